Background: an optimization exercise with open tools, aiming at small area. Do not read the settings as production practice.
At most, simulation tests tie the RTL to the original design; equivalence was not proved.
Runs are listed by start time; runs that overlapped did not see each other's results, and the first one shown may already differ from the original design.
The series may have gaps, and a smaller design here may also do less where the tests do not look.
The RTL of runs 1 and 2 was laid out without a check of its function.
No activity file was given, so power comes from the tool's default toggle rates.

<file path="flow/run.sh">
#!/bin/bash
# synth_recipe.tcl (not shown) runs the flow's synth.tcl, then flattens the netlist and writes it again
# the make line also repeats each setting of config.mk as NAME=value (left out here)
make -C /OpenROAD-flow-scripts/flow DESIGN_CONFIG=/design/flow/config.mk WORK_HOME=/design/flow/orfs CLKGATE_MAP_FILE= SYNTH_SCRIPT=/design/flow/synth_recipe.tcl finish
</file>
<file path="flow/config.mk">
export PLATFORM = sky130hd
export DESIGN_NAME = gstmcu
export DESIGN_NICKNAME = gstmcu
export VERILOG_FILES = /design/flow/design.v
export SDC_FILE = /design/flow/constraint.sdc
export NUM_CORES = 4
export LEC_CHECK = 0
export CAP_MARGIN = 20
export CORE_MARGIN = 2
export CORE_UTILIZATION = 40
export HOLD_SLACK_MARGIN = 0.1
export SLEW_MARGIN = 20
</file>
<file path="flow/constraint.sdc">
create_clock -name core_clock -period 20.0 [get_ports {clk32}]
set_input_delay 4.0000 -clock core_clock [delete_from_list [all_inputs] [get_ports {clk32}]]
set_output_delay 4.0000 -clock core_clock [all_outputs]
set_load 0.01 [all_outputs]
</file>
<file path="flow/design.v">
module mlatch (
    input clock,
    input s,     
    input r,     
    input g,     
    input  [WIDTH-1:0] d,  
    output reg [WIDTH-1:0] q   
);
parameter WIDTH = 1;
reg [WIDTH-1:0] val_reg;
always @(*) begin
    if (r)
        q = 0;
    else if (s)
        q = 1;
    else if (g)
        q = d;
    else
        q = val_reg;
end
always @(posedge clock) begin
    val_reg <= q;
end
endmodule
module register (
    input clock,
    input s,     
    input r,     
    input c,     
    input [WIDTH-1:0] d,     
    output reg [WIDTH-1:0] q     
);
parameter WIDTH = 1;
reg [WIDTH-1:0] val_reg;
reg c_d;
always @(*) begin
    if (r)
        q = 0;
    else if (s)
        q = 1;
    else
        q = val_reg;
end
always @(negedge clock) begin
    c_d <= c;
    if  (~c_d & c & ~r & ~s)
        val_reg <= d;
    else
        val_reg <= q;
end
endmodule
/*verilator lint_off UNOPTFLAT*/
module clockgen (
	input clk32,
	input resb,
	input porb,
	input turbo,
	output clk,
	output mhz8,
	output reg mhz8_en1,
	output reg mhz8_en2,
	output mhz4,
	output reg mhz4_en,
	output time0,
	output time1,
	output time2,
	output time3,
	output time4,
	output time5,
	output time6,
	output time7,
	output m2clock,
	output m2clock_en_p,
	output m2clock_en_n,
	output khz500,
	output khz500_en,
	output clk4,
	output latch
);
assign clk          = mhz16_s;
assign mhz8         = mhz8_s;
assign mhz4         = mhz4_s;
assign time0        = time0_s;
assign time1        = time1_s;
assign time2        = time2_s;
assign time3        = time3_s;
assign time4        = time4_s;
assign time5        = time5_s;
assign time6        = time6_s;
assign time7        = time7_s;
assign m2clock      = ~time6_s;
assign m2clock_en_p = ~time5_s &  time6_s;
assign m2clock_en_n =  time5_s & ~time6_s;
assign clk4         = l2_s;
assign latch        = ~latchb_s;
reg mhz16_s;
reg mhz8_sD, mhz8_s;
reg l2_s, l3_s;
reg mhz4_s;
reg time0_s;
reg time1_s;
reg time2_s;
reg time3_s;
reg time4_s;
reg time5_s;  
reg time6_s;
reg time7_s;  
reg latchb_s;
wire rst_all_n = porb & resb;
wire rst_l_n   = ~(porb & ~resb);
always @(posedge clk32, negedge rst_all_n) begin
	if (!rst_all_n) begin
		{ mhz16_s, mhz8_sD, mhz8_s, mhz8_en1, mhz8_en2, mhz4_s } <= 0;
	end else begin
		{ mhz8_en1, mhz8_en2 } <= 0;
		mhz16_s <= ~mhz16_s;
		if ( mhz16_s) mhz8_sD <= ~mhz8_sD;
		if (~mhz16_s) mhz8_s <= mhz8_sD;
		if ( mhz16_s & ~mhz8_s) mhz8_en1 <= 1;
		if ( mhz16_s &  mhz8_s) mhz8_en2 <= 1;
		if (~mhz16_s & ~mhz8_s) mhz4_s <= ~l2_s;
	end
end
always @(posedge clk32) begin
	if (rst_all_n) mhz4_en <= mhz16_s & ~mhz8_s & l2_s;
end
always @(posedge clk32, negedge rst_l_n) begin
	if (!rst_l_n) begin
		l2_s <= 0;
		l3_s <= 1;
	end else if (porb) begin
		if ( mhz16_s & ~mhz8_s) l2_s <= ~l2_s;
		if (mhz16_s & ~l2_s & ~mhz8_s) l3_s <= ~l3_s;
	end
end
always @(posedge clk32, negedge porb) begin
	if (!porb) begin
		{ time0_s, time1_s, time2_s, time3_s, time4_s, time5_s, time6_s, time7_s } <= 0;
		latchb_s <= 1;
	end else if (resb) begin
		if (~mhz16_s) time0_s <= turbo ? ~l2_s : ~l3_s;
		if ( mhz16_s) time1_s <= time0_s;
		if (~mhz16_s) time2_s <= time1_s;
		if ( mhz16_s) time3_s <= time2_s;
		if (~mhz16_s) time4_s <= time3_s;
		if ( mhz16_s) time5_s <= time4_s;
		if (~mhz16_s) time6_s <= time5_s;
		if ( mhz16_s) time7_s <= time6_s;
		if (~mhz16_s) latchb_s <= turbo ? ~(time2_s & ~time0_s) : ~(time5_s & ~time1_s);
	end
end
reg [1:0] khz500_cnt;
always @(posedge clk32, negedge porb) begin
	if (!porb)
		khz500_cnt <= 0;
	else if (m2clock_en_p) begin
		khz500_cnt <= khz500_cnt + 1'd1;
	end
end
assign khz500 = khz500_cnt[1];
assign khz500_en = khz500_cnt == 0 && m2clock_en_p;
endmodule
/*verilator lint_off UNOPTFLAT*/
module mcucontrol (
    input clk32,
    input porb,
    input resb,
    input turbo,
    input clk,
    input ias,
    input idev,
    input iram,
    input iuds,
    input ilds,
    input irwz,
    input ixdmab,
    input vmapb,
    input smapb,
    input ideb,
    input hde1,
    input addrselb,
    input time0,
    input time1,
    input lcycsel,
    input cycsel_en,
    input ivsync,
    input sreq,
    input sndon,
    input sfrep,
    input [21:1] snd,
    input [21:1] sft,
    output cmpcycb,
    output ramcycb,
    output refb,
    output frame,
    output reg vidb,
    output viden,
    output vos,
    output sndclk,
    output snden,  
    output sframe,
    output stoff,
    output rdat_n,
    output we_n,
    output wdat_n,
    output cmpcs_n,
    output dcyc_n,
    output sload_n,
    output sint
);
wire c1 = ~(lcycsel & time1);  
wire c1_en_p = lcycsel & time1 & clk;
wire c1_en_n = cycsel_en;
reg c1_rise, c1_fall;
always @(posedge clk32) begin
    c1_rise <= c1_en_p;
    c1_fall <= c1_en_n;
end
assign frame = ~pk005;
assign viden = ~vidb;  
assign refb = pk016 | pk024;
assign vos = ~(vidb & ~snden);
reg pk005,pk016;
always @(posedge clk32, negedge porb) begin
	if (!porb) { pk005, vidb, pk016 } <= { 1'b0, 1'b1, 1'b0 };
	else if (c1_en_p) begin
		pk005 <= ivsync;
		vidb  <= ideb;
		pk016 <= hde1;
	end
end
assign sndclk = ~(addrselb & snden);
assign snden = ~pk016 & pk024;
wire pk061 = (snd == sft) & ~c1;
wire sintsb = sframe;
assign stoff = pk061 & ~sfrep;
reg pk024, pk031;
always @(posedge clk32) begin
    if (!porb) pk031 <= 1'b0;  
    else if (c1_en_p) pk031 <= sndon;
end
mlatch sframe_l(clk32, 1'b0, !pk031, !clk ^ turbo, ~(pk061 & sfrep), sframe);
mlatch sint_l(clk32, !sintsb, 1'b0, c1_fall, 1'b0, sint);
always @(posedge clk32, negedge pk031) begin
    if (!pk031) pk024 <= 0;
    else if (c1_en_p) pk024 <= sreq;
end
mlatch sload_n_l(clk32, !porb, 1'b0, clk, ~(time1 & addrselb & snden), sload_n);  
wire cmap = (~irwz | iuds | ilds) & (~vmapb | ~smapb) & idev & ias;
wire ramsel = (~irwz | ilds | iuds) & ias & iram;
reg ramcyc,cmpcyc;
always @(posedge clk32, negedge cmap) begin
    if (!cmap) cmpcyc <= 0;
    else if(cycsel_en) cmpcyc <= cmap;
end
always @(posedge clk32, negedge ramsel) begin
    if (!ramsel) ramcyc <= 0;
    else if (cycsel_en) ramcyc <= ramsel;
end
wire dcyc;
mlatch dcyc_l(clk32, !porb, 1'b0, clk ^ turbo, !resb | (time1 & addrselb & viden), dcyc);  
assign dcyc_n = ~dcyc;
assign cmpcycb = ~cmpcyc;
assign ramcycb = ~ramcyc;
assign we_n = ~(ramcyc & cmpcycb & ~irwz & ~time0 & ~addrselb);
assign rdat_n = ~((cmpcyc & ramcycb & irwz) | (ramcyc & cmpcycb & irwz));
assign wdat_n = ~(~we_n | (cmpcyc & ramcycb & ~irwz & ~time1 & ~addrselb));
assign cmpcs_n =~((cmpcyc & ramcycb & ~irwz & ~time1 & ~addrselb) | (cmpcyc & ramcycb & irwz & lcycsel & ~time1) | ~resb);
endmodule
module gstmcu (
    input clk32,
    input resb,
    input porb,
    input  FC0,
    input  FC1,
    input  FC2,
    input  AS_N,
    input  RW,
    input  UDS_N,
    input  LDS_N,
    input  VMA_N,
    input  MFPINT_N,
    input  [23:1] A,     
    output reg [23:1] ADDR,  
    input  [15:0] DIN,
    output [15:0] DOUT,
    output OE_L,
    output OE_H,
    output CLK_O,  
    output MHZ8,
    output MHZ8_EN1,
    output MHZ8_EN2,
    output MHZ4,
    output MHZ4_EN,
    output KHZ500,
    output KHZ500_EN,
    input  RDY_N_I,
    output RDY_N_O,
    input  BG_N,
    input  BR_N_I,
    output BR_N_O,
    input  BGACK_N_I,
    output BGACK_N_O,
    output BERR_N,
    output IPL0_N,
    output IPL1_N,
    output IPL2_N,
    input  DTACK_N_I,
    output DTACK_N_O,
    output IACK_N,
    output ROM0_N,
    output ROM1_N,
    output ROM2_N,
    output ROM3_N,
    output ROM4_N,
    output ROM5_N,
    output ROM6_N,
    output ROMP_N,
    output RAM_N,
    output RAS0_N,
    output RAS1_N,
    output CAS0L_N,
    output CAS0H_N,
    output CAS1L_N,
    output CAS1H_N,
    output RAM_LDS,  
    output RAM_UDS,  
    output REF,  
    output VPA_N,
    output MFPCS_N,
    output SNDIR,
    output SNDCS,
    output N6850,
    output FCS_N,
    output RTCCS_N,
    output RTCRD_N,
    output RTCWR_N,
    output LATCH,
    output HSYNC_N,
    output VSYNC_N,
    output reg DE,
    output reg BLANK_N,
    output reg BLANK_H_N,  
    output reg BLANK_V_N,  
    output RDAT_N,
    output WE_N,
    output WDAT_N,
    output CMPCS_N,
    output DCYC_N,
    input  SREQ,
    output SLOAD_N,
    output SINT,
    output BUTTON_N,
    output reg JOYWE_N,
    output JOYRL_N,
    output JOYWL,
    output JOYRH_N,
    input  st,              
    input  extra_ram,       
    input  tos192k,         
    input  turbo,           
    input  viking_at_c0,    
    input  viking_at_e8,    
    output [1:0] bus_cycle  
);
always @(*) begin
    casez ({ addrselb, ixdmab, snden, refb })
        4'b00??: ADDR = dma_reg;  
        4'b01??: ADDR = A;  
        4'b1??0: ADDR = 0;  
        4'b1?11: ADDR = { 2'b0, snd };  
        4'b1?01: ADDR = vid_reg;  
    endcase
end
assign REF = addrselb & ~refb;
wire         ias  = ixdma ? aso : ~AS_N;
wire         irwz = ixdma ? drw : RW;
wire         irwb = ~irwz;
wire         iuds = ixdma ? dso : ~UDS_N;
wire         ilds = ixdma ? dso : ~LDS_N;
wire         ivma = ~VMA_N;
wire         ifc0  = ixdma ? 1'b1 : FC0;
wire         ifc1  = ixdma ? 1'b0 : FC1;
wire         ifc2  = ixdma ? 1'b1 : FC2;
wire         iiack = ias & ifc0 & ifc1 & ifc2;
wire         ifc2z = ifc2;
wire         fcx = ifc0 ^ ifc1;
wire [15:0]  id = DIN;
reg          udenb;
wire         doutb;
assign       OE_H = ~udenb;
assign       OE_L = ~doutb;
wire vclrb = ~(iiack & A[3:1] == 3'b100);
wire hclrb = ~(iiack & A[3:1] == 3'b010);
wire device = ixdmab & ifc2z & fcx;
wire idev = device & A[23:16] == 8'hFF;
assign IACK_N = ~(iiack & A[3:1] == 3'b110);
assign VPA_N = ~((idev & ias & A[15:9] == { 4'hF, 3'b110 }) | ~vclrb | ~hclrb);  
assign MFPCS_N = ~(idev & ias & A[15:6] == { 8'hFA, 2'b00 });   
wire   isndcsb = ~(idev & ias & A[15:8] == 8'h88);              
assign SNDIR   = ~isndcsb & ~irwz;
assign SNDCS   = ~isndcsb & ~A[1];
assign N6850   = idev & ivma & A[15:3] == { 12'hFC0, 1'b0 };   
wire   pifcsb  = ~(idev & ias & ilds & iuds & A[15:2] == { 12'h860, 2'b01 });  
wire   ifcsb   = pifcsb & resb;
assign FCS_N   = ifcsb;
assign RTCCS_N = ~(idev & ias & A[15:5] == { 8'hFC, 3'b001 });  
assign RTCRD_N = ~(irwz & ivma & ilds);
assign RTCWR_N = ~(irwb & ivma & ilds);
wire overlap = |A[15:3];
wire rvec = irwz & ~overlap & ifc2z & fcx & ixdmab;
wire rom = irwz & fcx & ixdmab;
wire irom0 = rom & ias & ~tos192k & A[23:18] == { 4'hE, 2'b10 };  
wire irom1 = rom & ias & ~tos192k & A[23:18] == { 4'hE, 2'b01 };  
wire irom2 = (ias & rvec & A[23:16] == 8'h00) |                  
             (rom & ias & ((~tos192k & A[23:18] == { 4'hE, 2'b00 }) | (tos192k & A[23:18] == { 4'hF, 2'b11 } & A[19:16] != 4'hF)));  
wire irom3 = (rom & ias & ~gamecart & A[23:16] == 8'hFB) | (rom & ias & gamecart & A[23:18] == { 4'hD, 2'b11 });
wire irom4 = (rom & ias & ~gamecart & A[23:16] == 8'hFA) | (rom & ias & gamecart & A[23:18] == { 4'hD, 2'b10 });
wire irom5 = rom & ias & A[23:18] == { 4'hD, 2'b01 };
wire irom6 = rom & ias & A[23:18] == { 4'hD, 2'b00 };
wire romp  = rom & ias & A[23:13] == { 8'hFE, 3'b000 };
wire romxb = ~(irom0 | irom1 | irom2 | irom3 | irom4 | irom6 | irom6 | romp);
assign ROM0_N = ~irom0;
assign ROM1_N = ~irom1;
assign ROM2_N = ~irom2;
assign ROM3_N = ~irom3;
assign ROM4_N = ~irom4;
assign ROM5_N = ~irom5;
assign ROM6_N = ~irom6;
assign ROMP_N = ~romp;
wire viking_c0 = viking_at_c0 && A[23:18] == 6'b110000;  
wire viking_e8 = viking_at_e8 && A[23:19] == 5'b11101;   
wire iram_extra = fcx & extra_ram & ((A[23] ^ A[22]) | (A[23] & A[22] & ~A[21]));
wire system = ifc2z | A[15:11] != 0;
wire irama = |A[21:16];
wire iramb = fcx & ~A[23] & ~A[22];
wire iramaa = irama & iramb;  
wire iramc = overlap & fcx & system;
wire iramab = A[23:16] == 0 & iramc;
wire iram = iramaa | iramab | ~ixdmab | viking_c0 | viking_e8 | iram_extra | ~resb;
assign RAM_N = ~iram;
wire dmadir  = idev & ias & iuds & A[15:1] == { 12'h860, 3'b011 };
wire dmadirb = ~dmadir;
wire mdesel  = idev & ias & A[15:1] == { 12'h826, 3'b000 };  
wire syncsel = idev & ias & A[15:1] == { 12'h820, 3'b101 };  
wire scrlsel = idev & ias & ilds & A[15:1] == { 12'h826, 3'b010 } & ~st;  
wire cartsel = idev & ias & A[15:1] == { 12'h900, 3'b000 } & ~st;
wire butsel  = idev & ias & A[15:1] == { 12'h920, 3'b000 } & ~st;
wire joysel  = idev & ias & A[15:1] == { 12'h920, 3'b001 } & ~st;
wire padsel  = idev & ias & A[15:3] == { 12'h921, 1'b0 } & ~st;
wire pensel  = idev & ias & A[15:2] == { 12'h922, 2'b00 } & ~st;
wire regs    = idev & ias & A[15:12] == 4'h8 & ~A[8] & ~A[11];
wire dma     =  A[9] &  A[10];   
wire video   =  A[9] & ~A[10];   
wire conf    = ~A[9] & ~A[10];   
wire vmapb   = ~(idev & A[15:6] == { 8'h82, 2'b01 });  
wire regrd   = irwz & A[7:4] == 4'h0 & ilds;
wire regwr   = irwb & A[7:4] == 4'h0 & ilds;
wire rconfigb = ~(regs & conf & regrd & A[3:1] == 3'd0);   
wire wconfigb = ~(regs & conf & regwr & A[3:1] == 3'd0);
wire rvidbhb  = ~(regs & video & regrd & A[3:1] == 3'd0);  
wire wvidbhb  = ~(regs & video & regwr & A[3:1] == 3'd0);
wire rvidbmb  = ~(regs & video & regrd & A[3:1] == 3'd1);  
wire wvidbmb  = ~(regs & video & regwr & A[3:1] == 3'd1);
wire rlochb   = ~(regs & video & regrd & A[3:1] == 3'd2);  
wire wlochb   = ~(regs & video & regwr & A[3:1] == 3'd2) | st;
wire rlocmb   = ~(regs & video & regrd & A[3:1] == 3'd3);  
wire wlocmb   = ~(regs & video & regwr & A[3:1] == 3'd3) | st;
wire rloclb   = ~(regs & video & regrd & A[3:1] == 3'd4);  
wire wloclb   = ~(regs & video & regwr & A[3:1] == 3'd4) | st;
wire rvidblb  = ~(regs & video & regrd & A[3:1] == 3'd6) | st;  
wire wvidblb  = ~(regs & video & regwr & A[3:1] == 3'd6) | st;
wire rhoffb   = ~(regs & video & regrd & A[3:1] == 3'd7) | st;  
wire whoffb   = ~(regs & video & regwr & A[3:1] == 3'd7) | st;
wire rdmahb   = ~(regs & dma & regrd & A[3:1] == 3'd4);    
wire wdmah    = ~(regs & dma & regwr & A[3:1] == 3'd4);
wire rdmamb   = ~(regs & dma & regrd & A[3:1] == 3'd5);    
wire wdmam    = ~(regs & dma & regwr & A[3:1] == 3'd5);
wire rdmalb   = ~(regs & dma & regrd & A[3:1] == 3'd6);    
wire wdmal    = ~(regs & dma & regwr & A[3:1] == 3'd6);
wire regxackb = ~((regs & (A[9] | ~A[10]) & (~dma | A[3]) & A[7:4] == 4'h0) | ~srgackb);
wire srgackb = ~(idev & ias & A[15:5] == { 8'h89, 3'b000 }) | st;  
wire sndrgb  = ~(~srgackb & ilds & irwz);
wire smapb   = ~(idev & A[15:5] == { 8'h89, 3'b001 }) | st;        
wire rscntlb = ~(idev & ias & ilds & irwz & A[15:1] == { 12'h890, 3'd0 }) | st;
wire wscntlb = ~(idev & ias & ilds & irwb & A[15:1] == { 12'h890, 3'd0 }) | st;
wire rsfbhb  = ~(idev & ias & ilds & irwz & A[15:1] == { 12'h890, 3'd1 }) | st;
wire wsfbhb  = ~(idev & ias & ilds & irwb & A[15:1] == { 12'h890, 3'd1 }) | st;
wire rsfbmb  = ~(idev & ias & ilds & irwz & A[15:1] == { 12'h890, 3'd2 }) | st;
wire wsfbmb  = ~(idev & ias & ilds & irwb & A[15:1] == { 12'h890, 3'd2 }) | st;
wire rsfblb  = ~(idev & ias & ilds & irwz & A[15:1] == { 12'h890, 3'd3 }) | st;
wire wsfblb  = ~(idev & ias & ilds & irwb & A[15:1] == { 12'h890, 3'd3 }) | st;
wire rsfchb  = ~(idev & ias & ilds & irwz & A[15:1] == { 12'h890, 3'd4 }) | st;
wire rsfcmb  = ~(idev & ias & ilds & irwz & A[15:1] == { 12'h890, 3'd5 }) | st;
wire rsfclb  = ~(idev & ias & ilds & irwz & A[15:1] == { 12'h890, 3'd6 }) | st;
wire rsfthb  = ~(idev & ias & ilds & irwz & A[15:1] == { 12'h890, 3'd7 }) | st;
wire wsfthb  = ~(idev & ias & ilds & irwb & A[15:1] == { 12'h890, 3'd7 }) | st;
wire rsftmb  = ~(idev & ias & ilds & irwz & A[15:1] == { 12'h891, 3'd0 }) | st;
wire wsftmb  = ~(idev & ias & ilds & irwb & A[15:1] == { 12'h891, 3'd0 }) | st;
wire rsftlb  = ~(idev & ias & ilds & irwz & A[15:1] == { 12'h891, 3'd1 }) | st;
wire wsftlb  = ~(idev & ias & ilds & irwb & A[15:1] == { 12'h891, 3'd1 }) | st;
wire padrb = 1;  
wire penrb = 1;  
assign doutb = ~(~sndrgb | ~padrb | ~penrb | (regs & (A[9] | ~A[10]) & (~dma | A[3]) & A[7:4] == 4'h0 & ilds & irwz));
assign DOUT[15:8] = { 6'b111111, idout_h };
assign DOUT[ 7:0] = vid_o & snd_o & dma_o;
assign HSYNC_N = resb & iihsync;
assign VSYNC_N = resb & iivsync;
assign IPL0_N = 1'b1;
assign IPL1_N = MFPINT_N & (hintb | ~vintb);
assign IPL2_N = MFPINT_N & vintb;
wire hintb;
register hintb_r(clk32, ~(resb & porb & hclrb), 1'b0, iihsync, 1'b0, hintb);
wire vintb;
register vintb_r(clk32, ~(resb & porb & vclrb), 1'b0, iivsync, 1'b0, vintb);
reg [6:0] berr_cnt;
assign BERR_N = ~berr_cnt[6];
always @(posedge clk32, negedge porb) begin
    if (!porb) berr_cnt <= 0;
    else if (~ias) berr_cnt <= 0;
    else if (MHZ8_EN1) berr_cnt <= berr_cnt + 1'd1;
end
wire gamecart;
register gamecart_r(clk32, 1'b0, ~(resb & porb), irwb & cartsel & iuds, id[8], gamecart);
wire noscroll;
mlatch noscroll_l(clk32, ~(resb & porb), 1'b0, scrlsel, ~|id[3:0], noscroll);
wire mde1;
register mde1_r(clk32, 1'b0, ~(resb & porb), ~(irwb & mdesel & iuds) ^ st, id[9], mde1);
wire mde0;
register mde0_r(clk32, 1'b0, ~(resb & porb), ~(irwb & mdesel & iuds) ^ st, id[8], mde0);
wire pal;
register pal_r(clk32, 1'b0, ~(resb & porb), ~(irwb & syncsel & iuds), id[9], pal);
wire ntsc = ~pal;
reg drw;
wire porb_resb = porb & resb;
reg dmadirb_d;
always @(posedge clk32) dmadirb_d <= dmadirb;  
always @(posedge clk32, negedge porb_resb) begin : drw_block
	if (!porb_resb) drw <= 1;
	else if (~dmadirb_d & dmadirb) drw <= id[8];
end
wire penr = iuds & ilds & irwz & pensel;
wire padr = ilds & irwz & padsel;
wire butr = ilds & irwz & butsel;
assign BUTTON_N = ~butr;
assign JOYRL_N = ~(joysel & ilds & irwz);
assign JOYWL = joysel & irwb & ilds;
assign JOYRH_N = ~(joysel & iuds & irwz);
always @(posedge clk32) begin
    if (!resb || !JOYRL_N) JOYWE_N <= 1;
    else if (JOYWL) JOYWE_N <= 0;
end
reg [9:8] idout_h;
always @(*) begin
	idout_h = 2'b11;
	if (cartsel & irwz & iuds) idout_h = { 1'b0, gamecart };
	if (syncsel & irwz & iuds) idout_h = { pal, 1'b0 };
	udenb = ~(irwz & iuds & (cartsel | syncsel));
end
reg wloclb_rs, wlocmb_rs, wlochb_rs;
always @(posedge clk32) begin
    if (~porb | ~frame) { wloclb_rs, wlocmb_rs, wlochb_rs } <= 3'b000;
    if (~wloclb) wloclb_rs <= 1'b1;
    if (~wlocmb) wlocmb_rs <= 1'b1;
    if (~wlochb) wlochb_rs <= 1'b1;
end
wire [23:1] vld;
assign vld[23:22] = extra_ram ? ((~wlochb | wlochb_rs)? id[7:6] : lvd[23:22]) : 2'b00;
assign vld[21:16] = (~wlochb | wlochb_rs) ? id[5:0] : lvd[21:16];
assign vld[15: 8] = (~wlocmb | wlocmb_rs) ? id[7:0] : lvd[15: 8];
assign vld[ 7: 1] = (~wloclb | wloclb_rs) ? id[7:1] : lvd[ 7: 1];
wire [7:0] hoff;
mlatch #(.WIDTH(8)) hoff_l(clk32, 1'b0, ~(resb & porb), ~whoffb, id[7:0], hoff);
wire [23:1] lvd;
mlatch #(.WIDTH(7)) lvd_ll(clk32, 1'b0, ~(resb & porb & wvidbmb & wvidbhb), ~wvidblb, id[7:1], lvd[ 7: 1]);
mlatch #(.WIDTH(8)) lvd_ml(clk32, 1'b0, ~(resb & porb), ~wvidbmb, id[7:0], lvd[15: 8]);
mlatch #(.WIDTH(8)) lvd_hl(clk32, 1'b0, ~(resb & porb), ~wvidbhb, id[7:0], lvd[23:16]);
wire [3:0] conf_reg;
mlatch #(.WIDTH(4)) conf_l(clk32, 1'b0, ~porb, ~wconfigb, id[3:0], conf_reg[3:0]);
wire rs2b = ~conf_reg[2];
wire rs3b = ~conf_reg[3];
reg [7:0] vid_o;
always @(*) begin
	vid_o = 8'hff;
	if (~rhoffb)   vid_o = hoff;
	if (~rvidblb)  vid_o = { lvd[7:1], 1'b0 };
	if (~rvidbmb)  vid_o = lvd[15:8];
	if (~rvidbhb)  vid_o = { extra_ram ? lvd[23:22] : 2'b00, lvd[21:16] };
	if (~rconfigb) vid_o = { 4'b0000, conf_reg };
	if (~rloclb)   vid_o = { vid[7:1], 1'b0 };
	if (~rlocmb)   vid_o = vid[15:8];
	if (~rlochb)   vid_o = vid[23:16];
end
wire [21:1] sfb, sft_l;
reg  [21:1] sft;
wire  [3:1] snd_ctrl;
wire sndon;
wire sfrep = snd_ctrl[1];
mlatch #(.WIDTH(7)) sfb_ll(clk32, 1'b0, (~resb & porb), ~wsfblb, id[7:1], sfb[ 7: 1]);
mlatch #(.WIDTH(8)) sfb_ml(clk32, 1'b0, (~resb & porb), ~wsfbmb, id[7:0], sfb[15: 8]);
mlatch #(.WIDTH(6)) sfb_hl(clk32, 1'b0, (~resb & porb), ~wsfbhb, id[5:0], sfb[21:16]);
mlatch #(.WIDTH(3)) sctl_l(clk32, 1'b0, (~resb & porb), ~wscntlb, id[3:1], snd_ctrl);
mlatch #(.WIDTH(1)) sndon_l(clk32, 1'b0, (~resb & porb) | stoff, ~wscntlb, id[0], sndon);
mlatch #(.WIDTH(7)) sft_lll(clk32, 1'b0, (~resb & porb), ~wsftlb, id[7:1], sft_l[ 7: 1]);
mlatch #(.WIDTH(8)) sft_mll(clk32, 1'b0, (~resb & porb), ~wsftmb, id[7:0], sft_l[15: 8]);
mlatch #(.WIDTH(6)) sft_hll(clk32, 1'b0, (~resb & porb), ~wsfthb, id[5:0], sft_l[21:16]);
always @(posedge clk32) if (~porb) sft <= 0; else if (~sframe) sft <= sft_l;
reg [7:0] snd_o;
always @(*) begin
	snd_o = 8'hff;
	if (~rsfblb)  snd_o = { sfb[7:1], 1'b0 };
	if (~rsfbmb)  snd_o = sfb[15:8];
	if (~rsfbhb)  snd_o = { 2'b00, sfb[21:16] };
	if (~rscntlb) snd_o = { 4'b0000, snd_ctrl, sndon };
	if (~rsftlb)  snd_o = { sft[7:1], 1'b0 };
	if (~rsftmb)  snd_o = sft[15:8];
	if (~rsfthb)  snd_o = { 2'b00, sft[21:16] };
	if (~rsfclb)  snd_o = { snd[7:1], 1'b0 };
	if (~rsfcmb)  snd_o = snd[15:8];
	if (~rsfchb)  snd_o = { 2'b00, snd[21:16] };
end
reg sndack;   
always @(posedge clk32, posedge isndcsb) begin
	reg sndack1;
	if (isndcsb) { sndack, sndack1 } <= 0;
	else if (MHZ8_EN1) begin
		sndack1 <= ~isndcsb;
		sndack  <= sndack1;
	end
end
assign RDY_N_O = ~aso;
wire   ready = RDY_N_O & RDY_N_I;
wire fcsackb;
register fcsackb_r(clk32, ~(porb & ias), 1'b0, ready, ifcsb, fcsackb);
reg dtack_d;
always @(posedge clk32, negedge porb) begin
	if (!porb) dtack_d <= 0;
	else if (MHZ8_EN2) dtack_d <= dtack & ~DTACK_N_I;
end
reg p8001_s, p8008_s, p8010_s;
wire porb_ixdma = porb & ixdma;
always @(posedge clk32, negedge porb_ixdma) begin
	if (!porb_ixdma) {p8001_s, p8008_s, p8010_s} <= 3'b001;
	else if (MHZ8_EN1) begin
		p8001_s <= p8008_s;
		p8008_s <= p8001_s ^ ~(p8008_s & p8001_s & ~dtack_d);
	end else if (MHZ8_EN2) begin
		p8010_s <= ~(p8001_s & p8008_s);
	end
end
wire   aso   = p8008_s | ~p8010_s;
wire   dso   = (p8008_s & p8001_s) | (p8008_s & drw) | ~p8010_s;
wire   dtack   = sndack | ~ramcycb | ~cmpcycb | ~romxb | ~regxackb | cartsel | syncsel | butr | joysel | padr | penr | ~fcsackb;
assign DTACK_N_O = ~dtack;
wire   ixdmab    = ~ixdma;
wire   br_n      = BR_N_I & BR_N_O;
wire   bgack_n   = BGACK_N_I & BGACK_N_O;
assign BGACK_N_O = ixdmab;
assign BR_N_O    = ~br_o;
reg    ixdma;    
reg    p9033;
reg    br_o;     
wire   p9033_i   = (ready & ~ias) | (p9033 & ias);
wire   ixdma_i   = ixdma | (~ias & ~BG_N);
wire   br_o_i    = (br_n | br_o) & (BG_N | br_o) & p9033 & bgack_n;
always @(posedge clk32, negedge porb_resb) begin
	if (!porb_resb) begin
		p9033 <= 0;
		br_o <= 0;
		ixdma <= 0;
	end else if (MHZ8_EN1) begin
		p9033 <= p9033_i;
		br_o <= br_o_i;
		if (!p9033_i) ixdma <= 0;
	end else if (MHZ8_EN2) begin
		ixdma <= ixdma_i;
	end
end
wire sela = rs2b & rs3b;
wire [3:0] ramaaa = sela ? { ~ADDR[21] & ~ADDR[20], ~ADDR[19], ~ADDR[18], ~ADDR[17] } : { 1'b1, ~ADDR[21], ~ADDR[20], ~ADDR[19] };
wire ram1 = (extra_ram & (~ADDR[23] | ~ADDR[22] | (ADDR[23] & ADDR[22] & ~ADDR[21]))) | viking_c0 | viking_e8 | (rs3b ? &ramaaa : ADDR[21]);
wire ram2 = rs3b ? ramaaa[3] & ramaaa[2] & ramaaa[1] & ~ramaaa[0] : ~ADDR[21];
wire ram1a, ram2a;
wire udsl, ldsl;
mlatch ram1a_l(clk32, 1'b0, !porb, turbo ? MHZ8 : clk4, ram1, ram1a);
mlatch ram2a_l(clk32, 1'b0, !porb, turbo ? MHZ8 : clk4, ram2, ram2a);
mlatch ldsl_l (clk32, 1'b0, !porb, turbo ? MHZ8 : clk4, ilds, ldsl);
mlatch udsl_l (clk32, 1'b0, !porb, turbo ? MHZ8 : clk4, iuds, udsl);
wire rascyc = turbo ? ~time3_t : time0_s;
assign RAS0_N = ~( (rascyc & addrselb & (~refb | (ram1a & vos))) | (~rascyc & ~addrselb & ram1a & ~ramcycb) );
assign RAS1_N = ~( (rascyc & addrselb & (~refb | (ram2a & vos))) | (~rascyc & ~addrselb & ram2a & ~ramcycb) );
assign CAS0L_N = ~( (time2 & ~lcycsel & ram1a & vos) | (~time2 & lcycsel & ram1a & ~ramcycb & ldsl) );
assign CAS0H_N = ~( (time2 & ~lcycsel & ram1a & vos) | (~time2 & lcycsel & ram1a & ~ramcycb & udsl) );
assign CAS1L_N = ~( (time2 & ~lcycsel & ram2a & vos) | (~time2 & lcycsel & ram2a & ~ramcycb & ldsl) );
assign CAS1H_N = ~( (time2 & ~lcycsel & ram2a & vos) | (~time2 & lcycsel & ram2a & ~ramcycb & udsl) );
assign RAM_LDS = (time0 & addrselb & (ram1a | ram2a) & vos) | (~time0 & ~addrselb & (ram1a | ram2a) & ~ramcycb & ldsl);
assign RAM_UDS = (time0 & addrselb & (ram1a | ram2a) & vos) | (~time0 & ~addrselb & (ram1a | ram2a) & ~ramcycb & udsl);
wire clk,clk4,m2clock,m2clock_en_p,m2clock_en_n;
wire time0_s,time1_s,time2_s,time3_s,time4_s,time5_s,time6_s,time7_s;
wire latch_s;
assign bus_cycle = { ~time4_s, ~time0_s };
assign CLK_O = clk;
clockgen clockgen_s (
    .clk32(clk32),
    .clk(clk),
    .resb(resb),
    .porb(porb),
    .turbo(1'b0),
    .mhz8(MHZ8),
    .mhz8_en1(MHZ8_EN1),
    .mhz8_en2(MHZ8_EN2),
    .mhz4(MHZ4),
    .mhz4_en(MHZ4_EN),
    .clk4(clk4),
    .time0(time0_s),
    .time1(time1_s),
    .time2(time2_s),
    .time3(time3_s),
    .time4(time4_s),
    .time5(time5_s),
    .time6(time6_s),
    .time7(time7_s),
    .m2clock(m2clock),
    .m2clock_en_p(m2clock_en_p),
    .m2clock_en_n(m2clock_en_n),
    .khz500(KHZ500),
    .khz500_en(KHZ500_EN),
    .latch(latch_s)
);
wire clk4_t,time0_t,time1_t,time2_t,time3_t,time4_t,time5_t,time6_t,time7_t,latch_t;
clockgen clockgen_t (
    .clk32(clk32),
    .clk(),
    .resb(resb),
    .porb(porb),
    .turbo(1'b1),
    .mhz8(),
    .mhz8_en1(),
    .mhz8_en2(),
    .mhz4(),
    .mhz4_en(),
    .clk4(),
    .time0(time0_t),
    .time1(time1_t),
    .time2(time2_t),
    .time3(time3_t),
    .time4(time4_t),
    .time5(time5_t),
    .time6(time6_t),
    .time7(time7_t),
    .m2clock(),
    .m2clock_en_p(),
    .m2clock_en_n(),
    .khz500(),
    .khz500_en(),
    .latch(latch_t)
);
assign LATCH = turbo ? latch_t : latch_s;
wire time0 = turbo ? time0_t : time0_s;
wire time1 = turbo ? time1_t : time1_s;
wire time2 = turbo ? time2_t : time2_s;
wire time4 = turbo ? time4_t : time4_s;
wire addrselb = turbo ? ~time4_t : ~time5_s;
wire lcycsel = turbo ? time4_t : time7_s;
wire cycsel_en = turbo ? (time3_t & ~time4_t) : (time6_s & ~time7_s);
wire stoff, sframe;
wire refb,frame,vidb,viden,sndclk_loc,sload_n_loc,snden,vos;
wire cmpcycb, ramcycb;
wire dcyc_n_loc;
mcucontrol mcucontrol (
    .clk32(clk32),
    .porb(porb),
    .resb(resb),
    .turbo(turbo),
    .clk(clk),
    .ias(ias),
    .idev(idev),
    .iram(iram),
    .iuds(iuds),
    .ilds(ilds),
    .irwz(irwz),
    .ixdmab(ixdmab),
    .vmapb(vmapb),
    .smapb(smapb),
    .ivsync(ivsync),
    .ideb(ideb),
    .hde1(hde1),
    .addrselb(addrselb),
    .sreq(SREQ),
    .sndon(sndon),
    .lcycsel(lcycsel),
    .cycsel_en(cycsel_en),
    .time0(time0),
    .time1(time1),
    .frame(frame),
    .refb(refb),
    .vidb(vidb),
    .viden(viden),
    .vos(vos),
    .snd(snd),
    .sft(sft),
    .stoff(stoff),
    .sfrep(sfrep),
    .sframe(sframe),
    .sndclk(sndclk_loc),
    .snden(snden),
    .cmpcycb(cmpcycb),
    .ramcycb(ramcycb),
    .rdat_n(RDAT_N),
    .we_n(WE_N),
    .wdat_n(WDAT_N),
    .cmpcs_n(CMPCS_N),
    .dcyc_n(dcyc_n_loc),
    .sload_n(sload_n_loc),
    .sint(SINT)
);
wire vidclkb = turbo ? ~(time0_s | vidb) : ~(time5_s | vidb);  
assign DCYC_N = dcyc_n_loc | (time5_s & turbo);
wire sndclk = sndclk_loc | (time1_s & turbo);
wire sndclk_en = (turbo ? (~time0_s & ~time7_s) : (addrselb & time4)) & snden;
assign SLOAD_N = sload_n_loc | (time1_s & turbo);
wire interlace = 0;  
wire ihsync = ~(iihsync & resb);
wire ivsync = ~(iivsync & resb);
wire vertclk;
reg  [6:0] hsc;
wire [6:0] hsc_load_val_ste = { mde1 | interlace, 2'b00, mde1, 1'b0, ntsc & ~mde1, ~(ntsc & ~mde1) };
wire [6:0] hsc_load_val_st = mde1 ? 7'h48 : ntsc ? 7'h1 : 7'h0;
reg        hsc_load;  
wire       hsc_reload = hsc == 7'd127;
reg        iihsync;
wire [6:0] ihsync_set = mde1 ? 7'd121 : 7'd101;
wire [6:0] ihsync_res = mde1 ? 7'd127 : 7'd111;
always @(posedge clk32, negedge resb) begin
	if (!resb) begin
		hsc <= 0;
		hsc_load <= 0;
		iihsync <= 1;
	end else if (m2clock_en_p) begin
		hsc <= hsc + 1'd1;
		if (hsc_reload | hsc_load) begin
			hsc_load <= ~hsc_load;
			if (st & ~hsc_load) hsc <= hsc_load_val_st;
			if (~st) hsc <= hsc_load_val_ste;
		end
		if (hsc == ihsync_set) iihsync <= 0;
		if (hsc == ihsync_res) iihsync <= 1;
	end
end
wire ideb = ~DE;
wire cpal = ~mde1 & ~ntsc;
wire cntsc = ~mde1 & ntsc;
reg  [7:0] hdec;
reg        hblank;
wire       hblank_set = (cntsc & hdec == 8'd8 ) |  (cpal & hdec == 8'd9);
wire       hblank_reset = mde1 | hdec == 8'd114;
reg        hde, hde1;
wire       hde_set_ste = (cntsc & hdec == 8'd11) | (cpal & hdec == 8'd12) | (mde1 & hdec == 8'd2);
wire       hde_set_st  = (cntsc & hdec == 8'd15) | (cpal & hdec == 8'd16) | (mde1 & hdec == 8'd3);
wire       hde_reset   = (cntsc & hdec == 8'd95) | (cpal & hdec == 8'd96) | (mde1 & hdec == 8'd43);
reg        hde_set_r1, hde_set_r2, hde_set_r3, hde_set_r4;
always @(posedge clk32, negedge porb) begin
	if (!porb) begin
		hdec <= 0;
		hblank <= 0;
		{ hde_set_r1, hde_set_r2, hde_set_r3, hde_set_r4 } <= 0;
		hde <= 0;
	end else begin
		if ((m2clock_en_p && hsc == ihsync_set) || ihsync) begin
			hdec <= 0;
			hblank <= 0;
			{ hde_set_r1, hde_set_r2, hde_set_r3, hde_set_r4 } <= 0;
			hde <= 0;
		end else
		if (m2clock_en_n) begin
			hdec <= hdec + 1'd1;
			if (hblank_set) hblank <= 1;
			if (hblank_reset) hblank <= 0;
			hde_set_r1 <= hde_set_ste;
			hde_set_r2 <= hde_set_r1;
			hde_set_r3 <= hde_set_r2;
			hde_set_r4 <= hde_set_r3;
			if (hde_reset) hde <= 0;
			else if (~st &&  noscroll && ((~mde1 & hde_set_r4 ) || (mde1 && hde_set_r1))) hde <= 1;
			else if (~st && !noscroll && ((~mde0 & hde_set_ste) || (mde0 && hde_set_r2))) hde <= 1;
			else if ( st && hde_set_st) hde <= 1;
		end
	end
end
always @(posedge clk32, negedge porb) begin
	if (!porb) begin
		BLANK_N <= 1;
		hde1 <= 0;
		DE <= 1;
	end else if (m2clock_en_p) begin
		BLANK_N <= hblank & vblank;
		hde1 <= hde;
		DE <= hde & vde;
	end
end
wire iivsync_a;
wire       vertclk_en = (st ? hsc_reload : hsc_load) & m2clock_en_p;
reg  [8:0] vsc;
wire [8:0] vsc_load_val_ste = { 1'b0, ~mde1, ~mde1, ~mde1 & ntsc, ~mde1 & ntsc, 1'b1, mde1, ~mde1 & ntsc, 1'b0 };
wire [8:0] vsc_load_val_st  = mde1 ? 9'd11 : cpal ? 9'd199 : 9'd249;
reg        vsc_load;
reg        iivsync;
wire [8:0] ivsync_set = mde1 ? 9'd510 : 9'd508;
always @(posedge clk32, negedge resb) begin
	if (!resb) begin
		vsc <= 0;
		vsc_load <= 1;
		iivsync <= 1;
	end else if (vertclk_en) begin
		vsc <= vsc + 1'd1;
		if (~st && (vsc == 9'd511 || vsc_load)) begin
			vsc_load <= ~vsc_load;
			vsc <= vsc_load_val_ste;
			iivsync <= 1;
		end
		if (st && vsc == 9'd511) begin
			vsc <= vsc_load_val_st;
			iivsync <= 1;
		end
		if (vsc == ivsync_set) iivsync <= 0;
	end
end
reg vde, vblank;
reg  [8:0] vdec;
wire       vblank_set =   (cpal & vdec == 9'd24) | (cntsc & vdec == 9'd15);         
wire       vblank_reset = mde1 | (cpal & vdec == 9'd307) | (cntsc & vdec == 9'd257);  
wire       vde_set =      (mde1 & vdec == 9'd35 ) | (cpal & vdec == 9'd62 ) | (cntsc & vdec == 9'd33 );  
wire       vde_reset =    (mde1 & vdec == 9'd435) | (cpal & vdec == 9'd262) | (cntsc & vdec == 9'd233);  
always @(posedge clk32, negedge porb) begin
	if (!porb) begin
		vdec <= 0;
		vde <= 0;
		vblank <= 0;
	end else begin
		if ((vertclk_en & vsc == ivsync_set) | ivsync) begin
			vdec <= 0;
			vde <= 0;
			vblank <= 0;
		end else
		if (m2clock_en_p && hsc == ihsync_res) begin
			vdec <= vdec + 1'd1;
			if (vde_set)   vde <= 1;
			if (vde_reset) vde <= 0;
			if (vblank_set) vblank <= 1;
			if (vblank_reset) vblank <= 0;
		end
	end
end
reg        mde1_l, cpal_l, cntsc_l;
reg        vblank_l, hblank_l;
always @(posedge clk32) begin
	if (ivsync) begin
		mde1_l <= mde1;
		cpal_l <= cpal;
		cntsc_l <= cntsc;
	end
	if (!porb) begin
		vblank_l <= 0;
		hblank_l <= 0;
		BLANK_V_N <= 0;
		BLANK_H_N <= 0;
	end else begin
	if (m2clock_en_p && hsc == ihsync_res) begin
		if ((mde1_l & vdec == 9'd35 ) | (cntsc_l & vdec == 9'd15 ) | (cpal_l & vdec == 9'd24 )) vblank_l <= 1;
		if ((mde1_l & vdec == 9'd435) | (cntsc_l & vdec == 9'd257) | (cpal_l & vdec == 9'd307)) vblank_l <= 0;
	end
	if (m2clock_en_n) begin
		if ((mde1_l & hdec == 8'd3 ) | (cntsc_l & hdec == 8'd8) | (cpal_l & hdec == 8'd9)) hblank_l <= 1;
		if ((mde1_l & hdec == 8'd43) | hdec == 8'd114) hblank_l <= 0;
	end
	if (m2clock_en_p) begin
		BLANK_V_N <= vblank_l;
		BLANK_H_N <= hblank_l;
	end
	end
end
reg  [23:1] vid, vid_reg;
reg vid_r_d, vidclk_d, vidb_d;
reg pf071, pf071_reg;
wire vid_r = pf071 & vidb;
wire vid_xll = wloclb & frame;
wire vid_xlm = wlocmb & frame;
wire vid_xlh = wlochb & frame;
wire vid_rr = ~(!porb | !frame | !wlochb | !wlocmb | !wloclb);
always @(*) begin
	vid = vid_reg;
	if (~vid_r_d & vid_r) vid = vid + {15'd0, hoff };
	else if (~vidclk_d & ~vidclkb) vid = vid_reg + 1'd1;
	if (!vid_xll) vid[ 7: 1] = vld[ 7: 1];
	if (!vid_xlm) vid[15: 8] = vld[15: 8];
	if (!vid_xlh) vid[23:16] = vld[23:16];
	if (!extra_ram) vid[23:22] = 2'b00;
	pf071 = pf071_reg;
	if (!vid_rr) pf071 = 0;
	else if (~vidb_d & vidb) pf071 = 1;
end
always @(posedge clk32) begin
	vid_r_d <= vid_r;
	vidclk_d <= ~vidclkb;
	vid_reg <= porb ? vid : 23'd0;  
	vidb_d <= vidb;
	pf071_reg <= pf071;
end
reg [21:1] snd;
always @(posedge clk32) begin
    if (!(porb & resb)) snd <= 0;
    else if (!sframe) snd <= sfb;  
    else if (sndclk_en) snd <= snd + 1'd1;
end
wire        dmaclk = ~(dso & ixdma);
reg  [23:1] dmaa, dma_reg;
reg         dmaclk_d;
always @(*) begin
	dmaa = dma_reg;
	if (~dmaclk_d & dmaclk) dmaa = dmaa + 1'd1;
	if (!wdmal) dmaa[ 7: 1] = id[7:1];
	if (!wdmam) dmaa[15: 8] = id[7:0];
	if (!wdmah) dmaa[23:16] = id[7:0];
	if (!extra_ram) dmaa[23:22] = 2'b00;
	if (~(resb & porb)) dmaa = 0;
end
always @(posedge clk32) begin
	dmaclk_d <= dmaclk;
	dma_reg <= dmaa;
end
reg [7:0] dma_o;
always @(*) begin
	dma_o = 8'hff;
	if (~rdmalb) dma_o = { dmaa[7:1], 1'b0 };
	if (~rdmamb) dma_o = dmaa[15:8];
	if (~rdmahb) dma_o = dmaa[23:16];
end
endmodule
</file>
==> results of run 1 <==
==> cells in the final DEF (no fill, tap or decap), types with 41 or more instances in the layout <==
cell             netlist  routed
a211oi_1              70      70
a21oi_1              122     121
and3_1                41      41
clkdlybuf4s50_1        0     153
dfrtp_1               89      88
dfxtp_1              207     207
inv_1                 49      61
mux2i_1              130     130
nand2_1              268     267
nand3_1               96      96
nand4_1               51      51
nor2_1               311     310
nor3_1                42      42
o21ai_0               97      97
xnor2_1               55      55
xor2_1                65      65
==> metal layers <==
layer,GRT usage [%],part of all wire [%]
met4,11.1,3.6
met3,4.94,8.0
met2,46.1,44
met1,43.4,45
met5,0,0
==> power by group <==
part / total [uW] / switching [uW] / internal, uW
clock network: 753 / 292 / 461
registers: 755 / 74.9 / 681
logic: 517 / 313 / 203
total: 2030 / 680 / 1350
==> kinds of logic (layout without fill, tap and decap cells) <==
group / after synthesis / in the layout / share of synthesized area, %
mux: 163 / 163 / 8.91
compound gates: 499 / 499 / 17.6
xor+xnor: 120 / 120 / 5.58
flops: 311 / 311 / 36.0
simple gates: 1001 / 1001 / 25.8
fa+ha+maj: 27 / 27 / 1.82
other cells: 1 / 7 / 0.0199
buf+inv: 199 / 324 / 4.29
==> critical path, delay by kind of cell <==
family	cells	cell delay (ns)
and+or+nand+nor	5	2.05
muxes	1	0.21
adders and majority gates	1	0.21
buffers and inverters	1	0.60
AOI/OAI and AO/OA	1	0.32
==> repair_timing <==
action | 4_1_cts | 5_1_grt
endpoints found under the hold margin | 1 | 0
endpoints found under the setup margin | 0 | 0
hold buffers | 1 | 0
gates resized for setup | 0 | 0
==> worst min path at each step <==
stage	cells past startpoint	endpoint	from	slack (ns)
floorplan	0	mcucontrol.pk024	mcucontrol.pk031	-0.003
global route	0	vidb_d	mcucontrol.vidb	0.46
global placement	0	mcucontrol.pk024	mcucontrol.pk031	0.007
CTS	0	vidb_d	mcucontrol.vidb	0.45
finish	0	vidb_d	mcucontrol.vidb	0.45
detailed placement	0	mcucontrol.pk024	mcucontrol.pk031	0.01
==> through the flow <==
stage,power (uW),setup WS (ns),area [sq um],util (%)
5_1_grt,2110,2.80,22200,47.8
3_5_place_dp,1280,2.56,20800,44.8
4_1_cts,2030,3.18,22200,47.7
2_1_floorplan,1050,3.84,18900,-
3_3_place_gp,1270,2.61,20800,44.8
6_report,2030,3.06,22200,47.8
==> layout make-up <==
type / instances / area share [%]
multi-input cells: 1817 / 50.8
flip-flops and latches: 311 / 30.5
repair buffers: 193 / 8.27
clock buffers: 49 / 4.69
well taps: 607 / 3.42
clock inverters: 31 / 1.43
inverters: 51 / 0.861
==> flow_summary.ini, run 1 <==
[critical_path]
slowest_stage = nor4_2
crit_required_ns = 10.46
start_kind = primary input
path_class = in -> reg
worstPathMaxFanout = 12
path_common_cell = nand2_1
arrival_ns = 7.40
crit_path_cell_trace = clkdlybuf4s50_1 -> ha_1 -> nand2_1 -> nor4_2 -> nand2_1 -> nor4_1 -> a21boi_0 -> mux2i_1 -> nand3_1
crit_end = fcsackb_r.val_reg
ff2ff_path_depth = 8
r2r_slack_ns = 6.82
r2r-end = gamecart_r.val_reg
reg2reg_from = ixdma
crit_path_start = A[22]
cpPeakStageDelay_ns = 0.72
crit_path_end_kind = flip-flop

[synthesis]
synth_flop_cell = dfxtp_1
syn_area_per_cell_sq_um = 8.12
synth_top_area_share_pct = 22.0
synth_seq_cells = 311
async_flop_share_pct = 32.2
synth_edf_count = 4
yosys-top-cells-area = dfxtp_1 (22%), dfrtp_1 (12%), mux2i_1 (6.9%), nor2_1 (6.2%), nand2_1 (5.3%)
synth_common_cells = nor2_1 (311), nand2_1 (268), dfxtp_1 (207)
syn-cell-area_sq_um = 18800
ys_types = 99
synthCells = 2321
ys_seq_area_share_pct = 36.0
yosysTopAreaCell = dfxtp_1
yosysMostFrequentCell = nor2_1
yosysWarnings = 11

[detailed_routing]
firstDrtPassIters = 5
routed_wl_mm = 75.9
ant_nets = 0
drt_iter0_markers = 2308
routed_via_density = 6.14
vias = 18800
wl_per_cell_microns = 24.8
drc = 0

[place]
io_buffers = 155
dp_cells = 2978
dp_hpwl_mm = 55.9
gp_congestion = 0.985

[clock_tree]
postCtsSetupRepairBufs = 0
ctsHtreeMaxLevel = 2
cts_made_buffers = 37
cts.clk_slew.worst_paths_ns = 0.06
cts.path.max_buffers = 3
cts_root_buffer = clkbuf_16
clk_latency_ns = 0.61
cts_tree = built
clock_sinks = 311

[global_routing]
overflow = 0
grt_antenna_before_repair = 0
grt_max_degree = 65
grt_pass1_wl_mm = 114
grt_usage_pct = 30.4
grt_pass1_vias = 17700

[outcome]
status = complete, no violations

[floorplanning]
die_w_microns = 221
initial_core_util_pct = 40.5
coreArea_sq_um = 46600
pin_count = 169
fp.dieArea_sq_um = 48900
rows = 79
die_height_microns = 221

[worst_hold_path]
holdCritPathClass = reg -> reg

[sta]
worst_slew_pin_slew_ns = 1.10
grt_setup_unrepaired = no
slew-limit-headroom_pct = 26.5
whs_ns = 0.448
fin_setup_tns_ns = 0
hold_violations = 0
skew_ns = 0.0613
finalSetupViolCount = 0
report.final.slew_viol_count = 0

[pwr]
cellPowerDensity_nw_per_um2 = 91.1
ir_worst_vdd_mv = 0.0640
p_leak_uw = 0.00865

[flow_run]
drv_cap = 0

[final_layout]
drive_above_1_share_pct = 7.54
nets = 2513
antenna_cells = 0
syn2layout_area_growth_pct = 18.0
regArea_sq_um = 6780
num-fill-cells = 4561
multi_input_area_sq_um = 11300
fin_cells = 3059
==> run 2, diff against run 1 <==
--- a/flow/design.v
+++ b/flow/design.v
@@ -54,7 +54,6 @@
 	input clk32,
 	input resb,
 	input porb,
-	input turbo,
 	output clk,
 	output mhz8,
 	output reg mhz8_en1,
@@ -75,7 +74,13 @@
 	output khz500,
 	output khz500_en,
 	output clk4,
-	output latch
+	output latch,
+	output time0_t,
+	output time1_t,
+	output time2_t,
+	output time3_t,
+	output time4_t,
+	output latch_t
 );
 assign clk          = mhz16_s;
 assign mhz8         = mhz8_s;
@@ -93,6 +98,12 @@
 assign m2clock_en_n =  time5_s & ~time6_s;
 assign clk4         = l2_s;
 assign latch        = ~latchb_s;
+assign time0_t      = time0_u;
+assign time1_t      = time1_u;
+assign time2_t      = time2_u;
+assign time3_t      = time3_u;
+assign time4_t      = time4_u;
+assign latch_t      = ~latchb_u;
 reg mhz16_s;
 reg mhz8_sD, mhz8_s;
 reg l2_s, l3_s;
@@ -138,7 +149,7 @@
 		{ time0_s, time1_s, time2_s, time3_s, time4_s, time5_s, time6_s, time7_s } <= 0;
 		latchb_s <= 1;
 	end else if (resb) begin
-		if (~mhz16_s) time0_s <= turbo ? ~l2_s : ~l3_s;
+		if (~mhz16_s) time0_s <= ~l3_s;
 		if ( mhz16_s) time1_s <= time0_s;
 		if (~mhz16_s) time2_s <= time1_s;
 		if ( mhz16_s) time3_s <= time2_s;
@@ -146,7 +157,21 @@
 		if ( mhz16_s) time5_s <= time4_s;
 		if (~mhz16_s) time6_s <= time5_s;
 		if ( mhz16_s) time7_s <= time6_s;
-		if (~mhz16_s) latchb_s <= turbo ? ~(time2_s & ~time0_s) : ~(time5_s & ~time1_s);
+		if (~mhz16_s) latchb_s <= ~(time5_s & ~time1_s);
+	end
+end
+reg time0_u, time1_u, time2_u, time3_u, time4_u, latchb_u;
+always @(posedge clk32, negedge porb) begin
+	if (!porb) begin
+		{ time0_u, time1_u, time2_u, time3_u, time4_u } <= 0;
+		latchb_u <= 1;
+	end else if (resb) begin
+		if (~mhz16_s) time0_u <= ~l2_s;
+		if ( mhz16_s) time1_u <= time0_u;
+		if (~mhz16_s) time2_u <= time1_u;
+		if ( mhz16_s) time3_u <= time2_u;
+		if (~mhz16_s) time4_u <= time3_u;
+		if (~mhz16_s) latchb_u <= ~(time2_u & ~time0_u);
 	end
 end
 reg [1:0] khz500_cnt;
@@ -698,6 +723,7 @@
 wire clk,clk4,m2clock,m2clock_en_p,m2clock_en_n;
 wire time0_s,time1_s,time2_s,time3_s,time4_s,time5_s,time6_s,time7_s;
 wire latch_s;
+wire time0_t,time1_t,time2_t,time3_t,time4_t,latch_t;
 assign bus_cycle = { ~time4_s, ~time0_s };
 assign CLK_O = clk;
 clockgen clockgen_s (
@@ -705,7 +731,6 @@
     .clk(clk),
     .resb(resb),
     .porb(porb),
-    .turbo(1'b0),
     .mhz8(MHZ8),
     .mhz8_en1(MHZ8_EN1),
     .mhz8_en2(MHZ8_EN2),
@@ -725,35 +750,13 @@
     .m2clock_en_n(m2clock_en_n),
     .khz500(KHZ500),
     .khz500_en(KHZ500_EN),
-    .latch(latch_s)
-);
-wire clk4_t,time0_t,time1_t,time2_t,time3_t,time4_t,time5_t,time6_t,time7_t,latch_t;
-clockgen clockgen_t (
-    .clk32(clk32),
-    .clk(),
-    .resb(resb),
-    .porb(porb),
-    .turbo(1'b1),
-    .mhz8(),
-    .mhz8_en1(),
-    .mhz8_en2(),
-    .mhz4(),
-    .mhz4_en(),
-    .clk4(),
-    .time0(time0_t),
-    .time1(time1_t),
-    .time2(time2_t),
-    .time3(time3_t),
-    .time4(time4_t),
-    .time5(time5_t),
-    .time6(time6_t),
-    .time7(time7_t),
-    .m2clock(),
-    .m2clock_en_p(),
-    .m2clock_en_n(),
-    .khz500(),
-    .khz500_en(),
-    .latch(latch_t)
+    .latch(latch_s),
+    .time0_t(time0_t),
+    .time1_t(time1_t),
+    .time2_t(time2_t),
+    .time3_t(time3_t),
+    .time4_t(time4_t),
+    .latch_t(latch_t)
 );
 assign LATCH = turbo ? latch_t : latch_s;
 wire time0 = turbo ? time0_t : time0_s;
@@ -988,9 +991,7 @@
 wire vid_xlh = wlochb & frame;
 wire vid_rr = ~(!porb | !frame | !wlochb | !wlocmb | !wloclb);
 always @(*) begin
-	vid = vid_reg;
-	if (~vid_r_d & vid_r) vid = vid + {15'd0, hoff };
-	else if (~vidclk_d & ~vidclkb) vid = vid_reg + 1'd1;
+	vid = vid_reg + ((~vid_r_d & vid_r) ? {15'd0, hoff} : {22'd0, ~vidclk_d & ~vidclkb});
 	if (!vid_xll) vid[ 7: 1] = vld[ 7: 1];
 	if (!vid_xlm) vid[15: 8] = vld[15: 8];
 	if (!vid_xlh) vid[23:16] = vld[23:16];
==> flow/flow/run.sh (new file) <==
#!/bin/bash
# Layout flow: the standard flow with smaller port buffers and no CTS dummy loads.
set -o pipefail
cp standard.sh flow/standard.sh.copy 2>/dev/null
export BUFFER_PORTS_ARGS="-buffer_cell sky130_fd_sc_hd__buf_1"
export CTS_ARGS="-sink_clustering_enable -repair_clock_nets -dont_use_dummy_load"
bash standard.sh > standard.log 2>&1
==> flow/flow/standard.sh.copy (new file) <==
#!/bin/bash
# The standard flow's own layout of this design, on the ORFS make targets given (by default finish). After
# finish it leaves the final layout's DEF at /design/flow/out/final.def.
set -euo pipefail
make -C /OpenROAD-flow-scripts/flow DESIGN_CONFIG=/design/flow/config.mk WORK_HOME=/design/flow/orfs CLKGATE_MAP_FILE= SYNTH_SCRIPT=/design/flow/synth_recipe.tcl CAP_MARGIN=20 CORE_MARGIN=2 CORE_UTILIZATION=40 HOLD_SLACK_MARGIN=0.1 SLEW_MARGIN=20 "${@:-finish}"
if [[ -f /design/flow/orfs/results/sky130hd/gstmcu/base/6_final.odb ]]; then
  : # left out here: write the final layout as DEF
fi
==> flow/standard.sh (new file) <==
#!/bin/bash
# synth_recipe.tcl (not shown) runs the flow's synth.tcl, then flattens the netlist and writes it again
# the make line also repeats each setting of config.mk as NAME=value (left out here)
make -C /OpenROAD-flow-scripts/flow DESIGN_CONFIG=/design/flow/config.mk WORK_HOME=/design/flow/orfs CLKGATE_MAP_FILE= SYNTH_SCRIPT=/design/flow/synth_recipe.tcl "${@:-finish}"
removed: flow/run.sh
==> flow_summary.ini, run 2 <==
[outcome]
status = complete, no violations

[global_routing]
grt_antenna_before_repair = 7
grt_pass1_wl_mm = 114
grt_usage_pct = 31.9
grt_max_degree = 65
overflow = 0
grt_pass1_vias = 17600

[synthesis]
synthCells = 2302
synth_common_cells = nor2_1 (295), nand2_1 (272), dfxtp_1 (207)
ys_types = 91
syn_area_per_cell_sq_um = 7.98
async_flop_share_pct = 31.3
yosysWarnings = 11
synth_edf_count = 4
syn-cell-area_sq_um = 18400
synth_flop_cell = dfxtp_1
yosysTopAreaCell = dfxtp_1
synth_seq_cells = 307
synth_top_area_share_pct = 22.5
yosysMostFrequentCell = nor2_1
yosys-top-cells-area = dfxtp_1 (23%), dfrtp_1 (12%), mux2i_1 (6.1%), nor2_1 (6.0%), nand2_1 (5.6%)
ys_seq_area_share_pct = 36.3

[floorplanning]
fp.dieArea_sq_um = 47700
initial_core_util_pct = 40.5
rows = 78
die_height_microns = 218
die_w_microns = 218
coreArea_sq_um = 45400
pin_count = 169

[pwr]
power.share.sequential_pct = 41.2
power.total_uw = 1780
power_switching_share_pct = 35.9
pwr-share-comb_pct = 26.0
power.internal_uw = 1140
ir_worst_vdd_mv = 0.0547
cellPowerDensity_nw_per_um2 = 86.9
p_sw_uw = 639
p_leak_uw = 0.00775
power_frac_clock_pct = 32.7

[detailed_routing]
routed_via_density = 6.18
firstDrtPassIters = 6
routed_wl_mm = 77.2
wl_per_cell_microns = 25.5
vias = 18700
ant_nets = 0
drc = 0
drt_iter0_markers = 2310

[clock_tree]
cts_made_buffers = 37
clock_sinks = 307
cts.path.max_buffers = 3
cts_tree = built
ctsHtreeMaxLevel = 2
cts_root_buffer = clkbuf_16
cts.clk_slew.worst_paths_ns = 0.03
clk_latency_ns = 0.62

[place]
gp_congestion = 0.984
dp_hpwl_mm = 57.7
io_buffers = 155
pre_cts_ws_ns = 2.87

[critical_path]
worstPathMaxFanout = 8
r2r_slack_ns = 6.68
crit_required_ns = 10.46
start_kind = primary input
crit_path_end_kind = flip-flop
slowest_stage = or4b_1
path_class = in -> reg
crit_path_cell_trace = buf_1 -> or4b_1 -> or4_1 -> nor3_2 -> nand4_1 -> xnor2_1 -> nor2b_1 -> mux2i_1 -> nor2_1
arrival_ns = 7.08
ff2ff_path_depth = 8
cpPeakStageDelay_ns = 0.80

[sta]
report.final.slew_viol_count = 0
fin_setup_tns_ns = 0
setup_slack_ns = 3.38
whs_ns = 0.431
slew-limit-headroom_pct = 19.9
grt_setup_unrepaired = no
worst_slew_pin_slew_ns = 1.18
finalSetupViolCount = 0
hold_violations = 0
skew_ns = 0.0830

[worst_hold_path]
holdCritPathClass = reg -> reg
min_path_cells = 2

[flow_run]
drv_cap = 0

[final_layout]
layout_common_cells = nor2_1 (293), nand2_1 (271), dfxtp_1 (207)
syn2layout_area_growth_pct = 11.6
num-fill-cells = 4587
nets = 2509
drive_above_1_share_pct = 6.83
final_common_cell = nor2_1
## run 2: kinds of logic after synthesis
family	count (synthesis)	synth area share (%)
AO/OA/AOI/OAI	509	18.0
buffers and inverters	212	4.71
other	1	0.0204
adder cells (fa/ha/maj)	27	1.88
XOR/XNOR	113	5.38
multiplexers	137	7.63
AND/OR/NAND/NOR	996	26.0
flip-flops	307	36.3
## run 2: worst paths after layout
kind	from	endpoint
worst max-delay path	A[12]	mde1_r.val_reg
worst min-delay path	hintb_r.c_d	hintb_r.val_reg
worst max register to register	ixdma	gamecart_r.val_reg
worst min register to register	hintb_r.c_d	hintb_r.val_reg
max in group asynchronous	A[16]	asynchronous set/reset pin
min in group asynchronous	mcucontrol.pk031	mcucontrol.pk024
## run 2: area by class of cell
type / instances / area, sq um / area share [%]
multi-input cells: 1789 / 10900 / 53.1
well taps: 600 / 751 / 3.66
clock buffers: 37 / 926 / 4.51
repair buffers: 205 / 962 / 4.69
inverters: 66 / 248 / 1.21
flip-flops and latches: 307 / 6680 / 32.6
diodes: 5 / 12.5 / 0.0610
clock inverters: 13 / 48.8 / 0.238
## run 2: metrics by stage
stage	utilization (%)	std cells	area (sq um)
2_1_floorplan	-	2308	18400
3_3_place_gp	43.0	2966	19500
3_5_place_dp	43.0	2966	19500
4_1_cts	45.2	3016	20500
5_1_grt	45.2	3019	20500
6_report	45.2	3022	20500
## run 2: what timing repair did
action                                 in CTS  in global routing
hold buffers                                1                  0
endpoints found under the hold margin       1                  0
resized for setup                           0                  0
buffers inserted                            0                  0
## run 2: per-layer routing
layer | routed length [microns] | global-route usage [%]
met5 | 37 | 0
met4 | 3010 | 12.8
met3 | 7980 | 7.63
met2 | 33400 | 48.2
met1 | 32800 | 43.5
## run 2: critical path, delay by kind of cell
kind / cells / cell delay, ns
and+or+nand+nor: 6 / 2.38
muxes: 1 / 0.21
buffers and inverters: 1 / 0.27
xor gates and xnor gates: 1 / 0.21
## run 2: power groups by stage
stage          combinational (uW)  sequential (uW)  clock (uW)
2_1_floorplan                 277              720        4.30
3_3_place_gp                  442              743        4.30
3_5_place_dp                  448              745        4.30
4_1_cts                       450              733         594
5_1_grt                       497              741         619
6_report                      464              735         583
==> run 3, diff against run 2 <==
--- a/flow/design.v
+++ b/flow/design.v
@@ -56,8 +56,8 @@
 	input porb,
 	output clk,
 	output mhz8,
-	output reg mhz8_en1,
-	output reg mhz8_en2,
+	output mhz8_en1,
+	output mhz8_en2,
 	output mhz4,
 	output reg mhz4_en,
 	output time0,
@@ -83,6 +83,8 @@
 	output latch_t
 );
 assign clk          = mhz16_s;
+assign mhz8_en1     = ~mhz16_s &  mhz8_sD & ~mhz8_s;
+assign mhz8_en2     = ~mhz16_s & ~mhz8_sD &  mhz8_s;
 assign mhz8         = mhz8_s;
 assign mhz4         = mhz4_s;
 assign time0        = time0_s;
@@ -121,14 +123,11 @@
 wire rst_l_n   = ~(porb & ~resb);
 always @(posedge clk32, negedge rst_all_n) begin
 	if (!rst_all_n) begin
-		{ mhz16_s, mhz8_sD, mhz8_s, mhz8_en1, mhz8_en2, mhz4_s } <= 0;
+		{ mhz16_s, mhz8_sD, mhz8_s, mhz4_s } <= 0;
 	end else begin
-		{ mhz8_en1, mhz8_en2 } <= 0;
 		mhz16_s <= ~mhz16_s;
 		if ( mhz16_s) mhz8_sD <= ~mhz8_sD;
 		if (~mhz16_s) mhz8_s <= mhz8_sD;
-		if ( mhz16_s & ~mhz8_s) mhz8_en1 <= 1;
-		if ( mhz16_s &  mhz8_s) mhz8_en2 <= 1;
 		if (~mhz16_s & ~mhz8_s) mhz4_s <= ~l2_s;
 	end
 end
@@ -604,18 +603,14 @@
 mlatch #(.WIDTH(4)) conf_l(clk32, 1'b0, ~porb, ~wconfigb, id[3:0], conf_reg[3:0]);
 wire rs2b = ~conf_reg[2];
 wire rs3b = ~conf_reg[3];
-reg [7:0] vid_o;
-always @(*) begin
-	vid_o = 8'hff;
-	if (~rhoffb)   vid_o = hoff;
-	if (~rvidblb)  vid_o = { lvd[7:1], 1'b0 };
-	if (~rvidbmb)  vid_o = lvd[15:8];
-	if (~rvidbhb)  vid_o = { extra_ram ? lvd[23:22] : 2'b00, lvd[21:16] };
-	if (~rconfigb) vid_o = { 4'b0000, conf_reg };
-	if (~rloclb)   vid_o = { vid[7:1], 1'b0 };
-	if (~rlocmb)   vid_o = vid[15:8];
-	if (~rlochb)   vid_o = vid[23:16];
-end
+wire [7:0] vid_o = ~( ({8{~rhoffb}}   & ~hoff)
+                    | ({8{~rvidblb}}  & ~{ lvd[7:1], 1'b0 })
+                    | ({8{~rvidbmb}}  & ~lvd[15:8])
+                    | ({8{~rvidbhb}}  & ~{ extra_ram ? lvd[23:22] : 2'b00, lvd[21:16] })
+                    | ({8{~rconfigb}} & ~{ 4'b0000, conf_reg })
+                    | ({8{~rloclb}}   & ~{ vid[7:1], 1'b0 })
+                    | ({8{~rlocmb}}   & ~vid[15:8])
+                    | ({8{~rlochb}}   & ~vid[23:16]) );
 wire [21:1] sfb, sft_l;
 reg  [21:1] sft;
 wire  [3:1] snd_ctrl;
@@ -630,23 +625,19 @@
 mlatch #(.WIDTH(8)) sft_mll(clk32, 1'b0, (~resb & porb), ~wsftmb, id[7:0], sft_l[15: 8]);
 mlatch #(.WIDTH(6)) sft_hll(clk32, 1'b0, (~resb & porb), ~wsfthb, id[5:0], sft_l[21:16]);
 always @(posedge clk32) if (~porb) sft <= 0; else if (~sframe) sft <= sft_l;
-reg [7:0] snd_o;
-always @(*) begin
-	snd_o = 8'hff;
-	if (~rsfblb)  snd_o = { sfb[7:1], 1'b0 };
-	if (~rsfbmb)  snd_o = sfb[15:8];
-	if (~rsfbhb)  snd_o = { 2'b00, sfb[21:16] };
-	if (~rscntlb) snd_o = { 4'b0000, snd_ctrl, sndon };
-	if (~rsftlb)  snd_o = { sft[7:1], 1'b0 };
-	if (~rsftmb)  snd_o = sft[15:8];
-	if (~rsfthb)  snd_o = { 2'b00, sft[21:16] };
-	if (~rsfclb)  snd_o = { snd[7:1], 1'b0 };
-	if (~rsfcmb)  snd_o = snd[15:8];
-	if (~rsfchb)  snd_o = { 2'b00, snd[21:16] };
-end
+wire [7:0] snd_o = ~( ({8{~rsfblb}}  & ~{ sfb[7:1], 1'b0 })
+                    | ({8{~rsfbmb}}  & ~sfb[15:8])
+                    | ({8{~rsfbhb}}  & ~{ 2'b00, sfb[21:16] })
+                    | ({8{~rscntlb}} & ~{ 4'b0000, snd_ctrl, sndon })
+                    | ({8{~rsftlb}}  & ~{ sft[7:1], 1'b0 })
+                    | ({8{~rsftmb}}  & ~sft[15:8])
+                    | ({8{~rsfthb}}  & ~{ 2'b00, sft[21:16] })
+                    | ({8{~rsfclb}}  & ~{ snd[7:1], 1'b0 })
+                    | ({8{~rsfcmb}}  & ~snd[15:8])
+                    | ({8{~rsfchb}}  & ~{ 2'b00, snd[21:16] }) );
 reg sndack;   
+reg sndack1;
 always @(posedge clk32, posedge isndcsb) begin
-	reg sndack1;
 	if (isndcsb) { sndack, sndack1 } <= 0;
 	else if (MHZ8_EN1) begin
 		sndack1 <= ~isndcsb;
@@ -1029,11 +1020,7 @@
 	dmaclk_d <= dmaclk;
 	dma_reg <= dmaa;
 end
-reg [7:0] dma_o;
-always @(*) begin
-	dma_o = 8'hff;
-	if (~rdmalb) dma_o = { dmaa[7:1], 1'b0 };
-	if (~rdmamb) dma_o = dmaa[15:8];
-	if (~rdmahb) dma_o = dmaa[23:16];
-end
+wire [7:0] dma_o = ~( ({8{~rdmalb}} & ~{ dmaa[7:1], 1'b0 })
+                    | ({8{~rdmamb}} & ~dmaa[15:8])
+                    | ({8{~rdmahb}} & ~dmaa[23:16]) );
 endmodule
==> flow/flow/run.sh (replaced) <==
#!/bin/bash
# Layout flow: the standard flow (standard.sh) with
#  - an area-oriented ABC script in synthesis (flow/my_synth.tcl, flow/area.abc),
#  - buf_1 cells as the port buffers,
#  - smaller clock-tree buffers and no CTS dummy loads.
set -euo pipefail
W=$(pwd)
export FLOW_SYNTH_TCL=$W/synth_recipe.tcl
sed "s#SYNTH_SCRIPT=[^ ]*#SYNTH_SCRIPT=$W/flow/my_synth.tcl#" standard.sh > my_standard.sh
grep -q "SYNTH_SCRIPT=$W/flow/my_synth.tcl" my_standard.sh
export BUFFER_PORTS_ARGS="-buffer_cell sky130_fd_sc_hd__buf_1"
export CTS_ARGS="-sink_clustering_enable -repair_clock_nets -dont_use_dummy_load -buf_list sky130_fd_sc_hd__clkbuf_8 -sink_clustering_size 15 -sink_clustering_max_diameter 80"
bash my_standard.sh > standard.log 2>&1
==> flow/flow/area.abc (new file) <==
&get -n
&st
&dc2
&syn3
&dc2
&deepsyn -T 60
&dch -f
&nf -R 1000 -p -F 8 -A 4 -a
&st
&dch -f
&nf -R 1000 -p -F 8 -A 4 -a
&put
==> flow/flow/my_synth.tcl (new file) <==
# The standard synthesis (synth_recipe.tcl), with Yosys's abc call given an
# area-oriented ABC script; flip-flop mapping and everything else is unchanged.
set my_abc_script [file join [file dirname [file normalize [info script]]] area.abc]
proc abc {args} {
  set i [lsearch $args -script]
  if {$i >= 0} { set args [lreplace $args $i [expr {$i+1}] -script $::my_abc_script] }
  yosys abc {*}$args
}
source $::env(FLOW_SYNTH_TCL)
removed: flow/flow/standard.sh.copy
==> flow_summary.ini, run 3 <==
[outcome]
status = complete, no violations

[detailed_routing]
drt_iter0_markers = 1482
vias = 15700
firstDrtPassIters = 5
routed_wl_mm = 58.6
routed_via_density = 6.15
drc = 0
ant_nets = 0
wl_per_cell_microns = 23.0

[pwr]
ir_worst_vdd_mv = 0.0610
power_frac_clock_pct = 24.4
power.share.sequential_pct = 52.2
power_switching_share_pct = 35.5
p_leak_uw = 0.00664
power.internal_uw = 896
pwr-share-comb_pct = 23.5
p_sw_uw = 492
cellPowerDensity_nw_per_um2 = 80.0

[synthesis]
yosysWarnings = 11
synth_edf_count = 4
ys_seq_area_share_pct = 42.8
synth_common_cells = nor2_1 (213), dfxtp_1 (207), nand2_1 (206)
ys_types = 68
yosysMostFrequentCell = nor2_1
synthCells = 1812
syn-cell-area_sq_um = 15500
yosysTopAreaCell = dfxtp_1
synth_flop_cell = dfxtp_1
synth_seq_cells = 305
syn_area_per_cell_sq_um = 8.55
synth_top_area_share_pct = 26.8
yosys-top-cells-area = dfxtp_1 (27%), dfrtp_1 (13%), a22o_1 (5.3%), nor2_1 (5.2%), nand2_1 (5.0%)
async_flop_share_pct = 30.8

[critical_path]
ff2ff_path_depth = 11
worstPathMaxFanout = 3
crit_path_cell_trace = nand2_1 -> nand4_1 -> nor3b_1 -> o21ai_0 -> nand2_1 -> a21oi_1 -> nand4_1 -> a2111oi_1 -> buf_1
cpPeakStageDelay_ns = 0.75
arrival_ns = 13.01
reg2reg_from = ixdma
start_kind = flip-flop
r2r-end = fcsackb_r.val_reg
path_class = reg -> out
r2r_slack_ns = 6.24
crit_required_ns = 16.00
crit_path_end_kind = output port
slowest_stage = a2111oi_1

[sta]
clock.fmax_mhz = 58.9
grt_setup_unrepaired = no
fin_setup_tns_ns = 0
period_share_pct = 85.1
worst_slew_pin_slew_ns = 1.03
period_minus_slack_ns = 17.01
hold_violations = 0
report.final.slew_viol_count = 0
finalSetupViolCount = 0
slew-limit-headroom_pct = 30.3
skew_ns = 0.106

[clock_tree]
clock_sinks = 305
ctsHtreeMaxLevel = 1
cts_resized = 0
postCtsSetupRepairBufs = 0
cts_root_buffer = clkbuf_8
cts_tree = built
cts.clk_slew.worst_paths_ns = 0.03
cts_made_buffers = 26
clk_latency_ns = 0.63
cts.path.max_buffers = 3

[global_routing]
grt_max_degree = 41
grt_pass1_wl_mm = 90.1
grt_pass1_vias = 15000
grt_antenna_before_repair = 1
grt_usage_pct = 28.4
overflow = 0

[flow_run]
drv_cap = 0

[final_layout]
nets = 2126
fin_cells = 2552
finalInstanceArea_sq_um = 17300
syn2layout_area_growth_pct = 12.0
layout_common_cells = nor2_1 (212), dfxtp_1 (207), nand2_1 (206)
drive_above_1_share_pct = 3.59
final_common_cell = nor2_1
antenna_cells = 0

[floorplanning]
coreArea_sq_um = 38500
initial_core_util_pct = 40.3
pin_count = 169
die_w_microns = 201
rows = 72
die_height_microns = 201
fp.dieArea_sq_um = 40300

[worst_hold_path]
holdCritPathClass = reg -> reg
min_from = hintb_r.val_reg
holdPathEnd = hintb_r.val_reg
min_path_cells = 1

[place]
placed_area_sq_um = 16900
dp_hpwl_mm = 44.3
gp_congestion = 0.994
io_buffers = 155
dp_cells = 2513
[run 3: metal layers]
metal / vias to the layer above / routed length [microns] / share of wire [%] / global-route usage (%)
li1: 7210 / - / - / -
met1: 7603 / 24900 / 43 / 38.6
met2: 720 / 26400 / 45 / 45.0
met3: 152 / 4720 / 8.1 / 4.50
met4: 2 / 2550 / 4.4 / 11.9
met5: - / 18 / 0.031 / 0
[run 3: final cells by class]
class | instances | area, sq um
flip-flops and latches | 305 | 6630
clock inverters | 13 | 48.8
clock buffers | 26 | 358
inverters | 87 | 327
repair buffers | 185 | 816
multi-input cells | 1418 | 8520
well taps | 518 | 648
fillers | 3923 | 21100
[run 3: logic make-up (layout without fill, tap and decap cells)]
| group | count (synthesis) | in the layout | synth area share, % |
|---|---|---|---|
| AO/OA/AOI/OAI | 539 | 539 | 24.2 |
| XOR/XNOR | 51 | 51 | 2.88 |
| adder cells (fa/ha/maj) | 27 | 27 | 2.23 |
| buffers and inverters | 95 | 311 | 2.47 |
| flip-flops | 305 | 305 | 42.8 |
| multiplexers | 22 | 22 | 1.54 |
| other | 1 | 7 | 0.0242 |
| AND/OR/NAND/NOR | 772 | 772 | 23.8 |
[run 3: metrics by stage]
stage | power [uW] | utilization, % | hold slack, ns | setup slack (ns)
after global placement | 1050 | 44.0 | 0.0177 | 2.69
after CTS | 1390 | 45.1 | 0.455 | 2.87
after global routing | 1460 | 45.1 | 0.482 | 2.33
final | 1390 | 45.1 | 0.459 | 2.99
after detailed placement | 1060 | 44.0 | 0.0198 | 2.61
after floorplan | 923 | - | 0.000496 | 3.37
[run 3: worst max-delay path, delay by kind of cell (launching register included)]
family	cells	cell delay, ns
flops	1	0.32
compound gates	3	1.16
buf+inv	1	0.23
simple gates	5	0.66
[run 3: worst max path at each step]
stage,from,end,slack (ns)
3_3_place_gp,A[23],fcsackb_r.val_reg,2.69
4_1_cts,gamecart_r.val_reg,DTACK_N_O,2.87
5_1_grt,A[23],DOUT[7],2.33
6_report,gamecart_r.val_reg,DTACK_N_O,2.99
2_1_floorplan,A[22],fcsackb_r.val_reg,3.37
3_5_place_dp,A[22],fcsackb_r.val_reg,2.61
[run 3: power by group through the flow]
stage | clock network (uW) | logic [uW] | registers, uW
global route | 368 | 359 | 731
global placement | 4.35 | 317 | 733
floorplan | 4.35 | 201 | 718
finish | 338 | 326 | 724
CTS | 343 | 322 | 722
detailed placement | 4.35 | 320 | 735
[run 3: timing repair]
action / 4_1_cts / 5_1_grt
endpoints found under the hold margin: 1 / 0
hold buffers: 1 / 0
endpoints found under the setup margin: 0 / 0
==> run 4, diff against run 3 <==
--- a/flow/design.v
+++ b/flow/design.v
@@ -974,8 +974,9 @@
 	end
 end
 reg  [23:1] vid, vid_reg;
-reg vid_r_d, vidclk_d, vidb_d;
+reg vidclk_d, vidb_d;
 reg pf071, pf071_reg;
+wire vid_r_d = pf071_reg & vidb_d;
 wire vid_r = pf071 & vidb;
 wire vid_xll = wloclb & frame;
 wire vid_xlm = wlocmb & frame;
@@ -992,7 +993,6 @@
 	else if (~vidb_d & vidb) pf071 = 1;
 end
 always @(posedge clk32) begin
-	vid_r_d <= vid_r;
 	vidclk_d <= ~vidclkb;
 	vid_reg <= porb ? vid : 23'd0;  
 	vidb_d <= vidb;
--- a/flow/config.mk
+++ b/flow/config.mk
@@ -8,5 +8,6 @@
 export CAP_MARGIN = 20
 export CORE_MARGIN = 2
 export CORE_UTILIZATION = 40
+export GPL_TIMING_DRIVEN = 0
 export HOLD_SLACK_MARGIN = 0.1
 export SLEW_MARGIN = 20
==> flow_summary.ini, run 4 <==
[sta]
worst_slew_pin_slew_ns = 1.21
hold_violations = 0
grt_setup_unrepaired = no
slew-limit-headroom_pct = 17.3
skew_ns = 0.0528
finalSetupViolCount = 0
whs_ns = 0.415
report.final.slew_viol_count = 0

[synthesis]
yosysTopAreaCell = dfxtp_1
yosysMostFrequentCell = nand2_1
synth_seq_cells = 303
yosysWarnings = 11
synth_edf_count = 4
synth_flop_cell = dfxtp_1
syn-cell-area_sq_um = 15500
synth-simple-area-share_pct = 23.8
synth_top_area_share_pct = 26.5
synth_compound_area_share_pct = 24.1
synth_common_cells = nand2_1 (233), dfxtp_1 (205), nor2_1 (171)
syn_area_per_cell_sq_um = 8.56
yosys.area_share.adder_pct = 2.23
yosys-top-cells-area = dfxtp_1 (27%), dfrtp_1 (13%), a22o_1 (5.8%), nand2_1 (5.7%), nor2_1 (4.2%)
ys_types = 70
synth_top_family_by_area = compound AO/OA/AOI/OAI gates
synth_mux_area_share_pct = 1.67
synth-xor-area-share_pct = 3.06
async_flop_share_pct = 31.0
synthCells = 1806
ys_seq_area_share_pct = 42.6

[final_layout]
layout_common_cells = nand2_1 (233), dfxtp_1 (205), nor2_1 (170)
drive_above_1_share_pct = 3.52
num-fill-cells = 3892
final_common_cell = nand2_1
syn2layout_area_growth_pct = 12.3
finalInstanceArea_sq_um = 17400
nets = 2109

[detailed_routing]
vias = 15600
drc = 0
wl_per_cell_microns = 23.9
routed_wl_mm = 60.6
ant_nets = 0
drt_iter0_markers = 1631
firstDrtPassIters = 6
routed_via_density = 6.15

[global_routing]
grt_antenna_before_repair = 4
grt_max_degree = 36
grt_usage_pct = 29.3
grt_pass1_wl_mm = 91.5
overflow = 0
grt_pass1_vias = 14800

[floorplanning]
fp.dieArea_sq_um = 40200
rows = 72
coreArea_sq_um = 38400
pin_count = 169
initial_core_util_pct = 40.3
die_w_microns = 201
die_height_microns = 201

[pwr]
p_leak_uw = 0.00655
cellPowerDensity_nw_per_um2 = 81.1
ir_worst_vdd_mv = 0.0543

[clock_tree]
cts_root_buffer = clkbuf_8
clk_latency_ns = 0.61
postCtsSetupRepairBufs = 0
clock_sinks = 303
cts_resized = 0
cts.path.max_buffers = 3
cts.clk_slew.worst_paths_ns = 0.11
ctsHtreeMaxLevel = 1
cts_made_buffers = 25
cts_tree = built

[place]
io_buffers = 155
gp_congestion = 0.947
placed_area_sq_um = 16900
dp_hpwl_mm = 46.0

[critical_path]
arrival_ns = 7.04
worstPathMaxFanout = 9
start_kind = primary input
crit_required_ns = 10.49
path_class = in -> reg
crit_path_end_kind = flip-flop

[worst_hold_path]
holdCritPathClass = reg -> reg

[flow_run]
drv_cap = 0

[outcome]
status = complete, no violations
==> run 4: routing by layer <==
layer	routed length (microns)	vias to the layer above	GRT usage, %
li1	-	7156	-
met1	25900	7491	40.1
met2	26700	768	45.9
met3	4710	176	4.17
met4	3260	4	13.4
met5	15	-	0
==> run 4: per-stage QoR <==
step / setup TNS (ns) / setup slack [ns] / instances / util, % / total power [uW]
6_report: 0 / 3.45 / 2537 / 45.2 / 1410
5_1_grt: 0 / 3.08 / 2535 / 45.2 / 1470
4_1_cts: 0 / 3.52 / 2535 / 45.2 / 1400
3_5_place_dp: 0 / 2.90 / 2497 / 44.2 / 1080
3_3_place_gp: -9.03 / -1.82 / 2485 / 43.5 / 1070
2_1_floorplan: 0 / 3.88 / 1812 / - / 930
==> run 4: logic make-up (layout without fill, tap and decap cells) <==
kind of cell | after synthesis | count (layout)
other | 1 | 9
muxes | 24 | 24
DFF | 303 | 303
xor gates and xnor gates | 54 | 54
adders and majority gates | 27 | 27
and+or+nand+nor | 764 | 764
AOI/OAI and AO/OA | 539 | 539
buffers and inverters | 94 | 299
==> run 4: critical path, stage by stage <==
cell and delay, ns:
buf_1 0.36, and4_1 0.28, nand2_1 0.08, nand4b_1 0.27, nor2_1 0.34, nand3_1 0.18
nor3_1 0.55, and2_0 0.44, and3_1 0.28, a21oi_1 0.11, nand3_1 0.09, o21ai_0 0.07
==> run 4: final timing paths <==
| kind | startpoint | end | slack (ns) | cells after the start |
|---|---|---|---|---|
| setup / recovery | A[21] | pal_r.val_reg | 3.45 | 12 |
| hold / removal | dmadirb_d | drw | 0.41 | 2 |
| setup reg to reg | ixdma | pal_r.val_reg | 6.76 | 10 |
| hold reg to reg | dmadirb_d | drw | 0.41 | 2 |
| max in group asynchronous | A[21] | mcucontrol.cmpcyc | 14.43 | 9 |
| min in group asynchronous | ixdma | p8008_s | 0.56 | 1 |
==> run 4: what timing repair did <==
action | CTS | global route
setup endpoints to repair | 0 | 0
endpoints found under the hold margin | 1 | 0
hold buffers | 1 | 0
==> run 4: power by group <==
group / internal [uW] / switching [uW]
registers: 665 / 58.6
clock network: 115 / 219
logic: 115 / 235
total: 895 / 513
==> run 4: layout make-up <==
class	count	area [sq um]	area share (%)
clock inverters	13	48.8	0.281
clock buffers	25	344	1.98
well taps	518	648	3.73
flip-flops and latches	303	6590	38.0
multi-input cells	1415	8560	49.3
inverters	86	323	1.86
repair buffers	168	795	4.58
plain buffers	7	52.6	0.303
diodes	2	5.00	0.0288
==> run 5, diff against run 4 <==
--- a/flow/design.v
+++ b/flow/design.v
@@ -527,7 +527,7 @@
 wire penrb = 1;  
 assign doutb = ~(~sndrgb | ~padrb | ~penrb | (regs & (A[9] | ~A[10]) & (~dma | A[3]) & A[7:4] == 4'h0 & ilds & irwz));
 assign DOUT[15:8] = { 6'b111111, idout_h };
-assign DOUT[ 7:0] = vid_o & snd_o & dma_o;
+assign DOUT[ 7:0] = vid_o & snd_o;
 assign HSYNC_N = resb & iihsync;
 assign VSYNC_N = resb & iivsync;
 assign IPL0_N = 1'b1;
@@ -603,14 +603,25 @@
 mlatch #(.WIDTH(4)) conf_l(clk32, 1'b0, ~porb, ~wconfigb, id[3:0], conf_reg[3:0]);
 wire rs2b = ~conf_reg[2];
 wire rs3b = ~conf_reg[3];
-wire [7:0] vid_o = ~( ({8{~rhoffb}}   & ~hoff)
-                    | ({8{~rvidblb}}  & ~{ lvd[7:1], 1'b0 })
-                    | ({8{~rvidbmb}}  & ~lvd[15:8])
-                    | ({8{~rvidbhb}}  & ~{ extra_ram ? lvd[23:22] : 2'b00, lvd[21:16] })
-                    | ({8{~rconfigb}} & ~{ 4'b0000, conf_reg })
-                    | ({8{~rloclb}}   & ~{ vid[7:1], 1'b0 })
-                    | ({8{~rlocmb}}   & ~vid[15:8])
-                    | ({8{~rlochb}}   & ~vid[23:16]) );
+wire       rd_regs = regs & regrd;
+reg  [7:0] vdm_mux;
+always @(*) begin
+	case ({ A[10:9], A[3:1] })
+	5'b01_000: vdm_mux = { extra_ram ? lvd[23:22] : 2'b00, lvd[21:16] };
+	5'b01_001: vdm_mux = lvd[15:8];
+	5'b01_010: vdm_mux = vid[23:16];
+	5'b01_011: vdm_mux = vid[15:8];
+	5'b01_100: vdm_mux = { vid[7:1], 1'b0 };
+	5'b01_110: vdm_mux = st ? 8'hff : { lvd[7:1], 1'b0 };
+	5'b01_111: vdm_mux = st ? 8'hff : hoff;
+	5'b00_000: vdm_mux = { 4'b0000, conf_reg };
+	5'b11_100: vdm_mux = dmaa[23:16];
+	5'b11_101: vdm_mux = dmaa[15:8];
+	5'b11_110: vdm_mux = { dmaa[7:1], 1'b0 };
+	default:   vdm_mux = 8'hff;
+	endcase
+end
+wire [7:0] vid_o = rd_regs ? vdm_mux : 8'hff;
 wire [21:1] sfb, sft_l;
 reg  [21:1] sft;
 wire  [3:1] snd_ctrl;
@@ -625,16 +636,24 @@
 mlatch #(.WIDTH(8)) sft_mll(clk32, 1'b0, (~resb & porb), ~wsftmb, id[7:0], sft_l[15: 8]);
 mlatch #(.WIDTH(6)) sft_hll(clk32, 1'b0, (~resb & porb), ~wsfthb, id[5:0], sft_l[21:16]);
 always @(posedge clk32) if (~porb) sft <= 0; else if (~sframe) sft <= sft_l;
-wire [7:0] snd_o = ~( ({8{~rsfblb}}  & ~{ sfb[7:1], 1'b0 })
-                    | ({8{~rsfbmb}}  & ~sfb[15:8])
-                    | ({8{~rsfbhb}}  & ~{ 2'b00, sfb[21:16] })
-                    | ({8{~rscntlb}} & ~{ 4'b0000, snd_ctrl, sndon })
-                    | ({8{~rsftlb}}  & ~{ sft[7:1], 1'b0 })
-                    | ({8{~rsftmb}}  & ~sft[15:8])
-                    | ({8{~rsfthb}}  & ~{ 2'b00, sft[21:16] })
-                    | ({8{~rsfclb}}  & ~{ snd[7:1], 1'b0 })
-                    | ({8{~rsfcmb}}  & ~snd[15:8])
-                    | ({8{~rsfchb}}  & ~{ 2'b00, snd[21:16] }) );
+wire       rd_snd = idev & ias & ilds & irwz & A[15:5] == { 8'h89, 3'b000 } & ~st;
+reg  [7:0] snd_mux;
+always @(*) begin
+	case (A[4:1])
+	4'd0:    snd_mux = { 4'b0000, snd_ctrl, sndon };
+	4'd1:    snd_mux = { 2'b00, sfb[21:16] };
+	4'd2:    snd_mux = sfb[15:8];
+	4'd3:    snd_mux = { sfb[7:1], 1'b0 };
+	4'd4:    snd_mux = { 2'b00, snd[21:16] };
+	4'd5:    snd_mux = snd[15:8];
+	4'd6:    snd_mux = { snd[7:1], 1'b0 };
+	4'd7:    snd_mux = { 2'b00, sft[21:16] };
+	4'd8:    snd_mux = sft[15:8];
+	4'd9:    snd_mux = { sft[7:1], 1'b0 };
+	default: snd_mux = 8'hff;
+	endcase
+end
+wire [7:0] snd_o = rd_snd ? snd_mux : 8'hff;
 reg sndack;   
 reg sndack1;
 always @(posedge clk32, posedge isndcsb) begin
@@ -1020,7 +1039,4 @@
 	dmaclk_d <= dmaclk;
 	dma_reg <= dmaa;
 end
-wire [7:0] dma_o = ~( ({8{~rdmalb}} & ~{ dmaa[7:1], 1'b0 })
-                    | ({8{~rdmamb}} & ~dmaa[15:8])
-                    | ({8{~rdmahb}} & ~dmaa[23:16]) );
 endmodule
--- a/flow/config.mk
+++ b/flow/config.mk
@@ -5,9 +5,9 @@
 export SDC_FILE = /design/flow/constraint.sdc
 export NUM_CORES = 4
 export LEC_CHECK = 0
-export CAP_MARGIN = 20
+export CAP_MARGIN = 10
 export CORE_MARGIN = 2
 export CORE_UTILIZATION = 40
 export GPL_TIMING_DRIVEN = 0
 export HOLD_SLACK_MARGIN = 0.1
-export SLEW_MARGIN = 20
+export SLEW_MARGIN = 10
==> flow_summary.ini, run 5 <==
[sta]
period_share_pct = 83.5
finalSetupViolCount = 0
period_minus_slack_ns = 16.70
skew_ns = 0.0506
grt_setup_unrepaired = no
clock.fmax_mhz = 59.9
worst_slew_pin_slew_ns = 1.30
hold_violations = 0
setup_slack_ns = 3.30
fin_setup_tns_ns = 0
slew-limit-headroom_pct = 13.6
report.final.slew_viol_count = 0

[clock_tree]
cts_root_buffer = clkbuf_8
cts_made_buffers = 25
cts_resized = 0
ctsHtreeMaxLevel = 1
cts.path.max_buffers = 3
cts.clk_slew.worst_paths_ns = 0.10
clock_sinks = 303
clk_latency_ns = 0.61
cts_tree = built

[final_layout]
final_common_cell = nand2_1
fin_cells = 2473
nets = 2054
syn2layout_area_growth_pct = 11.9
utilization_pct = 45.5
num-fill-cells = 3771
layout_common_cells = nand2_1 (218), dfxtp_1 (205), nor2_1 (158)
finalInstanceArea_sq_um = 17200
drive_above_1_share_pct = 3.62
antenna_cells = 0

[synthesis]
syn-cell-area_sq_um = 15400
ys_seq_area_share_pct = 42.9
syn_area_per_cell_sq_um = 8.76
synth_flop_cell = dfxtp_1
synth_compound_area_share_pct = 24.4
synth_mux_area_share_pct = 2.33
synth-simple-area-share_pct = 22.8
yosys.area_share.adder_pct = 2.25
synth_top_family_by_area = compound AO/OA/AOI/OAI gates
synth_top_area_share_pct = 26.7
synth_edf_count = 4
synth_seq_cells = 303
yosysWarnings = 11
synthCells = 1753
synth_common_cells = nand2_1 (218), dfxtp_1 (205), nor2_1 (159)
ys_types = 66
async_flop_share_pct = 31.0
yosysTopAreaCell = dfxtp_1
yosysMostFrequentCell = nand2_1
yosys-top-cells-area = dfxtp_1 (27%), dfrtp_1 (14%), a22o_1 (5.4%), nand2_1 (5.3%), nor2_1 (3.9%)
synth-xor-area-share_pct = 2.85

[pwr]
cellPowerDensity_nw_per_um2 = 80.2
power_switching_share_pct = 35.5
power.share.sequential_pct = 52.2
power_frac_clock_pct = 23.7
power.internal_uw = 889
p_sw_uw = 490
pwr-share-comb_pct = 24.2
p_leak_uw = 0.00639
ir_worst_vdd_mv = 0.0578

[global_routing]
overflow = 0
grt_max_degree = 45
grt_usage_pct = 29.3
grt_antenna_before_repair = 1
grt_pass1_vias = 14300
grt_pass1_wl_mm = 88.1

[worst_hold_path]
holdCritPathClass = reg -> reg
min_from = clockgen_s.latchb_s
min_path_cells = 2
holdPathEnd = clockgen_s.latchb_s

[detailed_routing]
drc = 0
wl_per_cell_microns = 24.1
ant_nets = 0
firstDrtPassIters = 9
routed_via_density = 6.16
drt_iter0_markers = 1637
routed_wl_mm = 59.7
vias = 15200

[floorplanning]
fp.dieArea_sq_um = 40000
pin_count = 169
die_w_microns = 200
coreArea_sq_um = 37800
die_height_microns = 200
initial_core_util_pct = 40.7
rows = 71

[outcome]
status = complete, no violations

[critical_path]
crit_path_end_kind = output port
crit_required_ns = 16.00
worstPathMaxFanout = 9
arrival_ns = 12.70
path_common_cell = and3_1
ff2ff_path_depth = 10
path_class = in -> out
r2r-end = mde0_r.val_reg
cpPeakStageDelay_ns = 0.99
slowest_stage = nor3_1
reg2reg_from = p8010_s
start_kind = primary input
r2r_slack_ns = 6.87

[place]
gp_congestion = 0.985
pre_cts_ws_ns = 3.05
io_buffers = 155
dp_hpwl_mm = 45.2
placed_area_sq_um = 16800
dp_cells = 2434

[flow_run]
drv_cap = 0
==> run 5: worst max-delay path, delay by kind of cell <==
| kind | cells | cell delay [ns] |
|---|---|---|
| AO/OA/AOI/OAI | 8 | 1.88 |
| adder cells (fa/ha/maj) | 2 | 0.41 |
| buffers and inverters | 3 | 0.53 |
| multiplexers | 1 | 0.32 |
| AND/OR/NAND/NOR | 21 | 5.55 |
==> run 5: area by class of cell <==
| class | count | area [sq um] | area share, % |
|---|---|---|---|
| clock buffers | 25 | 344 | 2.00 |
| inverters | 83 | 312 | 1.81 |
| clock inverters | 13 | 48.8 | 0.284 |
| plain buffers | 7 | 52.6 | 0.306 |
| repair buffers | 166 | 743 | 4.32 |
| multi-input cells | 1365 | 8470 | 49.2 |
| well taps | 511 | 639 | 3.72 |
| flip-flops and latches | 303 | 6590 | 38.3 |
==> run 5: how the worst max path moves through the flow <==
| stage | startpoint | end | slack (ns) |
|---|---|---|---|
| 6_report | A[19] | DOUT[5] | 3.30 |
| 5_1_grt | A[19] | DOUT[5] | 2.87 |
| 4_1_cts | A[19] | DOUT[5] | 3.49 |
| 3_5_place_dp | resb | mde1_r.val_reg | 3.05 |
| 3_3_place_gp | porb | vintb_r.val_reg | -1.35 |
| 2_1_floorplan | A[22] | mde0_r.val_reg | 4.05 |
==> run 5: repair_timing <==
action	CTS	global route
hold buffers	1	0
endpoints found under the hold margin	1	0
setup buffers	0	0
==> run 5: cell families after synthesis <==
logic type,Yosys count
compound gates,529
xor+xnor,50
fa+ha+maj,27
buf+inv,91
flops,303
mux,30
other cells,1
simple gates,722
==> run 5: layer usage <==
metal / GRT usage [%] / vias to the layer above / share of wire [%]
met5: 0 / - / 0.022
met3: 4.67 / 160 / 8.8
met1: 39.2 / 7319 / 41
li1: - / 7002 / -
met2: 47.1 / 759 / 46
met4: 12.1 / 2 / 4.2
==> run 5: through the flow <==
stage | hold slack, ns | power, uW
floorplan | 0.000496 | 917
global placement | 0.0179 | 1050
detailed placement | 0.0200 | 1060
CTS | 0.456 | 1380
global route | 0.469 | 1450
finish | 0.457 | 1380
==> run 5: power groups by stage <==
stage	Clock, uW	Combinational, uW	Sequential [uW]
after floorplan	4.35	199	714
after global placement	4.35	314	729
after detailed placement	4.35	328	730
after CTS	333	329	718
after global routing	357	366	727
final	326	333	720
==> run 6, diff against run 5 <==
==> flow/flow/run.sh (replaced) <==
#!/bin/bash
# Layout flow: the standard flow (standard.sh) with
#  - an area-oriented ABC script in synthesis, best of several seeds (flow/my_synth.tcl, flow/area.abc),
#  - buf_1 cells as the port buffers,
#  - smaller clock-tree buffers and no CTS dummy loads.
set -euo pipefail
W=$(pwd)
export FLOW_SYNTH_TCL=$W/synth_recipe.tcl
sed "s#SYNTH_SCRIPT=[^ ]*#SYNTH_SCRIPT=$W/flow/my_synth.tcl#" standard.sh > my_standard.sh
grep -q "SYNTH_SCRIPT=$W/flow/my_synth.tcl" my_standard.sh
export BUFFER_PORTS_ARGS="-buffer_cell sky130_fd_sc_hd__buf_1"
export CTS_ARGS="-sink_clustering_enable -repair_clock_nets -dont_use_dummy_load -buf_list sky130_fd_sc_hd__clkbuf_4 -sink_clustering_size 9 -sink_clustering_max_diameter 60"
bash my_standard.sh > standard.log 2>&1
==> flow/flow/area.abc (replaced) <==
&get -n
&st
&dc2
&syn3
&dc2
&deepsyn -T 60 -S SEED
&dch -f
&nf -R 1000 -p -F 8 -A 4 -a
&st
&dch -f
&nf -R 1000 -p -F 8 -A 4 -a
&put
==> flow/flow/my_synth.tcl (replaced) <==
# The standard synthesis (synth_recipe.tcl), with Yosys's abc call replaced:
# the combinational logic is mapped with an area-oriented ABC script
# (flow/area.abc) once per deepsyn seed, and the smallest result is kept.
# Flip-flop mapping and everything else is unchanged.
set my_abc_template [file join [file dirname [file normalize [info script]]] area.abc]
set my_abc_seeds {0 1 2 3}
proc abc {args} {
  set i [lsearch $args -script]
  set fh [open $::my_abc_template r]; set tmpl [read $fh]; close $fh
  set lib_args {}
  foreach lib $::env(LIB_FILES) { lappend lib_args -liberty $lib }
  yosys design -save my_pre_abc
  set best_area {}
  set best_seed {}
  foreach seed $::my_abc_seeds {
    yosys design -load my_pre_abc
    set f [file join $::env(OBJECTS_DIR) area_seed$seed.abc]
    set fh [open $f w]; puts -nonewline $fh [string map [list SEED $seed] $tmpl]; close $fh
    yosys abc {*}[lreplace $args $i [expr {$i+1}] -script $f]
    set rep [tee -q -s result.string stat {*}$lib_args]
    regexp {Chip area for module[^:]*:\s*([0-9.]+)} $rep -> area
    puts "MY_ABC seed $seed: area $area"
    if {$best_area eq {} || $area < $best_area} {
      set best_area $area
      set best_seed $seed
      yosys design -save my_best_abc
    }
  }
  yosys design -load my_best_abc
  puts "MY_ABC kept seed $best_seed: area $best_area"
}
source $::env(FLOW_SYNTH_TCL)
==> flow_summary.ini, run 6 <==
[outcome]
status = complete, no violations

[synthesis]
syn_area_per_cell_sq_um = 8.76
synth_seq_cells = 303
synth_top_area_share_pct = 26.7
synthCells = 1753
synth_edf_count = 4
yosysTopAreaCell = dfxtp_1
ys_seq_area_share_pct = 42.9
syn-cell-area_sq_um = 15400
ys_types = 66
async_flop_share_pct = 31.0
yosysMostFrequentCell = nand2_1
synth_flop_cell = dfxtp_1
yosysWarnings = 11
synth_common_cells = nand2_1 (218), dfxtp_1 (205), nor2_1 (159)
yosys-top-cells-area = dfxtp_1 (27%), dfrtp_1 (14%), a22o_1 (5.4%), nand2_1 (5.3%), nor2_1 (3.9%)

[critical_path]
ff2ff_path_depth = 10
slowest_stage = nor3_1
r2r-end = mde0_r.val_reg
path_class = in -> out
crit_required_ns = 16.00
worstPathMaxFanout = 9
reg2reg_from = p8010_s
crit_path_end_kind = output port
path_common_cell = and3_1
arrival_ns = 12.71
r2r_slack_ns = 6.86
start_kind = primary input
cpPeakStageDelay_ns = 1.02

[detailed_routing]
wl_per_cell_microns = 24.2
firstDrtPassIters = 10
vias = 15300
routed_wl_mm = 60.2
drc = 0
ant_nets = 0
drt_iter0_markers = 1549
routed_via_density = 6.16

[worst_hold_path]
min_path_cells = 2
holdCritPathClass = reg -> reg
min_from = clockgen_s.latchb_s
holdPathEnd = clockgen_s.latchb_s

[pwr]
ir_worst_vdd_mv = 0.0636
power_switching_share_pct = 36.5
power.internal_uw = 870
power_frac_clock_pct = 23.1
power.share.sequential_pct = 52.5
pwr-share-comb_pct = 24.4
p_leak_uw = 0.00640
cellPowerDensity_nw_per_um2 = 79.9
p_sw_uw = 501

[global_routing]
grt_usage_pct = 29.8
grt_max_degree = 45
overflow = 0
grt_pass1_vias = 14400
grt_antenna_before_repair = 2
grt_pass1_wl_mm = 88.9

[floorplanning]
coreArea_sq_um = 37800
die_w_microns = 200
pin_count = 169
initial_core_util_pct = 40.7
rows = 71
fp.dieArea_sq_um = 40000
die_height_microns = 200

[sta]
finalSetupViolCount = 0
period_minus_slack_ns = 16.71
report.final.slew_viol_count = 0
skew_ns = 0.0748
grt_setup_unrepaired = no
worst_slew_pin_slew_ns = 1.31
clock.fmax_mhz = 59.8
period_share_pct = 83.6
slew-limit-headroom_pct = 12.6
hold_violations = 0
whs_ns = 0.456

[place]
gp_congestion = 0.985
dp_hpwl_mm = 45.2
dp_cells = 2434
io_buffers = 155

[final_layout]
drive_above_1_share_pct = 4.35
num-fill-cells = 3789
final_common_cell = nand2_1
layout_common_cells = nand2_1 (218), dfxtp_1 (205), nor2_1 (158)
syn2layout_area_growth_pct = 11.7
utilization_pct = 45.4
fin_cells = 2489
nets = 2069

[clock_tree]
cts_made_buffers = 40
cts.clk_slew.worst_paths_ns = 0.09
cts_root_buffer = clkbuf_4
cts_hold_buf = 1
clock_sinks = 303
ctsHtreeMaxLevel = 2
cts.path.max_buffers = 3
cts_tree = built
cts_resized = 0
clk_latency_ns = 0.76
postCtsSetupRepairBufs = 0

[flow_run]
drv_cap = 0
run 6: cell counts after synthesis:
Identical to the previous run, type by type.
run 6: cells by family after synthesis:
kind of cell	share of synthesized area [%]
DFF	42.9
and+or+nand+nor	22.8
xor gates and xnor gates	2.85
AOI/OAI and AO/OA	24.4
other	0.0244
muxes	2.33
buffers and inverters	2.39
adders and majority gates	2.25
run 6: metrics by stage:
| stage | cell area, sq um | setup slack, ns | total power, uW | TNS, ns |
|---|---|---|---|---|
| after floorplan | 15400 | 4.05 | 917 | 0 |
| final | 17200 | 3.29 | 1370 | 0 |
| after CTS | 17100 | 3.49 | 1370 | 0 |
| after detailed placement | 16800 | 3.05 | 1060 | 0 |
| after global placement | 16600 | -1.35 | 1050 | -5.52 |
| after global routing | 17200 | 2.87 | 1450 | 0 |
run 6: per-layer routing:
metal	share of wire [%]	global-route usage, %
met5	0.022	0
met4	4.5	13.3
met3	9.0	5.98
met2	45	47.0
met1	41	39.4
run 6: worst max-delay path, delay by kind of cell:
family / cells / cell delay [ns]
buf+inv: 3 / 0.54
mux: 1 / 0.32
fa+ha+maj: 2 / 0.41
compound gates: 8 / 1.86
simple gates: 21 / 5.56
run 6: power groups by stage:
| stage | logic [uW] | registers (uW) | clock network (uW) |
|---|---|---|---|
| final | 334 | 720 | 316 |
| after global routing | 366 | 727 | 354 |
| after global placement | 314 | 729 | 4.35 |
| after floorplan | 199 | 714 | 4.35 |
| after CTS | 329 | 718 | 327 |
| after detailed placement | 328 | 730 | 4.35 |
run 6: cell type report:
cell class              instances  area (sq um)  share of cell area, %
diodes                          1          2.50                 0.0146
repair buffers                166           743                   4.33
well taps                     511           639                   3.73
plain buffers                   7          52.6                  0.306
multi-input cells            1365          8470                   49.4
clock buffers                  40           300                   1.75
clock inverters                13          48.8                  0.284
inverters                      83           312                   1.82
flip-flops and latches        303          6590                   38.4
run 6: how the worst max path moves through the flow:
| stage | cells after the start | start | slack, ns | end |
|---|---|---|---|---|
| floorplan | 11 | A[22] | 4.05 | mde0_r.val_reg |
| global placement | 6 | porb | -1.35 | vintb_r.val_reg |
| detailed placement | 5 | resb | 3.05 | mde1_r.val_reg |
| CTS | 35 | A[19] | 3.49 | DOUT[5] |
| global route | 35 | A[19] | 2.87 | DOUT[5] |
| finish | 35 | A[19] | 3.29 | DOUT[5] |
